This is an optimization exercise on Yosys and OpenROAD, whose aim is a short achievable clock period and few clock cycles, not a production implementation.
Only simulation tests tie the RTL to the original design; equivalence was not proved.
The runs stand in the order in which they began. Some may have run side by side, so a run need not build on the results above it, and the first need not be the original design.
Not every run is shown, and edits may drop behaviour that the tests do not exercise.
No activity file was given, so power comes from the tool's default toggle rates.

===== config.mk =====
export PLATFORM = sky130hd
export DESIGN_NAME = RISCV_TOP
export DESIGN_NICKNAME = RISCV_TOP
export VERILOG_FILES = /design/flow/design.v
export SDC_FILE = /design/flow/constraint.sdc
export NUM_CORES = 4
export LEC_CHECK = 0
export CAP_MARGIN = 20
export CORE_MARGIN = 2
export CORE_UTILIZATION = 40
export SLEW_MARGIN = 20

===== design.v =====
`timescale 1ns / 1ps
module ADDER_4(IN,OUT
    );
input  [31:0] IN;
output [31:0] OUT;
		assign OUT = IN +3'b100;
	endmodule
`timescale 1ns / 1ps
module MUX_2(	IN2MUX_1,IN2MUX_2,OUT2MUX,S_MUX
    );
input  [31:0] IN2MUX_1,IN2MUX_2;
input  S_MUX;
output [31:0] OUT2MUX;
reg    [31:0] OUT2MUX;
always @(*) begin
	case (S_MUX)
		1'b0: begin OUT2MUX=IN2MUX_1; end
		1'b1: begin OUT2MUX=IN2MUX_2; end
	endcase	
end 
endmodule
`timescale 1ns / 1ps
module MUX_4(	IN4MUX_1,IN4MUX_2,IN4MUX_3,OUT4MUX,S_MUX
    );
input  [31:0] IN4MUX_1,IN4MUX_2,IN4MUX_3;
input  [1:0] S_MUX;
output [31:0] OUT4MUX;
reg    [31:0] OUT4MUX;
always @(*) begin
	case (S_MUX)
		2'b00: begin OUT4MUX=IN4MUX_1; end
		2'b01: begin OUT4MUX=IN4MUX_2; end
		2'b10: begin OUT4MUX=IN4MUX_3; end
		default:OUT4MUX =32'h00000000;
	endcase	
end 
endmodule
`timescale 1ns / 1ps
module PC(IN_PC,OUT_PC,CLK,RST
    );
input       CLK,RST;
input  [31:0]   IN_PC;
output [31:0]   OUT_PC;
reg    [31:0]   OUT_PC;
	always @(posedge CLK , negedge RST) begin
		if (RST==1'b0)
			OUT_PC <= 32 'h0;
		else
			OUT_PC <= IN_PC;
	end
endmodule
`timescale 1ns / 1ps
module REG_FILE( ADD_A,ADD_B,ADD_D,REG_A,REG_B,REG_D,WE,CLK
    );
input  CLK,WE;
input  [4:0] ADD_A,ADD_B,ADD_D;
input  [31:0] REG_D;
output [31:0] REG_A,REG_B; 
reg    [31:0] reg_file [31:0];
assign  REG_A= (ADD_A==5'b00000)?  32'h00000000:reg_file [ADD_A] ;  
assign  REG_B= (ADD_B==5'b00000)?  32'h00000000:reg_file [ADD_B] ;
always @(posedge CLK ) begin  
	if (WE==1'b1) 
		reg_file[ADD_D]<=REG_D; 
end
endmodule
`timescale 1ns / 1ps
module BRANCH_COMP(IN_1,IN_2,EQUEL,LESS,LESS_U
    );
	input  [31:0] IN_1;
	input  [31:0] IN_2;
	output reg EQUEL;
	output LESS,LESS_U;
		always @(*) begin
			if (IN_1== IN_2)
				EQUEL=1'b1;
			else  
				EQUEL=1'b0;
		end
	assign LESS   = ($signed(IN_1) < $signed(IN_2));
	assign LESS_U = (IN_1 < IN_2);
	endmodule
`timescale 1ns / 1ps
module IMM_GENRATOR(INSTR,IMM_OUT,IMM_SEL
    );
input  [31:0] INSTR;
input  [2:0]  IMM_SEL;
output [31:0] IMM_OUT;
reg    [31:0] IMM_OUT;
	always @(*) begin
		case(IMM_SEL)
			 3'b000: begin IMM_OUT= {{11{INSTR[31]}},INSTR[31],INSTR[19:12],INSTR[20],INSTR[30:21],1'b0}; end 
			 3'b001: begin IMM_OUT= {{21{INSTR[31]}},INSTR[30:20]};                             end   
			 3'b010: begin IMM_OUT= {{20{INSTR[31]}},INSTR[7],INSTR[30:25],INSTR[11:8],1'b0};   end   
			 3'b011:begin  IMM_OUT= {{21{INSTR[31]}},INSTR[30:25],INSTR[11:7]};                 end   
			 3'b100:begin  IMM_OUT= {INSTR[31:12],12'h000};                                    end   
			 default:begin IMM_OUT= 32'h00000000;                                              end
		endcase
	end
endmodule
`timescale 1ns / 1ps
module ALU_RSIC(ALU_IN1,ALU_IN2,ALU_OUT,SEL_ALU
    );
input  [31:0] ALU_IN1,ALU_IN2;
input  [3:0]  SEL_ALU;  
output [31:0] ALU_OUT;
reg    [31:0] ALU_OUT; 
wire   [31:0] ALU_IN_COMP;  
assign ALU_IN_COMP = (SEL_ALU[3]== 1'b1)? ~ALU_IN2:ALU_IN2;
always @(*) begin 
	case (SEL_ALU[2:0])  
		3'b000:begin ALU_OUT= ALU_IN1 + ALU_IN_COMP + SEL_ALU[3]; end
		3'b001:begin ALU_OUT= ALU_IN1 << ALU_IN2[4:0];             end
		3'b010:begin ALU_OUT= {31'b0, $signed(ALU_IN1) < $signed(ALU_IN2)}; end
		3'b011:begin ALU_OUT= {31'b0, ALU_IN1 < ALU_IN2};          end
		3'b100:begin ALU_OUT= ALU_IN1 ^ ALU_IN2;                   end
		3'b101:begin ALU_OUT= (SEL_ALU[3]== 1'b1)? ($signed(ALU_IN1) >>> ALU_IN2[4:0]) : (ALU_IN1 >> ALU_IN2[4:0]); end
		3'b110:begin ALU_OUT= ALU_IN1 | ALU_IN2;                  end
		3'b111:begin ALU_OUT= ALU_IN1 & ALU_IN2;                  end
	endcase	
end
endmodule
`timescale 1ns / 1ps
module CONTROL_UNIT( INST_CTRL,  BrEq_CTRL ,BrLt_CTRL ,BrLtU_CTRL ,ALUsel_CTRL 
,WBACK_sel_CTRL,PCsel_CTRL,IMMsel_CTRL ,REGFILE_en_CTRL ,Bsel_CTRL,Asel_CTRL ,D_MEM_we_CTRL
    );
input [31:0]  INST_CTRL;
input         BrEq_CTRL,BrLt_CTRL,BrLtU_CTRL;
output [3:0]  ALUsel_CTRL;
output [1:0]  WBACK_sel_CTRL,Asel_CTRL;
output [2:0]  IMMsel_CTRL;
output        PCsel_CTRL,REGFILE_en_CTRL,Bsel_CTRL,D_MEM_we_CTRL;
reg 	[3:0]   ALUsel_CTRL;
reg 	[1:0]   WBACK_sel_CTRL,Asel_CTRL;
reg 	[2:0]   IMMsel_CTRL;
reg        	 PCsel_CTRL,REGFILE_en_CTRL,Bsel_CTRL,D_MEM_we_CTRL;
reg            br_taken;
always @(*) begin
	case (INST_CTRL[14:12])
		3'b000:  br_taken =  BrEq_CTRL;		 
		3'b001:  br_taken = ~BrEq_CTRL;		 
		3'b100:  br_taken =  BrLt_CTRL;		 
		3'b101:  br_taken = ~BrLt_CTRL;		 
		3'b110:  br_taken =  BrLtU_CTRL;		 
		3'b111:  br_taken = ~BrLtU_CTRL;		 
		default: br_taken = 1'b0;
	endcase
end
always @(*)begin 
    case(INST_CTRL[6:0])
		7'b1101111: begin					 
				IMMsel_CTRL = 3'b000; ALUsel_CTRL = 4'b0000;
				WBACK_sel_CTRL = 2'b10; REGFILE_en_CTRL = 1'b1;
				Asel_CTRL = 2'b01; Bsel_CTRL = 1'b1;
				D_MEM_we_CTRL= 1'b0; PCsel_CTRL = 1'b1;
		end
		7'b1100111: begin					 
				IMMsel_CTRL = 3'b001; ALUsel_CTRL = 4'b0000;
				WBACK_sel_CTRL = 2'b10; REGFILE_en_CTRL = 1'b1;
				Asel_CTRL = 2'b00; Bsel_CTRL = 1'b1;
				D_MEM_we_CTRL= 1'b0; PCsel_CTRL = 1'b1;
		end
		7'b1100011: begin					 
				IMMsel_CTRL = 3'b010; ALUsel_CTRL = 4'b0000;
				WBACK_sel_CTRL= 2'b10; REGFILE_en_CTRL = 1'b0;
				Asel_CTRL = 2'b01; Bsel_CTRL= 1'b1;
			   D_MEM_we_CTRL= 1'b0; PCsel_CTRL = br_taken;
		end
		7'b0000011: begin					 
		   	IMMsel_CTRL = 3'b001; ALUsel_CTRL = 4'b0000;
				WBACK_sel_CTRL = 2'b00; REGFILE_en_CTRL = 1'b1;
				Asel_CTRL = 2'b00; Bsel_CTRL = 1'b1;
				D_MEM_we_CTRL= 1'b0; PCsel_CTRL = 1'b0;
		end
		7'b0100011: begin					 
				IMMsel_CTRL = 3'b011; ALUsel_CTRL= 4'b0000;
				WBACK_sel_CTRL = 2'b01; REGFILE_en_CTRL = 1'b0;
				Asel_CTRL = 2'b00;  Bsel_CTRL= 1'b1;
				D_MEM_we_CTRL = 1'b1; PCsel_CTRL = 1'b0;
		end
		7'b0010011:	begin					 
				IMMsel_CTRL = 3'b001; ALUsel_CTRL = {(INST_CTRL[14:12]==3'b101) & INST_CTRL[30],INST_CTRL[14:12]};
				WBACK_sel_CTRL = 2'b01; REGFILE_en_CTRL = 1'b1;
				Asel_CTRL = 2'b00;  Bsel_CTRL = 1'b1;
				D_MEM_we_CTRL = 1'b0; PCsel_CTRL = 1'b0;
		end
		7'b0110011: begin						 
				IMMsel_CTRL = 3'b001;  ALUsel_CTRL = {INST_CTRL[30],INST_CTRL[14:12]};
				WBACK_sel_CTRL = 2'b01; REGFILE_en_CTRL= 1'b1;
				Asel_CTRL= 2'b00; Bsel_CTRL = 1'b0;
				D_MEM_we_CTRL = 1'b0; PCsel_CTRL = 1'b0;
		end
		7'b0110111: begin						 
				IMMsel_CTRL = 3'b100;  ALUsel_CTRL = 4'b0000;
				WBACK_sel_CTRL = 2'b01; REGFILE_en_CTRL= 1'b1;
				Asel_CTRL= 2'b10; Bsel_CTRL = 1'b1;
				D_MEM_we_CTRL = 1'b0; PCsel_CTRL = 1'b0;
		end
		7'b0010111: begin						 
				IMMsel_CTRL = 3'b100;  ALUsel_CTRL = 4'b0000;
				WBACK_sel_CTRL = 2'b01; REGFILE_en_CTRL= 1'b1;
				Asel_CTRL= 2'b01; Bsel_CTRL = 1'b1;
				D_MEM_we_CTRL = 1'b0; PCsel_CTRL = 1'b0;
		end
		default :begin						 
				IMMsel_CTRL = 3'b001;  ALUsel_CTRL =  4'b0000;
				WBACK_sel_CTRL = 2'b01;  REGFILE_en_CTRL= 1'b0;
				Asel_CTRL = 2'b00; Bsel_CTRL = 1'b1;
				D_MEM_we_CTRL = 1'b0; PCsel_CTRL = 1'b0;
		 end
		endcase
    end
endmodule
`timescale 1ns / 1ps
module DATA_PATH_TOP( CLK ,RST,INST,PCsel,IMMsel,REGFILE_en,Bsel,Asel,ALUsel,D_MEM_we,WBACK_sel,BrEq,BrLt,BrLtU,
	IMEM_ADDR,IMEM_DATA,DMEM_ADDR,DMEM_WDATA,DMEM_WE,DMEM_RDATA
    );
output [31:0] INST;
output        BrEq,BrLt,BrLtU;
input [3:0]  ALUsel;
input	[1:0]  WBACK_sel;
input [2:0]  IMMsel;
input [1:0]  Asel;
input 		 CLK ,RST;
input			 PCsel,REGFILE_en,Bsel,D_MEM_we;
output [31:0] IMEM_ADDR;
input  [31:0] IMEM_DATA;
output [31:0] DMEM_ADDR,DMEM_WDATA;
output        DMEM_WE;
input  [31:0] DMEM_RDATA;
wire [31:0] pc_plus4,out_muxpc;      
wire [31:0] out_pc;                  
wire [31:0]	instr;                   
wire [31:0] immdata;                 
wire [31:0] data_a,data_b,data_d;    
wire [31:0] in1_alu,in2_alu;         
wire [31:0] out_alu;                 
wire [31:0] data_mem_out;            
wire [31:0] pc_target;               
assign pc_target = {out_alu[31:1],1'b0};
	MUX_2 mux_pc (
	.IN2MUX_1(pc_plus4),
	.IN2MUX_2(pc_target),
	.S_MUX(PCsel),
	.OUT2MUX(out_muxpc)
	);
	PC pc_DP(
	.IN_PC(out_muxpc),
	.OUT_PC(out_pc),
	.CLK(CLK),
	.RST(RST)
	);
	 ADDER_4 adder_DP(
	 .IN(out_pc),
	 .OUT(pc_plus4)
	  );
	assign IMEM_ADDR = out_pc;
	assign instr     = IMEM_DATA;
	IMM_GENRATOR  imm_DP(
	.INSTR(instr),
	.IMM_OUT(immdata),
	.IMM_SEL(IMMsel)
	 );
	REG_FILE  regfile_DP( 
	.ADD_A(instr[19:15]),
	.ADD_B(instr[24:20]),
	.ADD_D(instr[11:7]),
	.REG_A(data_a),
	.REG_B(data_b),
	.REG_D(data_d),
	.WE(REGFILE_en),
	.CLK (CLK)
    );
		BRANCH_COMP branch_cmp_DP(
		.IN_1(data_a),
		.IN_2(data_b),
		.EQUEL(BrEq),
		.LESS(BrLt),
		.LESS_U(BrLtU)
    );
	MUX_4 mux_a (
	.IN4MUX_1(data_a),
	.IN4MUX_2(out_pc),
	.IN4MUX_3(32'h00000000),
	.S_MUX(Asel),
	.OUT4MUX(in1_alu)
	);
	MUX_2 mux_b (
	.IN2MUX_1(data_b),
	.IN2MUX_2(immdata),
	.S_MUX(Bsel),
	.OUT2MUX(in2_alu)
	);
	ALU_RSIC alu(
	.ALU_IN1(in1_alu),
	.ALU_IN2(in2_alu),
	.ALU_OUT(out_alu),
	.SEL_ALU(ALUsel)
    );
	assign DMEM_ADDR   = out_alu;
	assign DMEM_WDATA  = data_b;
	assign DMEM_WE     = D_MEM_we;
	assign data_mem_out = DMEM_RDATA;
	MUX_4 mux_4_inst (
	.IN4MUX_1(data_mem_out),
	.IN4MUX_2(out_alu),
	.IN4MUX_3(pc_plus4),
	.OUT4MUX(data_d),
	.S_MUX(WBACK_sel)
    );
assign  INST= instr;
endmodule
`timescale 1ns / 1ps
module RISCV_TOP(RST ,CLK, imem_addr, imem_rdata, dmem_addr, dmem_wdata, dmem_we, dmem_rdata);
input RST ,CLK;
output [31:0] imem_addr;
input  [31:0] imem_rdata;
output [31:0] dmem_addr;
output [31:0] dmem_wdata;
output        dmem_we;
input  [31:0] dmem_rdata;
wire 			CLK,RST;
wire [31:0] inst_2_control;
wire 			brEQ_2_control,brLT_2_control,brLTU_2_control;
wire [3:0] 	alusel_2_DP;
wire [1:0] 	wb_sel_2_DP;
wire [2:0]  immsel_2_DP;
wire [1:0]  asel_2_DP;
wire 			PCsel_2_DP,REGFILE_en_2_DP,Bsel_2_DP,D_MEM_we_2_DP;
	CONTROL_UNIT  ctrl( 
	.INST_CTRL(inst_2_control), 
	.BrEq_CTRL (brEQ_2_control),
	.BrLt_CTRL (brLT_2_control),
	.BrLtU_CTRL (brLTU_2_control),
	.ALUsel_CTRL(alusel_2_DP), 
	.WBACK_sel_CTRL(wb_sel_2_DP),
	.PCsel_CTRL(PCsel_2_DP),
	.IMMsel_CTRL (immsel_2_DP),
	.REGFILE_en_CTRL (REGFILE_en_2_DP),
	.Bsel_CTRL(Bsel_2_DP),
	.Asel_CTRL (asel_2_DP),
	.D_MEM_we_CTRL(D_MEM_we_2_DP)
	 );
	DATA_PATH_TOP data_path( 
	.CLK(CLK), 
	.RST(RST),
	.INST(inst_2_control),
	.BrEq(brEQ_2_control),
	.BrLt(brLT_2_control),
	.BrLtU(brLTU_2_control),
	.ALUsel(alusel_2_DP),
	.WBACK_sel(wb_sel_2_DP),
	.PCsel(PCsel_2_DP),
	.IMMsel(immsel_2_DP),
	.REGFILE_en(REGFILE_en_2_DP),
	.Bsel(Bsel_2_DP),
	.Asel(asel_2_DP),
	.D_MEM_we(D_MEM_we_2_DP),
	.IMEM_ADDR(imem_addr),
	.IMEM_DATA(imem_rdata),
	.DMEM_ADDR(dmem_addr),
	.DMEM_WDATA(dmem_wdata),
	.DMEM_WE(dmem_we),
	.DMEM_RDATA(dmem_rdata)
	);
endmodule

===== run.sh =====
#!/bin/bash
# synth_recipe.tcl (not shown) runs the flow's synth.tcl, then flattens the netlist and writes it again
# the make line also repeats each setting of config.mk as NAME=value (left out here)
make -C /OpenROAD-flow-scripts/flow DESIGN_CONFIG=/design/flow/config.mk WORK_HOME=/design/flow/orfs CLKGATE_MAP_FILE= SYNTH_SCRIPT=/design/flow/synth_recipe.tcl finish

===== constraint.sdc =====
create_clock -name core_clock -period 15.0 [get_ports {CLK}]
set_input_delay 3.0000 -clock core_clock [delete_from_list [all_inputs] [get_ports {CLK}]]
set_output_delay 3.0000 -clock core_clock [all_outputs]
set_load 0.01 [all_outputs]

==> results_dict.tcl, run 1 <==
set metrics [dict create \
    min_path_cells 2 \
    htreeDepth 3 \
    skew_ps 60.8 \
    startpoint_type "primary input" \
    wl_per_cell_um 35.6 \
    firstDrtPassIters 8 \
    yosysUniqueCellTypes 85 \
    synthToLayoutAreaGrowth_pct 13.6 \
    tightest_slew_ps 1210 \
    holdPathEnd "data_path.pc_DP.OUT_PC[1]" \
    period_minus_slack_ps 13740 \
    syn-num-nets 4500 \
    final_antenna_net_count 0 \
    path_class "in2out" \
    synth_warnings 8 \
    cts_resized 0 \
    final-hold-violation-count 0 \
    setup_viol 0 \
    grt_pass1_vias 41500 \
    holdCritPathClass "reg2reg" \
    min_from "data_path.pc_DP.OUT_PC[1]" \
    port_buffers 161 \
    slew_violations 0 \
    route.detailed.drc 0 \
    rsz0062_at_grt "no" \
    r2r_start "data_path.regfile_DP.reg_file[20][4]" \
    netlist_area_mm2 0.0599 \
    syn_avg_cell_area_um2 14.0 \
    core_region_area_mm2 0.149 \
    routed-via-count 43000 \
    cts_root_buf "clkbuf_16" \
    critical_path_arrival_ps 10740 \
    outcome "finished clean" \
    grt_max_degree 97 \
    layout-drive-gt1-share_pct 18.7 \
    dieWidth_um 391 \
    post-route-period-util_pct 91.6 \
    cts_buffers 107 \
    ctsHoldBuffers 0 \
    initialDrtViolationCount 6094 \
    grtUsageTotal_pct 29.5 \
    grt_first_pass_wirelength_mm 320 \
    antenna_found_initial 5 \
    finalSetupTns_ps 0 \
    powerDensity_mw_per_mm2 125 \
    dp.final_hpwl_mm 150 \
    clock_path_buffers 3 \
    place_ws_ps 1470 \
    r2r_setup_slack_ps 7500 \
    wirelength_mm 229 \
    seq_area_frac_synth_pct 52.6 \
    clkLatencyLatePin_ps 770 \
    slew_headroom_pct 18.5 \
    setup_ws_ps 1260 \
    cts_tree "built" \
    rows 142 \
    start_util_pct 40.2 \
    syn_inst 4273 \
    cp-end-kind "output port" \
    r2r-end "data_path.regfile_DP.reg_file[17][28]" \
    p_leak_nw 23.8 \
    peakVddDrop_mv 0.0942 \
    layout.nets 4623 \
    cp_data_required_time_ps 12000 \
    clock-sinks 1055 \
    globalplace.congestion 1.01 \
    avgViaCountPerCell 6.69 \
    post_cts_buffers 0 \
    grt-ovfl-total 0 \
    io_pins 163 \
    rr_worst_depth 20 \
    synth_seq_cells 1055 \
    ys_async_sr_fraction_pct 2.94 \
    drv_cap 0 \
    max_freq_mhz 72.8 \
    dieArea_mm2 0.153 \
    ys.flop_type "edfxtp_1" \
    synth_edf_count 1024 \
    fp.dieH_um 391 \
    cp_max_fo 14 \
    clk_pin_slew_ps 60 \
]
==> state kept, by name, summed over array words and instances, names as in the netlist <==
register / cells
data_path.regfile_DP.reg_file: 1024
data_path.pc_DP.OUT_PC: 31
==> kinds of logic after synthesis <==
| family | count (synthesis) | synth area share [%] |
|---|---|---|
| AND/OR/NAND/NOR | 676 | 5.32 |
| adder cells (fa/ha/maj) | 161 | 3.37 |
| XOR/XNOR | 85 | 1.24 |
| AO/OA/AOI/OAI | 859 | 9.81 |
| multiplexers | 1008 | 24.6 |
| flip-flops | 1055 | 52.6 |
| other | 1 | 0.00626 |
| buffers and inverters | 428 | 3.04 |
==> worst max-delay path, cell delays in order <==
cell	delay [ps]
clkdlybuf4s50_1	750
or2_2	730
nor2_2	1010
a211oi_1	340
a32o_1	500
ha_1	420
o21ai_0	150
o21ai_0	290
nand2_1	190
o211ai_1	450
a2111oi_0	300
o41ai_1	750
a2111oi_0	230
a41oi_1	200
nor2_1	60
nor4_1	710
inv_1	110
clkdlybuf4s50_1	510
==> where the power goes <==
| part | leakage, nW | switching (mW) | total, mW | internal (mW) |
|---|---|---|---|---|
| Sequential | 9.54 | 0.109 | 3.72 | 3.61 |
| Combinational | 12.6 | 1.36 | 2.06 | 0.707 |
| Clock | 1.70 | 1.20 | 2.70 | 1.50 |
==> synthesized netlist by cell type, drive strengths merged, types with 34 or more instances <==
cell type | instances | area share, %
edfxtp | 1024 | 51
mux2i | 606 | 10
mux4 | 368 | 14
nor2 | 264 | 1.7
a21oi | 230 | 1.9
buf | 170 | 1.4
a22oi | 161 | 2.0
ha | 160 | 3.3
nand2 | 143 | 0.90
clkbuf | 140 | 0.88
inv | 116 | 0.73
o21ai | 73 | 0.61
xor2 | 50 | 0.73
a21o | 46 | 0.58
a211oi | 44 | 0.56
nand3 | 44 | 0.37
nor3 | 36 | 0.30
o22ai | 36 | 0.38
xnor2 | 35 | 0.51
mux2 | 34 | 0.65
==> placed cells by master, fill, tap and decap left out, types with 43 or more instances in the layout <==
cell and n:
inv_1 115, ha_1 160, edfxtp_1 1024, a21o_1 45, nand2_1 141, clkdlybuf4s50_1 151, buf_4 153, mux2i_1 606
a21oi_1 229, xor2_1 50, nor2_1 228, o21ai_0 69, mux4_2 368, a22oi_1 160, nand3_1 44, a211oi_1 43
clkbuf_16 107
==> worst max-delay path by stage <==
stage / startpoint / end / slack, ps / depth (start not counted)
floorplan: imem_rdata[21] / dmem_addr[28] / 2550 / 28
global placement: imem_rdata[19] / dmem_addr[28] / 1570 / 18
detailed placement: imem_rdata[19] / dmem_addr[28] / 1470 / 18
CTS: imem_rdata[19] / dmem_addr[28] / 1480 / 18
global route: imem_rdata[19] / dmem_addr[28] / 1100 / 18
finish: imem_rdata[19] / dmem_addr[28] / 1260 / 18
==> per-stage QoR <==
| stage | std cells | hold slack, ps | area (um2) | power (mW) | utilization (%) |
|---|---|---|---|---|---|
| floorplan | 4273 | 580 | 59900 | 4.82 | - |
| global placement | 6225 | 690 | 64500 | 5.76 | 43.2 |
| detailed placement | 6228 | 691 | 64500 | 5.78 | 43.2 |
| CTS | 6428 | 699 | 68000 | 8.46 | 45.6 |
| global route | 6431 | 747 | 68100 | 8.74 | 45.6 |
| finish | 6432 | 707 | 68100 | 8.49 | 45.6 |
==> layout make-up <==
| type | count | area [um2] |
|---|---|---|
| tap | 1944 | 2430 |
| clock buffer | 120 | 2730 |
| inverter | 118 | 457 |
| fill | 13100 | 81100 |
| timing repair buffer | 324 | 2960 |
| sequential | 1055 | 31500 |
| multi-input combinational | 2790 | 27200 |
| clock inverter | 80 | 773 |
| antenna | 1 | 2.50 |
==> layer usage <==
metal / wire length, um / vias up / global-route usage [%] / part of all wire, %
li1: - / 17500 / - / -
met1: 87500 / 22200 / 39.1 / 38
met2: 104000 / 2773 / 46.0 / 45
met3: 24300 / 566 / 6.16 / 11
met4: 13100 / 4 / 14.6 / 5.7
met5: 33 / - / 0 / 0.014
Testbench counts, summed over its fixed seeds: cycles 50,571.
==> run 2, diff against run 1 <==
--- a/design.v
+++ b/design.v
@@ -319,48 +319,197 @@
 output [31:0] dmem_wdata;
 output        dmem_we;
 input  [31:0] dmem_rdata;
-wire 			CLK,RST;
-wire [31:0] inst_2_control;
-wire 			brEQ_2_control,brLT_2_control,brLTU_2_control;
-wire [3:0] 	alusel_2_DP;
-wire [1:0] 	wb_sel_2_DP;
-wire [2:0]  immsel_2_DP;
-wire [1:0]  asel_2_DP;
-wire 			PCsel_2_DP,REGFILE_en_2_DP,Bsel_2_DP,D_MEM_we_2_DP;
-	CONTROL_UNIT  ctrl( 
-	.INST_CTRL(inst_2_control), 
-	.BrEq_CTRL (brEQ_2_control),
-	.BrLt_CTRL (brLT_2_control),
-	.BrLtU_CTRL (brLTU_2_control),
-	.ALUsel_CTRL(alusel_2_DP), 
-	.WBACK_sel_CTRL(wb_sel_2_DP),
-	.PCsel_CTRL(PCsel_2_DP),
-	.IMMsel_CTRL (immsel_2_DP),
-	.REGFILE_en_CTRL (REGFILE_en_2_DP),
-	.Bsel_CTRL(Bsel_2_DP),
-	.Asel_CTRL (asel_2_DP),
-	.D_MEM_we_CTRL(D_MEM_we_2_DP)
-	 );
-	DATA_PATH_TOP data_path( 
-	.CLK(CLK), 
-	.RST(RST),
-	.INST(inst_2_control),
-	.BrEq(brEQ_2_control),
-	.BrLt(brLT_2_control),
-	.BrLtU(brLTU_2_control),
-	.ALUsel(alusel_2_DP),
-	.WBACK_sel(wb_sel_2_DP),
-	.PCsel(PCsel_2_DP),
-	.IMMsel(immsel_2_DP),
-	.REGFILE_en(REGFILE_en_2_DP),
-	.Bsel(Bsel_2_DP),
-	.Asel(asel_2_DP),
-	.D_MEM_we(D_MEM_we_2_DP),
-	.IMEM_ADDR(imem_addr),
-	.IMEM_DATA(imem_rdata),
-	.DMEM_ADDR(dmem_addr),
-	.DMEM_WDATA(dmem_wdata),
-	.DMEM_WE(dmem_we),
-	.DMEM_RDATA(dmem_rdata)
-	);
+integer i;
+reg  [31:0] pc_f;             
+reg  [31:0] ir_x, pc_x;       
+reg         v_x;              
+reg         hz_x;             
+reg  [31:0] a_x, b_x;         
+reg         f1_x, f2_x;       
+reg  [31:1] wd_x, ldd_x;      
+reg         jal_x, jalr_x, st_x, ld_x;
+reg  [31:0] timm_x;           
+reg         b_eq, b_ne, b_lt, b_ge, b_ltu, b_geu;    
+reg         r_add, r_addi, r_sub, r_sll, r_slt, r_slti, r_sltu, r_sltiu;
+reg         r_xor, r_sr, r_or, r_and, r_lui, r_auipc, r_link;
+reg         sh_i, lg_i;       
+reg  [31:0] ma_m, wd_m;       
+reg         we_m;             
+reg  [31:1] ld_m;             
+reg  [31:1] wr_w;             
+reg  [31:0] res_w;            
+reg  [31:0] rf [1:31];        
+assign imem_addr  = pc_f;
+assign dmem_addr  = ma_m;
+assign dmem_wdata = wd_m;
+assign dmem_we    = we_m;
+reg [31:0] rf_nx [1:31];
+always @(*) begin
+	for (i = 1; i < 32; i = i + 1) begin
+		if (wr_w[i])
+			rf_nx[i] = res_w;
+		else if (ld_m[i])
+			rf_nx[i] = dmem_rdata;
+		else
+			rf_nx[i] = rf[i];
+	end
+end
+genvar gi;
+generate
+	for (gi = 1; gi < 32; gi = gi + 1) begin : g_rf
+		always @(posedge CLK) begin
+			rf[gi] <= rf_nx[gi];
+		end
+	end
+endgenerate
+wire [31:0] fi   = imem_rdata;
+wire [6:0]  f_op = fi[6:0];
+wire [2:0]  f_f3 = fi[14:12];
+wire f_lui   = (f_op == 7'b0110111);
+wire f_auipc = (f_op == 7'b0010111);
+wire f_jal   = (f_op == 7'b1101111);
+wire f_jalr  = (f_op == 7'b1100111);
+wire f_br    = (f_op == 7'b1100011);
+wire f_ld    = (f_op == 7'b0000011);
+wire f_st    = (f_op == 7'b0100011);
+wire f_opi   = (f_op == 7'b0010011);
+wire f_opr   = (f_op == 7'b0110011);
+wire f_alu   = f_opi | f_opr;
+wire f_use1  = f_jalr | f_br | f_ld | f_st | f_alu;
+wire f_use2  = f_opr | f_br | f_st;
+wire f_wr    = f_lui | f_auipc | f_jal | f_jalr | f_alu;
+reg [31:1] f_wd, f_ldd;
+reg [31:0] f_a, f_b;
+always @(*) begin
+	f_a = 32'd0;
+	f_b = 32'd0;
+	for (i = 1; i < 32; i = i + 1) begin
+		f_wd[i]  = f_wr & (fi[11:7] == i);
+		f_ldd[i] = f_ld & (fi[11:7] == i);
+		f_a = f_a | ({32{fi[19:15] == i}} & rf_nx[i]);
+		f_b = f_b | ({32{fi[24:20] == i}} & rf_nx[i]);
+	end
+end
+wire [31:0] f_timm = f_jal ? {{12{fi[31]}}, fi[19:12], fi[20], fi[30:21], 1'b0}
+                  : f_br  ? {{20{fi[31]}}, fi[7], fi[30:25], fi[11:8], 1'b0}
+                  :         {fi[31:12], 12'h000};
+wire x_ld_go = ld_x & (ir_x[11:7] != 5'd0);
+wire f_hz    = x_ld_go & ((f_use1 & (fi[19:15] == ir_x[11:7])) | (f_use2 & (fi[24:20] == ir_x[11:7])));
+wire x_wr    = |wd_x;
+wire f_fw1   = x_wr & (fi[19:15] == ir_x[11:7]);
+wire f_fw2   = x_wr & (fi[24:20] == ir_x[11:7]);
+wire [31:0] imm_i = {{21{ir_x[31]}}, ir_x[30:20]};
+wire [31:0] imm_s = {{21{ir_x[31]}}, ir_x[30:25], ir_x[11:7]};
+wire [31:0] imm_u = {ir_x[31:12], 12'h000};
+wire [31:0] imm_m = st_x ? imm_s : imm_i;       
+wire [31:0] a = f1_x ? res_w : a_x;
+wire [31:0] b = f2_x ? res_w : b_x;
+wire stall = v_x & hz_x;
+wire go    = v_x & ~hz_x;
+wire [31:0] add_r = a + b;
+wire [31:0] sub_r = a - b;
+wire [31:0] add_ix = a_x   + imm_m;
+wire [31:0] add_iw = res_w + imm_m;
+wire [31:0] add_i  = f1_x ? add_iw : add_ix;
+wire        eq_xx  = (a_x == b_x);
+wire        eq_wx  = (res_w == b_x);
+wire        eq_xw  = (a_x == res_w);
+wire        lt_xx  = ($signed(a_x) < $signed(b_x));
+wire        lt_wx  = ($signed(res_w) < $signed(b_x));
+wire        lt_xw  = ($signed(a_x) < $signed(res_w));
+wire        ltu_xx = (a_x < b_x);
+wire        ltu_wx = (res_w < b_x);
+wire        ltu_xw = (a_x < res_w);
+wire        eq     = f1_x ? (f2_x ? 1'b1 : eq_wx)  : (f2_x ? eq_xw  : eq_xx);
+wire        lt     = f1_x ? (f2_x ? 1'b0 : lt_wx)  : (f2_x ? lt_xw  : lt_xx);
+wire        ltu    = f1_x ? (f2_x ? 1'b0 : ltu_wx) : (f2_x ? ltu_xw : ltu_xx);
+wire        lti   = ($signed(a) < $signed(imm_i));
+wire        ltiu  = (a < imm_i);
+wire [4:0]  sh    = sh_i ? ir_x[24:20] : b[4:0];
+wire [31:0] sll   = a << sh;
+wire [31:0] sr    = a >> sh;
+wire [31:0] lb    = lg_i ? imm_i : b;
+wire [31:0] tgt   = pc_x + timm_x;
+wire [31:0] link  = pc_x + 32'd4;
+wire [31:0] wb =
+	  ({32{r_add}}   & add_r)
+	| ({32{r_addi}}  & add_i)
+	| ({32{r_sub}}   & sub_r)
+	| ({32{r_sll}}   & sll)
+	| ({32{r_sr}}    & sr)
+	| ({32{r_xor}}   & (a ^ lb))
+	| ({32{r_or}}    & (a | lb))
+	| ({32{r_and}}   & (a & lb))
+	| {31'd0, (r_slt & lt) | (r_slti & lti) | (r_sltu & ltu) | (r_sltiu & ltiu)}
+	| ({32{r_lui}}   & imm_u)
+	| ({32{r_auipc}} & tgt)
+	| ({32{r_link}}  & link);
+wire taken = (b_eq & eq) | (b_ne & ~eq) | (b_lt & lt) | (b_ge & ~lt) | (b_ltu & ltu) | (b_geu & ~ltu);
+wire redirect = go & (jal_x | jalr_x | taken);
+wire [31:0] npc = jalr_x ? {add_i[31:1], 1'b0} : {tgt[31:1], 1'b0};
+always @(posedge CLK or negedge RST) begin
+	if (RST == 1'b0) begin
+		pc_f <= 32'h0;
+		v_x  <= 1'b0;
+		we_m <= 1'b0;
+		ld_m <= 31'd0;
+		wr_w <= 31'd0;
+	end else begin
+		if (redirect) begin
+			pc_f <= npc;
+			v_x  <= 1'b0;
+		end else if (stall) begin
+			pc_f <= pc_x;
+			v_x  <= 1'b0;
+		end else begin
+			pc_f <= pc_f + 32'd4;
+			v_x  <= 1'b1;
+		end
+		we_m <= go & st_x;
+		ld_m <= go ? ldd_x : 31'd0;
+		wr_w <= go ? wd_x  : 31'd0;
+	end
+end
+always @(posedge CLK) begin
+	hz_x    <= go & f_hz;
+	f1_x    <= go & f_fw1;
+	f2_x    <= go & f_fw2;
+	a_x     <= f_a;
+	b_x     <= f_b;
+	ir_x    <= fi;
+	pc_x    <= pc_f;
+	wd_x    <= f_wd;
+	ldd_x   <= f_ldd;
+	jal_x   <= f_jal;
+	timm_x  <= f_timm;
+	jalr_x  <= f_jalr;
+	st_x    <= f_st;
+	ld_x    <= f_ld;
+	b_eq    <= f_br & (f_f3 == 3'b000);
+	b_ne    <= f_br & (f_f3 == 3'b001);
+	b_lt    <= f_br & (f_f3 == 3'b100);
+	b_ge    <= f_br & (f_f3 == 3'b101);
+	b_ltu   <= f_br & (f_f3 == 3'b110);
+	b_geu   <= f_br & (f_f3 == 3'b111);
+	r_add   <= f_opr & (f_f3 == 3'b000) & ~fi[30];
+	r_sub   <= f_opr & (f_f3 == 3'b000) &  fi[30];
+	r_addi  <= f_opi & (f_f3 == 3'b000);
+	r_sll   <= f_alu & (f_f3 == 3'b001);
+	r_slt   <= f_opr & (f_f3 == 3'b010);
+	r_slti  <= f_opi & (f_f3 == 3'b010);
+	r_sltu  <= f_opr & (f_f3 == 3'b011);
+	r_sltiu <= f_opi & (f_f3 == 3'b011);
+	r_xor   <= f_alu & (f_f3 == 3'b100);
+	r_sr    <= f_alu & (f_f3 == 3'b101);
+	r_or    <= f_alu & (f_f3 == 3'b110);
+	r_and   <= f_alu & (f_f3 == 3'b111);
+	r_lui   <= f_lui;
+	r_auipc <= f_auipc;
+	r_link  <= f_jal | f_jalr;
+	sh_i    <= f_opi;
+	lg_i    <= f_opi;
+	res_w   <= wb;
+	ma_m    <= add_i;
+	wd_m    <= b;
+end
 endmodule
==> flow/run.sh (new file) <==
#!/bin/bash
# Standard ORFS layout with two changes to how it is made:
#  - the timing repair steps (floorplan, CTS and global route) aim for a setup
#    slack well above zero, so the design is optimised for a shorter clock
#    period than the constraint's;
#  - the port buffers are buf_4 cells instead of the delay buffer that
#    buffer_ports picks by default (every port still gets its buffer).
# The SDC and every other setting are the standard flow's own. Each step logs to its own
# file here; ORFS's own logs are under orfs/logs.
set -euo pipefail
export SETUP_SLACK_MARGIN=${SETUP_SLACK_MARGIN:-10.6}
export BUFFER_PORTS_ARGS="-buffer_cell sky130_fd_sc_hd__buf_4"
bash standard.sh synth      > synth.log 2>&1
bash standard.sh floorplan  > floorplan.log 2>&1
bash standard.sh place      > place.log 2>&1
bash standard.sh cts        > cts.log 2>&1
bash standard.sh route      > route.log 2>&1
bash standard.sh finish     > finish.log 2>&1
test -f out/final.def
==> standard.sh (new file) <==
#!/bin/bash
# synth_recipe.tcl (not shown) runs the flow's synth.tcl, then flattens the netlist and writes it again
# the make line also repeats each setting of config.mk as NAME=value (left out here)
make -C /OpenROAD-flow-scripts/flow DESIGN_CONFIG=/design/flow/config.mk WORK_HOME=/design/flow/orfs CLKGATE_MAP_FILE= SYNTH_SCRIPT=/design/flow/synth_recipe.tcl "${@:-finish}"
--- a/config.mk
+++ b/config.mk
@@ -5,7 +5,11 @@
 export SDC_FILE = /design/flow/constraint.sdc
 export NUM_CORES = 4
 export LEC_CHECK = 0
-export CAP_MARGIN = 20
+export CAP_MARGIN = 40
+export CELL_PAD_IN_SITES_DETAIL_PLACEMENT = 1
+export CELL_PAD_IN_SITES_GLOBAL_PLACEMENT = 1
 export CORE_MARGIN = 2
 export CORE_UTILIZATION = 40
-export SLEW_MARGIN = 20
+export GPL_ROUTABILITY_DRIVEN = 1
+export PLACE_DENSITY = 0.5
+export SLEW_MARGIN = 40
removed: run.sh
==> results_dict.tcl, run 2 <==
set metrics [dict create \
    yosys-top-cells-area "dfxtp_1, mux2i_1, a22oi_1" \
    final_antenna_net_count 0 \
    layout_common_cells "dfxtp_1, nand2_1, o21ai_0" \
    highest_layer "met5" \
    drv_cap 0 \
    synth_edf_count 0 \
    ys.flop_type "dfxtp_1" \
    critical_path_arrival_ps 5200 \
    dp.final_hpwl_mm 314 \
    dieArea_mm2 0.204 \
    finalSetupTns_ps 0 \
    met3_length_mm 58.1 \
    syn_inst 9595 \
    tightest_slew_ps 1010 \
    start_util_pct 40.2 \
    syn_avg_cell_area_um2 8.35 \
    ys_async_sr_fraction_pct 6.73 \
    clock-sinks 1426 \
    yosys-top-cells-count "dfxtp_1, nand2_1, o21ai_0" \
    switchingPower_mw 5.13 \
    skew_ps 40.6 \
    seq_area_frac_synth_pct 36.2 \
    core_region_area_mm2 0.199 \
    p_clk_share_pct 33.3 \
    p_int_mw 8.13 \
    route.detailed.drc 0 \
    combPwrFrac_pct 32.5 \
    dieWidth_um 452 \
    avgViaCountPerCell 7.03 \
    cts_tree "built" \
    ctsHoldBuffers 0 \
    firstDrtPassIters 10 \
    synth_warnings 3 \
    layout.nets 9775 \
    io_pins 163 \
    synthToLayoutAreaGrowth_pct 16.1 \
    globalplace.congestion 1.03 \
    path_class "reg2reg" \
    cts_root_buf "clkbuf_16" \
    final_common_cell "dfxtp_1" \
    fp.dieH_um 452 \
    swShare_pct 38.7 \
    routed-wl-met2_mm 216 \
    clock_path_buffers 3 \
    grtUsageTotal_pct 48.3 \
    slew_violations 0 \
    netlist_area_mm2 0.0801 \
    wl_met1_mm 186 \
    cp_data_required_time_ps 15720 \
    cp-end-kind "register" \
    post-route-period-util_pct 29.9 \
    setup_viol 0 \
    period_minus_slack_ps 4480 \
    largest_reg_flops 992 \
    grt_first_pass_wirelength_mm 689 \
    peakVddDrop_mv 0.101 \
    initialDrtViolationCount 12200 \
    slew_headroom_pct 32.4 \
    regMostFlops "rf" \
    antenna_found_initial 44 \
    cts_buffers 169 \
    clkLatencyLatePin_ps 890 \
    netlist.area_leader.share_pct 33.2 \
    synth_seq_cells 1426 \
    outcome "finished clean" \
    powerDensity_mw_per_mm2 143 \
    rsz0062_at_grt "yes" \
    cp_max_fo 10 \
    synth_top_area_cell "dfxtp_1" \
    rows 164 \
    wirelength_mm 513 \
    routed-via-count 85800 \
    clk_pin_slew_ps 60 \
    startpoint_type "register" \
    max_freq_mhz 223 \
    holdCritPathClass "reg2reg" \
    seqPwrFrac_pct 34.2 \
    layout-drive-gt1-share_pct 13.2 \
    final-hold-violation-count 0 \
    grt_max_degree 67 \
    wl_per_cell_um 42.1 \
    htreeDepth 4 \
    p_leak_nw 33.0 \
    grt_pass1_vias 82300 \
    port_buffers 162 \
    yosysUniqueCellTypes 98 \
    syn-num-nets 9982 \
    synthMostInstantiatedCell "dfxtp_1" \
    grt-ovfl-total 0 \
    holdWs_ps 431 \
]
run 2: worst paths after layout:
check | start | endpoint | slack, ps | depth (start not counted)
min reg2reg | ldd_x[23] | ld_m[23] | 430 | 1
min in group asynchronous | RST | ld_m[21] | 2090 | 1
max in group asynchronous | RST | wr_w[28] | 11810 | 2
max reg2reg | f1_x | res_w[29] | 10520 | 16
max | f1_x | res_w[29] | 10520 | 16
min | ldd_x[23] | ld_m[23] | 430 | 1
run 2: layout make-up:
type,instances,area (um2)
diodes,25,62.6
repair buffers,545,5060
multi-input cells,6967,48400
flip-flops and latches,1426,29300
clock buffers,249,4920
well taps,2656,3320
inverters,278,1090
fillers,23000,106000
clock inverters,58,832
repair inverters,1,7.51
run 2: power groups by stage:
stage / sequential (mW) / combinational [mW] / clock [mW]
after detailed placement: 4.61 / 3.79 / 0
after global routing: 4.55 / 4.48 / 4.56
after CTS: 4.52 / 4.02 / 4.40
final: 4.54 / 4.31 / 4.41
after floorplan: 4.47 / 2.13 / 0
after global placement: 4.59 / 3.72 / 0
run 2: repair_timing:
action,CTS,global route
setup endpoints to repair,173,146
gates cloned,4,4
pin swaps,22,25
resized for setup,230,162
setup buffers,70,53
run 2: per-stage QoR:
stage	std cells	area, um2	util [%]	setup slack (ps)	total power, mW
finish	12200	93000	46.6	10520	13.3
global route	12200	93000	46.6	10440	13.6
CTS	12100	91700	46.0	10510	12.9
detailed placement	11700	84400	42.3	9160	8.40
global placement	11700	84000	42.1	8870	8.31
floorplan	9595	81200	-	10460	6.60
run 2: worst max-delay path, stage by stage (launching register included):
cell	delay, ps
dfxtp_4	440
buf_4	200
clkbuf_16	160
buf_4	130
mux2i_2	460
inv_1	350
ha_2	580
a21oi_1	170
nand3_1	120
o21ai_0	90
nand2_1	200
o2111ai_1	170
a221o_1	310
a31oi_1	270
o21ai_0	160
a221oi_1	260
nand2_1	220
run 2: cell families after synthesis:
kind of cell,synth area share (%)
xor gates and xnor gates,1.43
AOI/OAI and AO/OA,23.0
DFF,36.2
muxes,14.7
and+or+nand+nor,13.8
adders and majority gates,5.05
buffers and inverters,5.76
run 2: routing by layer:
metal,track usage [%],vias to the layer above
met1,55.7,42600
met5,0,-
met2,71.6,6355
li1,-,34400
met3,16.5,2389
met4,40.9,36
Testbench counts for the RTL of run 2, summed over its fixed seeds: cycles 54,783.
==> run 3, diff against run 2 <==
--- a/design.v
+++ b/design.v
@@ -338,6 +338,7 @@
 reg  [31:1] ld_m;             
 reg  [31:1] wr_w;             
 reg  [31:0] res_w;            
+reg  [31:0] res_rf;           
 reg  [31:0] rf [1:31];        
 assign imem_addr  = pc_f;
 assign dmem_addr  = ma_m;
@@ -347,7 +348,7 @@
 always @(*) begin
 	for (i = 1; i < 32; i = i + 1) begin
 		if (wr_w[i])
-			rf_nx[i] = res_w;
+			rf_nx[i] = res_rf;
 		else if (ld_m[i])
 			rf_nx[i] = dmem_rdata;
 		else
@@ -406,8 +407,14 @@
 wire [31:0] b = f2_x ? res_w : b_x;
 wire stall = v_x & hz_x;
 wire go    = v_x & ~hz_x;
-wire [31:0] add_r = a + b;
-wire [31:0] sub_r = a - b;
+wire [31:0] add_xx = a_x + b_x;
+wire [31:0] add_wx = res_w + b_x;
+wire [31:0] add_xw = a_x + res_w;
+wire [31:0] sub_xx = a_x - b_x;
+wire [31:0] sub_wx = res_w - b_x;
+wire [31:0] sub_xw = a_x - res_w;
+wire [31:0] add_r  = f1_x ? (f2_x ? {res_w[30:0], 1'b0} : add_wx) : (f2_x ? add_xw : add_xx);
+wire [31:0] sub_r  = f1_x ? (f2_x ? 32'd0 : sub_wx) : (f2_x ? sub_xw : sub_xx);
 wire [31:0] add_ix = a_x   + imm_m;
 wire [31:0] add_iw = res_w + imm_m;
 wire [31:0] add_i  = f1_x ? add_iw : add_ix;
@@ -509,6 +516,8 @@
 	sh_i    <= f_opi;
 	lg_i    <= f_opi;
 	res_w   <= wb;
+	if (go)
+		res_rf <= wb;
 	ma_m    <= add_i;
 	wd_m    <= b;
 end
==> results_dict.tcl, run 3 <==
set metrics [dict create \
    synth_top_area_cell "dfxtp_1" \
    cp_max_fo 4 \
    layout.nets 10400 \
    swShare_pct 38.7 \
    netlist_area_mm2 0.0849 \
    p_int_mw 8.30 \
    holdWs_ps 432 \
    cts_buffers 172 \
    min_from "ldd_x[1]" \
    synthMostInstantiatedCell "nand2_1" \
    combPwrFrac_pct 32.8 \
    start_util_pct 40.2 \
    synthToLayoutAreaGrowth_pct 17.0 \
    setup_ws_ps 10430 \
    grt_pass1_vias 88100 \
    place_ws_ps 8700 \
    skew_ps 83.3 \
    layout_common_cells "nand2_1, dfxtp_1, o21ai_0" \
    largest_reg_flops 992 \
    layout-drive-gt1-share_pct 14.1 \
    r2r-end "res_rf[31]" \
    regMostFlops "rf" \
    route.detailed.drc 0 \
    slew_headroom_pct 29.8 \
    cp_data_required_time_ps 15570 \
    r2r_setup_slack_ps 10430 \
    slew_violations 0 \
    rsz0062_at_grt "yes" \
    path_class "reg2reg" \
    avgViaCountPerCell 7.05 \
    antenna_found_initial 64 \
    ys_async_sr_fraction_pct 6.58 \
    synth_top_family_by_area "compound AO/OA/AOI/OAI gates" \
    powerDensity_mw_per_mm2 136 \
    synth_mux_area_share_pct 14.0 \
    synth_seq_cells 1458 \
    fin_area_mm2 0.0993 \
    setup_viol 0 \
    peakVddDrop_mv 0.126 \
    min_path_cells 1 \
    p_clk_share_pct 32.4 \
    finalSetupTns_ps 0 \
    htreeDepth 4 \
    initialDrtViolationCount 13400 \
    synth_compound_area_share_pct 23.6 \
    dieWidth_um 465 \
    clock_path_buffers 3 \
    synth-xor-area-share_pct 2.62 \
    r2r_start "b_x[13]" \
    wirelength_mm 554 \
    clk_pin_slew_ps 60 \
    port_buffers 162 \
    place_area_mm2 0.0896 \
    yosys.area_share.simple_pct 14.3 \
    synth_warnings 3 \
    clock-sinks 1458 \
    syn-num-nets 10600 \
    switchingPower_mw 5.25 \
    tightest_slew_ps 1040 \
    clkLatencyLatePin_ps 890 \
    synth_adder_area_share_pct 4.84 \
    globalplace.congestion 1.03 \
    fp.dieH_um 465 \
    yosys-top-cells-area "dfxtp_1, mux2i_1, a22oi_1" \
    ys.flop_type "dfxtp_1" \
    yosysUniqueCellTypes 97 \
    rows 169 \
    p_leak_nw 35.0 \
    post-route-period-util_pct 30.5 \
    final_common_cell "nand2_1" \
    yosys-top-cells-count "nand2_1, dfxtp_1, o21ai_0" \
    seq_area_frac_synth_pct 35.3 \
    period_minus_slack_ps 4570 \
    grt_first_pass_wirelength_mm 737 \
    post-route-util_pct 47.0 \
    netlist.area_leader.share_pct 31.4 \
    startpoint_type "register" \
    holdPathEnd "ld_m[1]" \
    holdCritPathClass "reg2reg" \
    cts_tree "built" \
    critical_path_arrival_ps 5140 \
    routed-via-count 92000 \
    core_region_area_mm2 0.211 \
    cts_root_buf "clkbuf_16" \
    grt-ovfl-total 0 \
    seqPwrFrac_pct 34.9 \
    io_pins 163 \
    max_freq_mhz 219 \
    final_antenna_net_count 0 \
    grt_max_degree 70 \
    rr_worst_depth 13 \
    dp.final_hpwl_mm 342 \
    syn_inst 10200 \
    final-hold-violation-count 0 \
    syn_avg_cell_area_um2 8.31 \
    grtUsageTotal_pct 48.7 \
    outcome "finished clean" \
    drv_cap 0 \
    cp-end-kind "register" \
    synth_edf_count 32 \
    dieArea_mm2 0.216 \
    wl_per_cell_um 42.4 \
    firstDrtPassIters 9 \
]
-- run 3: cell types whose count changed in the layout (fill, tap and decap cells not counted), moves of 29 or more --
cell / before / now
xnor2_1: 67 / 145
dfxtp_1: 1308 / 1270
o21ai_0: 1180 / 1234
a21oi_1: 259 / 316
a22oi_2: 28 / 57
buf_4: 373 / 404
nand3_1: 100 / 150
a21o_1: 63 / 107
o211ai_1: 36 / 67
nand2_1: 1299 / 1364
nor2_1: 336 / 389
xor2_1: 46 / 94
edfxtp_1: 0 / 32
a22oi_1: 847 / 804
-- run 3: logic make-up after synthesis --
kind of cell | Yosys count
fa+ha+maj | 324
simple gates | 2685
xor+xnor | 254
compound gates | 3152
flops | 1458
buf+inv | 1176
mux | 1172
-- run 3: stage by stage --
stage | power, mW | instances
after detailed placement | 8.72 | 12500
after global routing | 13.9 | 13000
after global placement | 8.63 | 12500
final | 13.6 | 13100
after floorplan | 6.88 | 10200
after CTS | 13.3 | 12900
-- run 3: routing by layer --
metal	track usage, %	part of all wire [%]
met1	56.8	36
met2	70.8	41
met3	17.1	12
met4	41.9	11
met5	0.178	0.11
-- run 3: power groups by stage --
stage	Sequential (mW)	Clock (mW)	Combinational, mW
finish	4.72	4.39	4.44
global route	4.74	4.54	4.64
CTS	4.69	4.38	4.20
detailed placement	4.79	0	3.93
global placement	4.78	0	3.85
floorplan	4.60	0	2.28
-- run 3: how the worst max path moves through the flow --
stage,startpoint,endpoint,slack (ps),cells after the start
after floorplan,imem_rdata[17],a_x[9],10410,8
after global placement,imem_rdata[19],a_x[5],8630,8
after detailed placement,imem_rdata[20],b_x[18],8700,8
after CTS,pc_f[17],imem_addr[17],10530,1
after global routing,f1_x,res_rf[26],10470,17
final,b_x[13],res_rf[31],10430,13
-- run 3: final cells by class --
type | instances | area [um2]
Inverter | 240 | 915
Clock buffer | 253 | 5050
Tap cell | 2821 | 3530
Timing Repair Buffer | 594 | 5920
Fill cell | 24300 | 112000
Multi-Input combinational cell | 7587 | 52700
Clock inverter | 62 | 707
Antenna cell | 41 | 103
Sequential cell | 1458 | 30400
-- run 3: critical path: stages (launching register included) --
cell       delay (ps)
dfxtp_2           540
inv_1             180
o21ai_1           680
ha_1              360
a21oi_1           100
o21ai_0           370
a21oi_1           130
o21ai_0           420
a32oi_4           160
a211o_1           380
a31oi_1           210
o221ai_2          140
a2111oi_2         410
o21ai_1           170
-- run 3: timing repair --
action                     in CTS  in global routing
pin swaps                      40                 42
hold buffers                    0                  0
resized for setup             319                200
setup endpoints to repair     211                137
buffers inserted               96                 71
cloned                          4                 10
Testbench counts for the RTL of run 3, summed over its fixed seeds: cycles 54,783.
==> run 4, diff against run 3 <==
--- a/design.v
+++ b/design.v
@@ -407,14 +407,8 @@
 wire [31:0] b = f2_x ? res_w : b_x;
 wire stall = v_x & hz_x;
 wire go    = v_x & ~hz_x;
-wire [31:0] add_xx = a_x + b_x;
-wire [31:0] add_wx = res_w + b_x;
-wire [31:0] add_xw = a_x + res_w;
-wire [31:0] sub_xx = a_x - b_x;
-wire [31:0] sub_wx = res_w - b_x;
-wire [31:0] sub_xw = a_x - res_w;
-wire [31:0] add_r  = f1_x ? (f2_x ? {res_w[30:0], 1'b0} : add_wx) : (f2_x ? add_xw : add_xx);
-wire [31:0] sub_r  = f1_x ? (f2_x ? 32'd0 : sub_wx) : (f2_x ? sub_xw : sub_xx);
+wire [31:0] add_r = a + b;
+wire [31:0] sub_r = a - b;
 wire [31:0] add_ix = a_x   + imm_m;
 wire [31:0] add_iw = res_w + imm_m;
 wire [31:0] add_i  = f1_x ? add_iw : add_ix;
==> results_dict.tcl, run 4 <==
set metrics [dict create \
    outcome "finished clean" \
    cp_max_fo 10 \
    clock_path_buffers 3 \
    antenna_found_initial 60 \
    path_class "reg2reg" \
    cts_buffers 169 \
    peakVddDrop_mv 0.119 \
    worstSetupEndpoint "res_rf[28]" \
    yosys-top-cells-count "dfxtp_1, nand2_1, o21ai_0" \
    r2r_start "f1_x" \
    wirelength_mm 534 \
    syn_avg_cell_area_um2 8.40 \
    p_int_mw 8.39 \
    synth_warnings 3 \
    netlist_area_mm2 0.0809 \
    core_region_area_mm2 0.201 \
    synth_edf_count 32 \
    synthToLayoutAreaGrowth_pct 18.4 \
    setup_ws_ps 10400 \
    critical_path_arrival_ps 5160 \
    grtUsageTotal_pct 49.7 \
    r2r-end "res_rf[28]" \
    fin_area_mm2 0.0958 \
    cts_root_buf "clkbuf_16" \
    switchingPower_mw 5.66 \
    clock-sinks 1458 \
    finalSetupTns_ps 0 \
    dp.final_hpwl_mm 329 \
    slew_headroom_pct 29.3 \
    routed-via-count 87700 \
    firstDrtPassIters 7 \
    synth_seq_cells 1458 \
    layout.nets 9899 \
    swShare_pct 40.3 \
    ctsHoldBuffers 0 \
    skew_ps 67.6 \
    max_stage_delay_ps 630 \
    drv_cap 0 \
    rsz0062_at_grt "yes" \
    grt_first_pass_wirelength_mm 707 \
    slew_violations 0 \
    final_common_cell "nand2_1" \
    syn-num-nets 10000 \
    regMostFlops "rf" \
    cp_cell_sequence "buf_6, buf_16, mux2i_1, inv_1, ha_1, nor3_1, o2111ai_2, a31oi_1, nor2_1, a22o_1, a221oi_4, o211ai_1" \
    yosys-top-cells-area "dfxtp_1, mux2i_1, a22oi_1" \
    synthMostInstantiatedCell "dfxtp_1" \
    rr_worst_depth 12 \
    cp_data_required_time_ps 15560 \
    crit_slowest_cell "nor3_1" \
    yosysUniqueCellTypes 83 \
    grt_pass1_vias 82800 \
    power.total_mw 14.0 \
    ys.flop_type "dfxtp_1" \
    cts_tree "built" \
    place_area_mm2 0.0856 \
    clk_pin_slew_ps 70 \
    layout-drive-gt1-share_pct 15.3 \
    setup_viol 0 \
    netlist.area_leader.share_pct 32.9 \
    final-hold-violation-count 0 \
    dieArea_mm2 0.206 \
    seq_area_frac_synth_pct 37.1 \
    tightest_slew_ps 1050 \
    crit_path_start "f1_x" \
    fillerInstances 23000 \
    seqPwrFrac_pct 34.2 \
    p_clk_share_pct 31.2 \
    rows 165 \
    grt_max_degree 86 \
    synth_top_area_cell "dfxtp_1" \
    initialDrtViolationCount 14900 \
    globalplace.congestion 1.04 \
    clkLatencyLatePin_ps 880 \
    cp-end-kind "register" \
    io_pins 163 \
    powerDensity_mw_per_mm2 147 \
    startpoint_type "register" \
    final_antenna_net_count 0 \
    grt-ovfl-total 0 \
    max_freq_mhz 217 \
    place_ws_ps 8430 \
    post-route-util_pct 47.5 \
    post-route-period-util_pct 30.7 \
    period_minus_slack_ps 4600 \
    combPwrFrac_pct 34.6 \
    holdCritPathClass "reg2reg" \
    largest_reg_flops 992 \
    layout_common_cells "nand2_1, dfxtp_1, o21ai_0" \
    final-seq-area_mm2 0.0303 \
    start_util_pct 40.1 \
    syn_inst 9631 \
    multiInputGateArea_mm2 0.0495 \
    route.detailed.drc 0 \
    p_leak_nw 34.2 \
    fp.dieH_um 454 \
    dieWidth_um 454 \
    port_buffers 162 \
    htreeDepth 4 \
    r2r_setup_slack_ps 10400 \
    avgViaCountPerCell 7.10 \
    wl_per_cell_um 43.2 \
    ys_async_sr_fraction_pct 6.58 \
]
run 4: cell count changes in the layout (fill, tap and decap cells not counted), moves of 48 or more:
| cell | before | now |
|---|---|---|
| nand2_1 | 1364 | 1316 |
| o21ai_0 | 1234 | 1166 |
| xor2_1 | 94 | 43 |
| xnor2_1 | 145 | 57 |
| a21oi_1 | 316 | 263 |
| nor2_1 | 389 | 334 |
run 4: timing repair:
item,CTS,global route
gates resized for setup,344,255
pin swaps,37,68
setup buffers,92,86
cloned,5,4
setup endpoints to repair,228,161
run 4: worst max-delay path, delay by kind of cell (launching register included):
kind / cells / cell delay [ps]
compound gates: 5 / 1590
simple gates: 2 / 690
buf+inv: 3 / 740
fa+ha+maj: 1 / 350
mux: 1 / 460
flops: 1 / 450
run 4: power by group through the flow:
| stage | Sequential [mW] | Clock [mW] | Combinational [mW] |
|---|---|---|---|
| floorplan | 4.66 | 0 | 2.17 |
| global placement | 4.86 | 0 | 3.91 |
| detailed placement | 4.84 | 0 | 4.04 |
| CTS | 4.76 | 4.38 | 4.35 |
| global route | 4.81 | 4.54 | 5.01 |
| finish | 4.80 | 4.39 | 4.86 |
run 4: how the worst min path moves through the flow:
| stage | start | to | cells past startpoint |
|---|---|---|---|
| after floorplan | ldd_x[10] | ld_m[10] | 1 |
| after global placement | ldd_x[27] | ld_m[27] | 1 |
| after detailed placement | ldd_x[4] | ld_m[4] | 1 |
| after CTS | ldd_x[19] | ld_m[19] | 1 |
| after global routing | ldd_x[28] | ld_m[28] | 1 |
| final | ldd_x[14] | ld_m[14] | 1 |
run 4: metal layers:
layer / vias up / part of all wire (%) / track usage, %
li1: 34700 / - / -
met1: 43700 / 39 / 65.0
met2: 7163 / 38 / 65.5
met3: 2074 / 15 / 22.5
met4: 40 / 7.4 / 30.7
met5: - / 0.053 / 0.140
run 4: logic make-up after synthesis:
kind of cell | share of synthesized area (%)
AO/OA/AOI/OAI | 22.9
XOR/XNOR | 1.48
adder cells (fa/ha/maj) | 5.00
buffers and inverters | 5.44
flip-flops | 37.1
multiplexers | 14.2
AND/OR/NAND/NOR | 13.9
run 4: final cells by class:
| type | count | share of cell area, % |
|---|---|---|
| Antenna cell | 28 | 0.0732 |
| Clock buffer | 253 | 5.20 |
| Clock inverter | 63 | 0.798 |
| Inverter | 269 | 1.11 |
| Multi-Input combinational cell | 7007 | 51.7 |
| Sequential cell | 1458 | 31.7 |
| Tap cell | 2672 | 3.49 |
| Timing Repair Buffer | 607 | 6.01 |
run 4: stage by stage:
stage | instances | hold slack [ps]
6_report | 12400 | 429
5_1_grt | 12300 | 448
3_5_place_dp | 11800 | 420
3_3_place_gp | 11800 | 414
2_1_floorplan | 9631 | 413
4_1_cts | 12200 | 434
Testbench counts for the RTL of run 4, summed over its fixed seeds: cycles 54,783.
==> run 5, diff against run 4 <==
--- a/design.v
+++ b/design.v
@@ -407,8 +407,14 @@
 wire [31:0] b = f2_x ? res_w : b_x;
 wire stall = v_x & hz_x;
 wire go    = v_x & ~hz_x;
-wire [31:0] add_r = a + b;
-wire [31:0] sub_r = a - b;
+wire [31:0] add_xx = a_x + b_x;
+wire [31:0] add_wx = res_w + b_x;
+wire [31:0] add_xw = a_x + res_w;
+wire [31:0] sub_xx = a_x - b_x;
+wire [31:0] sub_wx = res_w - b_x;
+wire [31:0] sub_xw = a_x - res_w;
+wire [31:0] add_r  = f1_x ? (f2_x ? {res_w[30:0], 1'b0} : add_wx) : (f2_x ? add_xw : add_xx);
+wire [31:0] sub_r  = f1_x ? (f2_x ? 32'd0 : sub_wx) : (f2_x ? sub_xw : sub_xx);
 wire [31:0] add_ix = a_x   + imm_m;
 wire [31:0] add_iw = res_w + imm_m;
 wire [31:0] add_i  = f1_x ? add_iw : add_ix;
@@ -424,11 +430,13 @@
 wire        eq     = f1_x ? (f2_x ? 1'b1 : eq_wx)  : (f2_x ? eq_xw  : eq_xx);
 wire        lt     = f1_x ? (f2_x ? 1'b0 : lt_wx)  : (f2_x ? lt_xw  : lt_xx);
 wire        ltu    = f1_x ? (f2_x ? 1'b0 : ltu_wx) : (f2_x ? ltu_xw : ltu_xx);
-wire        lti   = ($signed(a) < $signed(imm_i));
-wire        ltiu  = (a < imm_i);
-wire [4:0]  sh    = sh_i ? ir_x[24:20] : b[4:0];
-wire [31:0] sll   = a << sh;
-wire [31:0] sr    = a >> sh;
+wire        lti   = f1_x ? ($signed(res_w) < $signed(imm_i)) : ($signed(a_x) < $signed(imm_i));
+wire        ltiu  = f1_x ? (res_w < imm_i) : (a_x < imm_i);
+wire [4:0]  sh_x  = sh_i ? ir_x[24:20] : b_x[4:0];
+wire        sh_w  = ~sh_i & f2_x;
+wire [4:0]  rw_sh = res_w[4:0];
+wire [31:0] sll   = f1_x ? (sh_w ? res_w << rw_sh : res_w << sh_x) : (sh_w ? a_x << rw_sh : a_x << sh_x);
+wire [31:0] sr    = f1_x ? (sh_w ? res_w >> rw_sh : res_w >> sh_x) : (sh_w ? a_x >> rw_sh : a_x >> sh_x);
 wire [31:0] lb    = lg_i ? imm_i : b;
 wire [31:0] tgt   = pc_x + timm_x;
 wire [31:0] link  = pc_x + 32'd4;
@@ -510,8 +518,7 @@
 	sh_i    <= f_opi;
 	lg_i    <= f_opi;
 	res_w   <= wb;
-	if (go)
-		res_rf <= wb;
+	res_rf  <= go ? wb : 32'd0;
 	ma_m    <= add_i;
 	wd_m    <= b;
 end
==> results_dict.tcl, run 5 <==
set metrics [dict create \
    ys.flop_type "dfxtp_1" \
    crit_slowest_cell "a2111oi_4" \
    dieArea_mm2 0.220 \
    cts_buffers 170 \
    fin_area_mm2 0.101 \
    dp.final_hpwl_mm 370 \
    max_freq_mhz 222 \
    yosysUniqueCellTypes 88 \
    clk_pin_slew_ps 60 \
    cp_cell_sequence "mux2_4, o21ai_4, inv_8, mux2i_1, mux2i_1, mux2i_4, o21ai_0, a2111oi_4, buf_4, o2111ai_1, nand4b_1, buf_4, and2_1" \
    clock_path_buffers 3 \
    cp_num_cells 13 \
    globalplace.congestion 1.03 \
    dieWidth_um 469 \
    wl_per_cell_um 42.5 \
    swShare_pct 38.4 \
    cp_data_required_time_ps 15700 \
    avgViaCountPerCell 7.13 \
    peakVddDrop_mv 0.106 \
    start_util_pct 40.3 \
    firstDrtPassIters 12 \
    slew_violations 0 \
    slew_headroom_pct 34.4 \
    ctsHoldBuffers 0 \
    yosys-top-cells-count "nand2_1, dfxtp_1, o21ai_0" \
    finalSetupTns_ps 0 \
    switchingPower_mw 5.14 \
    tightest_slew_ps 971 \
    p_clk_share_pct 33.3 \
    antenna_found_initial 71 \
    p_int_mw 8.25 \
    combPwrFrac_pct 32.2 \
    post-route-period-util_pct 30.1 \
    setup_viol 0 \
    grt_use_met1_pct 56.8 \
    synth_edf_count 0 \
    wirelength_mm 567 \
    grt-ovfl-total 0 \
    clock-sinks 1458 \
    drv_cap 0 \
    period_minus_slack_ps 4510 \
    port_buffers 162 \
    grtUsageTotal_pct 49.2 \
    yosys-top-cells-area "dfxtp_1, mux2i_1, o21ai_0" \
    use_met3_pct 17.1 \
    synth_warnings 3 \
    rsz0062_at_grt "yes" \
    final_antenna_net_count 0 \
    crit_buf_inv 3 \
    core_region_area_mm2 0.215 \
    met2_usage_pct 71.4 \
    regMostFlops "rf" \
    initialDrtViolationCount 14200 \
    busiest_layer "met2" \
    synth_seq_cells 1458 \
    grt_pass1_vias 91000 \
    syn_inst 10500 \
    grt_max_degree 67 \
    largest_reg_flops 992 \
    syn-num-nets 10900 \
    path_class "reg2reg" \
    critical_path_arrival_ps 5210 \
    netlist.area_leader.share_pct 31.5 \
    seqPwrFrac_pct 34.5 \
    cp-end-kind "register" \
    route.detailed.drc 0 \
    layout_common_cells "nand2_1, dfxtp_1, o21ai_0" \
    synthMostInstantiatedCell "nand2_1" \
    max_stage_delay_ps 540 \
    skew_ps 100 \
    powerDensity_mw_per_mm2 133 \
    p_leak_nw 36.3 \
    min_path_cells 1 \
    synth_top_area_cell "dfxtp_1" \
    outcome "finished clean" \
    netlist_area_mm2 0.0865 \
    htreeDepth 4 \
    synthToLayoutAreaGrowth_pct 16.8 \
    place_area_mm2 0.0914 \
    cp_top_family "compound AO/OA/AOI/OAI gates" \
    layout.nets 10700 \
    holdCritPathClass "reg2reg" \
    final_common_cell "nand2_1" \
    cts_tree "built" \
    seq_area_frac_synth_pct 34.3 \
    cp_max_fo 55 \
    clkLatencyLatePin_ps 910 \
    startpoint_type "register" \
    cts_root_buf "clkbuf_16" \
    fillerInstances 24700 \
    fp.dieH_um 469 \
    rows 170 \
    layout-drive-gt1-share_pct 13.9 \
    rr_worst_depth 13 \
    final-hold-violation-count 0 \
    grt_first_pass_wirelength_mm 755 \
    ys_async_sr_fraction_pct 6.58 \
    syn_avg_cell_area_um2 8.27 \
    io_pins 163 \
    r2r_setup_slack_ps 10490 \
    routed-via-count 95100 \
]
==> run 5: path summary, 6_finish.rpt <==
| path | startpoint | end |
|---|---|---|
| max | f2_x | res_rf[14] |
| min | ldd_x[2] | ld_m[2] |
| max reg2reg | f2_x | res_rf[14] |
| min reg2reg | ldd_x[2] | ld_m[2] |
| max in group asynchronous | RST | wr_w[27] |
| min in group asynchronous | RST | pc_f[28] |
==> run 5: metal layers <==
metal  part of all wire [%]  up-vias
met5                  0.058        -
met4                     11       38
met3                     12     2889
met2                     41     7429
met1                     36    46700
li1                       -    38000
==> run 5: final cells by class <==
type	count	area (um2)	area share, %
sequential	1458	30000	29.7
antenna	56	140	0.139
clock buffer	256	5050	5.00
inverter	254	963	0.954
clock inverter	55	867	0.858
tap	2838	3550	3.51
timing repair buffer	623	6120	6.06
multi-input combinational	7805	54300	53.8
==> run 5: logic make-up (layout without fill, tap and decap cells) <==
kind of cell	after synthesis	in the layout	share of synthesized area [%]
flops	1458	1458	34.3
xor+xnor	244	244	2.47
compound gates	3251	3251	24.1
fa+ha+maj	354	354	5.18
other cells	0	56	0
buf+inv	1201	1188	5.31
mux	1212	1212	14.2
simple gates	2744	2744	14.4
==> run 5: worst register-to-register path: cells and delay by family, from the launching register on <==
family                 cells  cell delay, ps
AOI/OAI and AO/OA          4            1320
buffers and inverters      3             670
muxes                      4            1360
and+or+nand+nor            2             540
DFF                        1             460
==> run 5: power by group through the flow <==
stage / registers [mW] / logic [mW] / clock network, mW
final: 4.62 / 4.31 / 4.47
after global routing: 4.63 / 4.49 / 4.62
after CTS: 4.59 / 4.07 / 4.45
after detailed placement: 4.69 / 3.84 / 0
after global placement: 4.68 / 3.75 / 0
after floorplan: 4.55 / 2.23 / 0
==> run 5: what timing repair did <==
action | CTS | global route
resized for setup | 297 | 159
cloned | 4 | 7
setup endpoints to repair | 213 | 133
pin swaps | 51 | 46
setup buffers | 120 | 67
==> run 5: metrics by stage <==
| step | setup slack, ps | std cells | hold slack (ps) | power (mW) | utilization (%) |
|---|---|---|---|---|---|
| finish | 10490 | 13300 | 432 | 13.4 | 47.0 |
| global route | 10500 | 13300 | 442 | 13.7 | 47.0 |
| CTS | 10510 | 13200 | 435 | 13.1 | 46.3 |
| detailed placement | 8640 | 12800 | 413 | 8.53 | 42.5 |
| global placement | 8250 | 12800 | 407 | 8.43 | 42.2 |
| floorplan | 10410 | 10500 | 413 | 6.78 | - |
Testbench counts for the RTL of run 5, summed over its fixed seeds: cycles 54,783.
==> run 6, diff against run 5 <==
--- a/flow/run.sh
+++ b/flow/run.sh
@@ -8,7 +8,7 @@
 # The SDC and every other setting are the standard flow's own. Each step logs to its own
 # file here; ORFS's own logs are under orfs/logs.
 set -euo pipefail
-export SETUP_SLACK_MARGIN=${SETUP_SLACK_MARGIN:-10.6}
+export SETUP_SLACK_MARGIN=${SETUP_SLACK_MARGIN:-10.9}
 export BUFFER_PORTS_ARGS="-buffer_cell sky130_fd_sc_hd__buf_4"
 bash standard.sh synth      > synth.log 2>&1
 bash standard.sh floorplan  > floorplan.log 2>&1
==> results_dict.tcl, run 6 <==
set metrics [dict create \
    holdCritPathClass "reg2reg" \
    clk_pin_slew_ps 70 \
    peakVddDrop_mv 0.141 \
    final-seq-area_mm2 0.0302 \
    yosys-top-cells-count "nand2_1, dfxtp_1, o21ai_0" \
    startpoint_type "primary input" \
    avgViaCountPerCell 7.42 \
    grtUsageTotal_pct 52.6 \
    fin_cells 13800 \
    dp.final_hpwl_mm 366 \
    yosys-top-cells-area "dfxtp_1, mux2i_1, o21ai_0" \
    cp_data_required_time_ps 15670 \
    cts_buffers 170 \
    antenna_found_initial 89 \
    holdPathEnd "ld_m[26]" \
    wl_per_cell_um 45.4 \
    initialDrtViolationCount 17000 \
    synth_warnings 3 \
    synth_seq_cells 1458 \
    grt_first_pass_wirelength_mm 800 \
    yosysUniqueCellTypes 88 \
    clock_path_buffers 3 \
    max_freq_mhz 223 \
    synthMostInstantiatedCell "nand2_1" \
    grt-ovfl-total 0 \
    powerDensity_mw_per_mm2 126 \
    slew_headroom_pct 28.5 \
    synth_edf_count 0 \
    rsz0062_at_grt "yes" \
    grt_pass1_vias 93900 \
    fp.dieH_um 469 \
    seq_area_frac_synth_pct 34.3 \
    layout.nets 11200 \
    r2r-end "res_rf[22]" \
    start_util_pct 40.3 \
    tightest_slew_ps 1070 \
    drv_cap 0 \
    io_pins 163 \
    firstDrtPassIters 10 \
    final_antenna_net_count 0 \
    period_minus_slack_ps 4490 \
    routed-via-count 102000 \
    synth_top_area_cell "dfxtp_1" \
    port_buffers 162 \
    layout_common_cells "nand2_1, o21ai_0, dfxtp_1" \
    layout-drive-gt1-share_pct 20.7 \
    multiInputGateArea_mm2 0.0563 \
    dieArea_mm2 0.220 \
    grt_max_degree 65 \
    final_common_cell "nand2_1" \
    path_class "in2reg" \
    route.detailed.drc 0 \
    crit_path_start "imem_rdata[24]" \
    rr_worst_depth 17 \
    cp_max_fo 30 \
    globalplace.congestion 1.02 \
    r2r_start "a_x[0]" \
    outcome "finished clean" \
    dieWidth_um 469 \
    final-hold-violation-count 0 \
    post-route-period-util_pct 30.0 \
    placed_cells 12800 \
    p_leak_nw 40.0 \
    largest_reg_flops 992 \
    wirelength_mm 627 \
    slew_violations 0 \
    core_region_area_mm2 0.215 \
    setup_viol 0 \
    skew_ps 92.4 \
    fillerInstances 24100 \
    netlist_area_mm2 0.0865 \
    syn_inst 10500 \
    min_path_cells 1 \
    syn-num-nets 10900 \
    critical_path_arrival_ps 5160 \
    cts_tree "built" \
    ctsHoldBuffers 0 \
    cp-end-kind "register" \
    min_from "ldd_x[26]" \
    regMostFlops "rf" \
    clkLatencyLatePin_ps 900 \
    synthToLayoutAreaGrowth_pct 27.0 \
    r2r_setup_slack_ps 10710 \
    clock-sinks 1458 \
    cts_root_buf "clkbuf_16" \
    finalSetupTns_ps 0 \
    ys_async_sr_fraction_pct 6.58 \
    syn_avg_cell_area_um2 8.27 \
    ys.flop_type "dfxtp_1" \
    htreeDepth 4 \
    netlist.area_leader.share_pct 31.5 \
    rows 170 \
]
==> run 6: cell types whose count changed in the layout (fill, tap and decap cells not counted), moves of 21 or more <==
cell / before / now
dfxtp_2: 58 / 112
buf_16: 13 / 65
dfxtp_1: 1291 / 1222
clkbuf_16: 177 / 201
o21ai_0: 1258 / 1237
buf_6: 71 / 203
buf_4: 461 / 565
a21oi_1: 295 / 269
buf_12: 44 / 156
a22oi_1: 814 / 691
a221oi_1: 61 / 39
ha_1: 336 / 310
diode_2: 56 / 82
a22oi_2: 31 / 154
==> run 6: worst max path at each step <==
| stage | endpoint | slack [ps] |
|---|---|---|
| 5_1_grt | imem_addr[0] | 10520 |
| 3_3_place_gp | b_x[26] | 8340 |
| 6_report | b_x[27] | 10510 |
| 4_1_cts | imem_addr[10] | 10530 |
| 3_5_place_dp | b_x[27] | 8620 |
| 2_1_floorplan | b_x[29] | 10410 |
==> run 6: cells by family after synthesis <==
kind of cell / count (synthesis) / share of synthesized area, %
compound gates: 3251 / 24.1
simple gates: 2744 / 14.4
flops: 1458 / 34.3
mux: 1212 / 14.2
buf+inv: 1201 / 5.31
fa+ha+maj: 354 / 5.18
xor+xnor: 244 / 2.47
==> run 6: layout make-up <==
class                   count  share of cell area (%)
multi-input cells        7805                    51.3
flip-flops and latches   1458                    27.4
repair buffers           1050                    11.6
clock buffers             254                    4.58
well taps                2838                    3.23
inverters                 254                   0.895
clock inverters            62                   0.772
diodes                     82                   0.187
==> run 6: critical path: stages <==
cell and delay (ps):
buf_16 130, buf_12 140, nand2b_4 90, buf_8 140, buf_12 120, nor2_4 60
buf_12 180, a22oi_1 270, nand4_1 160, or4_4 620
==> run 6: report_power, final <==
group	total, mW	switching (mW)	internal [mW]
Clock	4.54	1.99	2.55
Sequential	4.66	0.374	4.28
Combinational	4.70	3.01	1.69
==> run 6: metrics by stage <==
stage	hold slack [ps]	total power, mW	util, %	worst slack (ps)	cell area (um2)
floorplan	413	6.78	-	10410	88100
global placement	404	8.42	42.3	8340	90800
global route	441	14.2	51.1	10520	110000
CTS	437	13.4	49.0	10530	105000
detailed placement	413	8.52	42.7	8620	91600
finish	434	13.9	51.2	10510	110000
==> run 6: layer usage <==
layer | up-vias | global-route usage [%] | routed length (um) | share of wire (%)
met4 | 61 | 49.9 | 79000 | 13
met1 | 49900 | 58.6 | 213000 | 34
met5 | - | 0.563 | 1300 | 0.21
met3 | 3951 | 23.1 | 87400 | 14
met2 | 9562 | 74.2 | 246000 | 39
li1 | 39000 | - | - | -
==> run 6: what timing repair did <==
action                                  4_1_cts  5_1_grt
resized for setup                           838      465
endpoints found under the setup margin      279      243
gates cloned                                 47       26
setup buffers                               338      189
pin swaps                                   170      225

[port drivers added, routing unchanged]
How much do the figures lean on ideal ports? The routed layouts below were timed once more, with nothing changed but the port constraints.
Step 1 sets driving cells, clkbuf_16 on the clock port and buf_2 on the other inputs (assumed; they add their load-dependent delay and slew).
Step 2 moves the port delays by t, midway between the first and last clock arrival at a register: inputs arrive t later, outputs are due t later. That takes back most of the time a late clock gives input paths.
a / b / c = ideal ports / drivers / drivers and shift; a / b = the first two.
run | t (ns) | slack for setup (ns) | worst setup path at the end | cell pins on the clock port's net
run 1 | 0.829 | 1.262 / 1.241 / 1.241 | input to output | 1
run 2 | 0.964 | 10.518 / 10.450 / 9.628 | input to register | 1
run 3 | 0.935 | 10.431 / 10.431 / 9.584 | input to register | 1
run 4 | 0.938 | 10.396 / 10.396 / 9.527 | input to register | 1
run 5 | 0.948 | 10.491 / 10.441 / 9.571 | input to register | 1
run 6 | 0.962 | 10.506 / 10.388 / 9.427 | input to register | 1
After both steps every run listed still meets setup and hold. The setup slack of run 6, which loses most, moves by -0.118 ns with the drivers and by -1.079 ns with both steps.
